Context: an optimization exercise on an open-source flow, tuned for small area. The choices shown serve that exercise and are no tape-out recipe.
Only simulation tests tie the RTL to the original design; equivalence was not proved.
Runs are listed by start time; runs that overlapped did not see each other's results, and the first one shown may already differ from the original design.
Some runs may be left out. An edit can pass the tests and still lose a function that they never use.

### flow/config.mk
export PLATFORM = sky130hd
export DESIGN_NAME = color_pwm
export DESIGN_NICKNAME = color_pwm
export VERILOG_FILES = /design/flow/design.v
export SDC_FILE = /design/flow/constraint.sdc
export NUM_CORES = 4
export LEC_CHECK = 0
export CAP_MARGIN = 20
export CORE_MARGIN = 2
export CORE_UTILIZATION = 40
export PLACE_DENSITY = 0.6
export SLEW_MARGIN = 20
### flow/constraint.sdc
create_clock -name core_clock -period 4.0 [get_ports {CLK}]
set_input_delay 0.8000 -clock core_clock [delete_from_list [all_inputs] [get_ports {CLK}]]
set_output_delay 0.8000 -clock core_clock [all_outputs]
set_load 0.01 [all_outputs]
### flow/design.v
module pulse_generator
(
    input         clock,
    input         reset_n,
    input  [19:0] last_cycle,
    output        strobe
);
    reg [19:0] counter;
    always @(posedge clock or negedge reset_n)
    begin
        if (! reset_n)
            counter <= 0;
        else if (counter == last_cycle)
            counter <= 0;
        else
            counter <= counter + 1;
    end
    assign strobe = (counter == 0);
endmodule
module color_pwm
(
    input         CLK,          
    input         RST,          
    input         BUTTON,       
    output        RGB0_Red,     
    output        RGB0_Green,   
    output        RGB0_Blue     
);
    wire clock   = CLK;
    wire reset_n = ! RST;
    wire button  = BUTTON;
    wire red_strobe;
    wire green_strobe;
    wire blue_strobe;
    reg [19:0] last_cycle_red;
    reg [19:0] last_cycle_green;
    reg [19:0] last_cycle_blue;
    wire check_button;
    pulse_generator pulse_generator_red_strobe
    (
        .clock      ( clock            ),
        .reset_n    ( reset_n          ),
        .last_cycle ( last_cycle_red   ),
        .strobe     ( red_strobe       )
    );
    pulse_generator pulse_generator_green_strobe
    (
        .clock      ( clock            ),
        .reset_n    ( reset_n          ),
        .last_cycle ( last_cycle_green ),
        .strobe     ( green_strobe     )
    );
    pulse_generator pulse_generator_blue_strobe
    (
        .clock      ( clock            ),
        .reset_n    ( reset_n          ),
        .last_cycle ( last_cycle_blue  ),
        .strobe     ( blue_strobe      )
    );
    pulse_generator pulse_generator_check_button
    (
        .clock      ( clock         ),
        .reset_n    ( reset_n       ),
        .last_cycle ( 20'd11        ),
        .strobe     ( check_button  )
    );
    always @(posedge clock or negedge reset_n)
    begin
        if (! reset_n)
        begin
            last_cycle_red   <= 20;
            last_cycle_green <= 20;
            last_cycle_blue  <= 20;
        end
        else if (button & check_button)
        begin
            last_cycle_red   <= last_cycle_red   + 1;
            last_cycle_green <= last_cycle_green - 1;
            last_cycle_blue  <= last_cycle_blue  - 1;
        end
    end
    assign RGB0_Red   = ~ red_strobe;
    assign RGB0_Green = ~ green_strobe;
    assign RGB0_Blue  = ~ blue_strobe;
endmodule
### flow/run.sh
#!/bin/bash
# synth_recipe.tcl (not shown) runs the flow's synth.tcl, then flattens the netlist and writes it again
# the make line also repeats each setting of config.mk as NAME=value (left out here)
make -C /OpenROAD-flow-scripts/flow DESIGN_CONFIG=/design/flow/config.mk WORK_HOME=/design/flow/orfs CLKGATE_MAP_FILE= SYNTH_SCRIPT=/design/flow/synth_recipe.tcl finish
==> reports/results.txt, run 1 <==
status: complete, no violations
initial antenna violation count: 0
Post-CTS Setup Bufs: 0
#FFs+latches synth: 140
final core utilization: 45.7%
global-route wire length before repair: 24300 µm
final period utilization: 81.6%
# IOs: 6
hold buffer count at cts: 0
clock sinks: 140
clock transition at the registers of the reported paths: 0.06 ns
Initial Util: 40.5%
Critical Path Start Type: flop
crit end category: output pin
worst hold-check path type: reg -> reg
number of routed nets with antenna violations: 0
DPL Wire Length: 9490 µm
Slew @ Worst Pin: 0.799 ns
vias per cell: 5.12
YS warnings: 2
Root Buffer Master: clkbuf_16
sequential share of the synthesized area: 48.6%
Die Y: 138 µm
RSZ-0062 raised after global routing: false
Residual DRC: 0
Syn Inst Count: 711
gpl congestion: 0.829
Syn Nets: 725
final setup fails: 0
crit-path max FO: 6
clk latency of the worst-skew pair: 0.42 ns
GRT overflow: 0
commonest non-fill, non-tap cell in the layout: dfrtp_1
Area after DPL: 0.00752 mm²
number of global-route vias before repair: 4940
core area: 0.0178 mm²
syn_area_per_cell: 10.2 µm²
leading cell types in the layout, fill and taps excluded: dfrtp_1, xnor2_1, nor2_1
Max Fclk: 0.307 GHz
Tmin final: 3.26 ns
ANT cells: 0
Die W: 138 µm
Total Routing Usage GR: 15.4%
critical setup path kind: reg -> out
die area: 0.0192 mm²
nets: 727
WP data required: 3.20 ns
crit path DAT: 2.46 ns
synth unique cells: 34
CTS tree: yes
synthesis-to-layout area growth: 12.7%
H-tree level count: 4
Cell Area, Synth: 0.00722 mm²
Layout Skew: 0.0124 ns
final slew viol count: 0
Vias: 4894
clock buffer depth: 2
clock buffer count from CTS: 17
max_cap viols: 0
Total Wirelength: 13900 µm
post-cts repair resize count: 0
Sum Neg Setup Slack: 0 ns
DR WL/cell: 14.6 µm
slew margin rel.: 46.8%
Finished Cell Area: 0.00815 mm²
layout cells sized above 1: 6.61%
router iterations before antenna repair: 4
I/O Buffers: 5
Starting DRT DRC Count: 243
pin count of the biggest net entering global routing: 141
Final Hold Vio Count: 0
row cnt: 49
## area by class of cell
cell class	count	area [µm²]
Tap cell	229	287
Timing Repair Buffer	7	81.3
Multi-Input combinational cell	526	3570
Sequential cell	140	3510
Inverter	21	82.6
Clock buffer	26	509
Fill cell	1633	9700
Clock inverter	6	108
## synthesized netlist by cell type (all sizes together)
cell    number  area share [%]
and2         2            0.17
and3        15             1.3
and3b        1            0.12
and4        10             1.2
buf          3            0.21
clkbuf      21             1.1
dfrtp      134              46
dfstp        6             2.2
ha          11             1.9
inv         21             1.1
nand2       43             2.2
nand2b       3            0.26
nand3       43             3.0
nand3b       6            0.62
nand4       30             2.8
nand4b       2            0.24
nor2        90             4.7
nor2b        6            0.52
nor3        24             1.7
nor3b        4            0.48
nor4        30             3.2
nor4b        3            0.36
o21ai        2            0.14
or2          1           0.087
or3          4            0.35
or4          7            0.73
xnor2      104              13
xor2        85              10
## sequential cells by signal (all words and copies together) (netlist names)
name,cells
last_cycle_blue,20
pulse_generator_blue_strobe.counter,20
pulse_generator_check_button.counter,20
pulse_generator_red_strobe.counter,20
last_cycle_red,20
last_cycle_green,20
pulse_generator_green_strobe.counter,20
## worst paths after layout
kind | from | endpoint | slack, ns | depth (start not counted)
setup / recovery | pulse_generator_red_strobe.counter[0] | RGB0_Red | 0.74 | 6
hold / removal | last_cycle_blue[19] | last_cycle_blue[19] | 0.49 | 1
setup reg to reg | pulse_generator_check_button.counter[13] | last_cycle_blue[3] | 1.62 | 5
hold reg to reg | last_cycle_blue[19] | last_cycle_blue[19] | 0.49 | 1
max in group asynchronous | RST | last_cycle_red[14] | 2.44 | 3
min in group asynchronous | RST | pulse_generator_red_strobe.counter[4] | 0.90 | 3
## metal layers
metal	track usage (%)	vias up	routed length, µm
met5	0	-	0
met4	5.10	0	109
met3	3.74	9	318
met2	24.9	42	6720
met1	20.6	2441	6750
li1	-	2402	-
## per-stage QoR
| step | worst slack (ns) | std cells | hold WS (ns) |
|---|---|---|---|
| after floorplan | 1.46 | 711 | 0.447 |
| after global placement | 1.11 | 922 | 0.467 |
| after detailed placement | 1.08 | 923 | 0.481 |
| after CTS | 0.705 | 955 | 0.490 |
| after global routing | 0.611 | 955 | 0.517 |
| final | 0.738 | 955 | 0.488 |
## critical path: stages, from the launching register on
cell	delay [ns]
dfrtp_1	0.45
inv_1	0.09
ha_1	0.14
nor4b_1	0.30
nand4_1	0.12
or4_1	0.45
clkdlybuf4s50_1	0.51
## logic make-up (layout without fill, tap and decap cells)
group,after synthesis,after routing,synth area share [%]
AO/OA/AOI/OAI,2,2,0.139
XOR/XNOR,189,189,22.9
AND/OR/NAND/NOR,324,324,24.0
flip-flops,140,140,48.6
adder cells (fa/ha/maj),11,11,1.91
buffers and inverters,45,60,2.41
Power of run 1 is not shown: the default activity estimate is doubtful for this run.
==> inputs of run 2 (changes only) <==
==> flow/design.v (replaced) <==
module color_pwm
(
    input         CLK,          
    input         RST,          
    input         BUTTON,       
    output        RGB0_Red,     
    output        RGB0_Green,   
    output        RGB0_Blue     
);
    localparam [19:0] MR = 20'haaaaa;
    localparam [19:0] MS = 20'hffffd;
    localparam [19:0] MG = 20'h00015;
    reg  [19:0] yr;    
    reg  [19:0] yg;    
    reg  [19:0] ys;    
    reg  [1:0]  ka;
    reg  [1:0]  kb;
    wire check_button = ~(ka[0] | ka[1] | kb[0] | kb[1]);
    wire step         = BUTTON & check_button;
    wire [19:0] xr = yr ^ MR;
    wire [19:0] xg = yg ^ MG;
    wire [19:0] xs = ys ^ MS;
    wire [19:0] xr_next = { xr[18:0], xr[19] ^ xr[16] ^ ~(|xr[18:0]) };
    wire [19:0] xs_next = { xs[18:0], xs[19] ^ xs[16] ^ ~(|xs[18:0]) };
    wire [19:0] xg_prev = { xg[0] ^ xg[17] ^ ~(|xg[19:1]), xg[19:1] };
    wire eq_r = (yr ^ ys) == (MR ^ MS);
    wire eq_g = (yg ^ ys) == (MG ^ MS);
    always @(posedge CLK or posedge RST)
    begin
        if (RST)
        begin
            yr <= 20'd0;
            yg <= 20'd0;
            ys <= 20'd0;
            ka <= 2'd0;
            kb <= 2'd0;
        end
        else
        begin
            yr <= eq_r ? 20'd0 : (xr_next ^ MR);
            yg <= eq_g ? 20'd0 : (xg_prev ^ MG);
            if (step)
                ys <= xs_next ^ MS;
            ka <= { ka[0], ~(ka[0] | ka[1]) };
            kb <= { kb[0], ~kb[1] };
        end
    end
    assign RGB0_Red   = | yr;
    assign RGB0_Green = | yg;
    assign RGB0_Blue  = | yg;
endmodule
==> run 2 against run 1 <==
Highest routed layer unchanged. Utilization grew 0.14 points. Setup slack better by 0.51 ns. Count of clock-buffer cells in the layout shrank 15. Clock skew shrank 0.0037 ns. Global-route usage is 0.63 points higher. First-iteration DRC count is 61% lower. Wire length fell by 62%. Critical path type unchanged. Sequential cell count is 76 lower. Design area down 62%. Hold slack worse by 0.11 ns. Still clean. Critical endpoint is now RGB0_Blue. Cell count shrank 66%.
==> reports/results.txt, run 2 <==
Cell Area, Synth: 0.00279 mm² (-61%)
layout cells sized above 1: 16.0% (+9.4 points)
GRT overflow: 0 (unchanged)
Synth Flop Type: dfrtp_1
Crit-path slowest cell: clkdlybuf4s50_1
Post-CTS Setup Bufs: 0 (unchanged)
crit path DAT: 1.95 ns (-0.51 ns)
Total Wirelength: 5240 µm (-62%)
DPL Wire Length: 3690 µm (-61%)
Critical Path Start Type: flop
top flop regs: yg (20), yr (20), ys (20)
Syn Nets: 233 (-68%)
syn_area_per_cell: 12.1 µm² (+19%)
YS warnings: 1 (-1)
H-tree level count: 3 (-1)
max_cap viols: 0 (unchanged)
worst hold-check path type: reg -> reg
clock sinks: 64 (-54%)
Sum Neg Setup Slack: 0 ns (unchanged)
clock buffer count from CTS: 9 (-8)
ANT cells: 0 (unchanged)
Layout Skew: 0.00870 ns (-0.00374 ns)
Cell Chain, Critical Path: nor4_1 > nand3_1 > nor2_1 > nand2_1 > clkdlybuf4s50_1
DR WL/cell: 16.2 µm (+11%)
crit end category: output pin
clock buffer depth: 2 (unchanged)
synth unique cells: 25 (-26%)
CTS tree: yes
initial antenna violation count: 0 (unchanged)
Initial Util: 41.2% (+0.75 points)
Async SR Flop Fraction: 100% (unchanged)
sequential share of the synthesized area: 57.5% (+8.9 points)
router iterations before antenna repair: 4 (unchanged)
final slew viol count: 0 (unchanged)
number of routed nets with antenna violations: 0 (unchanged)
gpl congestion: 0.772 (-6.9%)
Die W: 87.5 µm (-37%)
post-synth top area share: 57.5% (+11 points)
most frequent cell after synthesis: dfrtp_1
Max Fclk: 0.364 GHz (+19%)
Root Buffer Master: clkbuf_8
die area: 0.00765 mm² (-60%)
clk latency of the worst-skew pair: 0.33 ns (-0.09 ns)
slew margin rel.: 39.2% (-7.6 points)
Starting DRT DRC Count: 95 (-61%)
Yosys top cell by area: dfrtp_1
I/O Buffers: 5 (unchanged)
Finished Cell Area: 0.00309 mm² (-62%)
commonest non-fill, non-tap cell in the layout: dfrtp_1
final period utilization: 68.7% (-13 points)
Area after DPL: 0.00290 mm² (-61%)
global-route wire length before repair: 9050 µm (-63%)
WP data required: 3.20 ns (about the same)
final setup fails: 0 (unchanged)
post-cts repair resize count: 0 (unchanged)
row cnt: 30 (-39%)
Vias: 1676 (-66%)
synthesis-to-layout area growth: 11.0%
number of global-route vias before repair: 1758 (-64%)
Syn Inst Count: 230 (-68%)
#FFs+latches synth: 64 (-54%)
post-placement worst setup slack: 1.43 ns (+0.354 ns)
crit-path max FO: 3 (-3)
EDFF count, synth: 0 (unchanged)
Slew @ Worst Pin: 0.912 ns (+0.113 ns)
final core utilization: 45.8% (+0.14 points)
Die Y: 87.5 µm (-37%)
clock transition at the registers of the reported paths: 0.07 ns (about the same)
Residual DRC: 0 (unchanged)
vias per cell: 5.19 (+1.3%)
Area contributors post-synth: dfrtp_1, xnor2_1, mux2_2
core area: 0.00676 mm² (-62%)
RSZ-0062 raised after global routing: false
Tmin final: 2.75 ns (-0.513 ns)
critical setup path kind: reg -> out
fin worst setup slack: 1.25 ns (+0.513 ns)
pin count of the biggest net entering global routing: 48 (-66%)
Commonest cells post-synth: dfrtp_1, nor2_1, xnor2_1, xor2_1, mux2_2
Top delay family on crit path: simple AND/OR/NAND/NOR gates
hold buffer count at cts: 0 (unchanged)
Max stage delay on crit path: 0.48 ns (-0.03 ns)
Final Hold Vio Count: 0 (unchanged)
status: complete, no violations
# IOs: 6 (unchanged)
Total Routing Usage GR: 16.1% (+0.63 points)
Buf+Inv Stages, Crit Path: 1 (-1)
leading cell types in the layout, fill and taps excluded: dfrtp_1, nor2_1, xnor2_1
nets: 242 (-67%)
[run 2: changes by cell type in the layout (fill, tap and decap cells not counted), moves of 14 or more]
cell       change
and3_1        -14
clkbuf_16     -17
dfrtp_1       -70
inv_1         -18
mux2_2        +17
nand2_1       -39
nand3_1       -39
nand4_1       -19
nor2_1        -62
nor3_1        -17
xnor2_1       -79
xor2_1        -64
[run 2: logic make-up (layout without fill, tap and decap cells)]
group | after synthesis | in the layout | share of synthesized area [%]
AND/OR/NAND/NOR | 84 | 84 | 17.2
XOR/XNOR | 46 | 46 | 14.5
multiplexers | 18 | 18 | 7.23
flip-flops | 64 | 64 | 57.5
AO/OA/AOI/OAI | 7 | 7 | 1.48
buffers and inverters | 11 | 24 | 2.11
[run 2: through the flow]
stage	hold slack (ns)	std cells
2_1_floorplan	0.354	230
3_3_place_gp	0.360	308
3_5_place_dp	0.368	308
4_1_cts	0.381	323
5_1_grt	0.404	323
6_report	0.378	323
[run 2: layout make-up]
cell class / count / area [µm²]
Timing Repair Buffer: 6 / 57.6
Clock inverter: 4 / 45.0
Multi-Input combinational cell: 155 / 1140
Clock buffer: 11 / 141
Tap cell: 80 / 100
Fill cell: 619 / 3660
Inverter: 3 / 11.3
Sequential cell: 64 / 1600
[run 2: worst paths after layout]
path	slack (ns)	startpoint	depth (start not counted)	to
max in group asynchronous	2.32	RST	3	yr[6]
max reg2reg	2.06	ys[11]	5	yr[0]
min	0.38	kb[0]	0	kb[1]
max	1.25	yg[13]	5	RGB0_Blue
min reg2reg	0.38	kb[0]	0	kb[1]
min in group asynchronous	0.75	RST	2	yg[14]
[run 2: worst register-to-register path, stage by stage (launching register included)]
cell	delay (ns)
dfrtp_1	0.46
xor2_1	0.20
nor4_1	0.29
nand3_1	0.17
nor3_4	0.56
nor2_1	0.12
[run 2: layer usage]
metal / up-vias / GRT usage (%) / share of wire, % / routed length (µm)
met5: - / 0 / 0 / 0
met4: 0 / 8.81 / 2.1 / 109
met3: 9 / 3.13 / 1.9 / 97
met2: 18 / 23.4 / 46 / 2390
met1: 848 / 22.5 / 50 / 2650
li1: 801 / - / - / -
Power of run 2 is not shown: the default activity estimate is doubtful for this run.
==> inputs of run 3 (changes only) <==
--- a/flow/design.v
+++ b/flow/design.v
@@ -7,9 +7,10 @@
     output        RGB0_Green,   
     output        RGB0_Blue     
 );
-    localparam [19:0] MR = 20'haaaaa;
-    localparam [19:0] MS = 20'hffffd;
-    localparam [19:0] MG = 20'h00015;
+    localparam [19:0] MR = 20'hfb20d;
+    localparam [19:0] MS = 20'h22264;
+    localparam [19:0] MG = 20'h33145;
+    reg         f;     
     reg  [19:0] yr;    
     reg  [19:0] yg;    
     reg  [19:0] ys;    
@@ -25,27 +26,40 @@
     wire [19:0] xg_prev = { xg[0] ^ xg[17] ^ ~(|xg[19:1]), xg[19:1] };
     wire eq_r = (yr ^ ys) == (MR ^ MS);
     wire eq_g = (yg ^ ys) == (MG ^ MS);
+    wire [19:0] yr_first = { MR[18:0], MR[19] ^ MR[16] ^ ~(|MR[18:0]) } ^ MR;
+    wire [19:0] yg_first = { MG[0] ^ MG[17] ^ ~(|MG[19:1]), MG[19:1] } ^ MG;
+    always @(posedge CLK)
+    begin
+        if (f)
+        begin
+            yr <= yr_first;
+            yg <= yg_first;
+        end
+        else
+        begin
+            yr <= eq_r ? 20'd0 : (xr_next ^ MR);
+            yg <= eq_g ? 20'd0 : (xg_prev ^ MG);
+        end
+    end
     always @(posedge CLK or posedge RST)
     begin
         if (RST)
         begin
-            yr <= 20'd0;
-            yg <= 20'd0;
+            f  <= 1'b1;
             ys <= 20'd0;
             ka <= 2'd0;
             kb <= 2'd0;
         end
         else
         begin
-            yr <= eq_r ? 20'd0 : (xr_next ^ MR);
-            yg <= eq_g ? 20'd0 : (xg_prev ^ MG);
+            f  <= 1'b0;
             if (step)
                 ys <= xs_next ^ MS;
             ka <= { ka[0], ~(ka[0] | ka[1]) };
             kb <= { kb[0], ~kb[1] };
         end
     end
-    assign RGB0_Red   = | yr;
-    assign RGB0_Green = | yg;
-    assign RGB0_Blue  = | yg;
+    assign RGB0_Red   = ~f & (| yr);
+    assign RGB0_Green = ~f & (| yg);
+    assign RGB0_Blue  = ~f & (| yg);
 endmodule
==> run 3 against run 2 <==
Wire length is 3.8% higher. Setup slack better by 0.063 ns. Non-clock buffer count stayed put. Critical path depth stayed put. Sequential share of layout area is 2.4 points lower. Global-route usage is 0.76 points higher. Design area is 6.6% lower. Count of clock-buffer cells in the layout stayed put. Critical endpoint is now RGB0_Red. Largest cell class unchanged. Highest routed layer unchanged.
==> reports/results.txt, run 3 <==
final setup fails: 0 (unchanged)
FF/Latch Area: 0.00143 mm² (-11%)
Vias: 1752 (+4.5%)
Syn Inst Count: 247 (+7.4%)
clock transition at the registers of the reported paths: 0.07 ns (about the same)
nets: 256 (+5.8%)
clock buffer count from CTS: 9 (unchanged)
Min-Delay Path Depth: 0 (unchanged)
clk latency of the worst-skew pair: 0.33 ns (about the same)
r2r setup slk: 1.58 ns (-0.48 ns)
Max Fclk: 0.372 GHz (+2.3%)
post-placement worst setup slack: 1.36 ns (-0.0676 ns)
leading cell types in the layout, fill and taps excluded: dfxtp_1, o21ai_0, xnor2_1
initial antenna violation count: 0 (unchanged)
Total Wirelength: 5440 µm (+3.8%)
Tmin final: 2.69 ns (-0.0630 ns)
row cnt: 29 (-3.3%)
RSZ-0062 raised after global routing: false
final period utilization: 67.2% (-1.6 points)
worst hold-check path type: reg -> reg
die area: 0.00718 mm² (-6.1%)
Commonest cells post-synth: dfxtp_1, o21ai_0, xnor2_1, dfrtp_1, xor2_1
RR Startpoint: ys[6]
Yosys top cell by area: dfxtp_1
DR WL/cell: 16.2 µm (about the same)
Layout Skew: 0.00838 ns (-0.000315 ns)
Async SR Flop Fraction: 38.5% (-62 points)
sequential share of the synthesized area: 54.8% (-2.7 points)
YS warnings: 1 (unchanged)
pin count of the biggest net entering global routing: 32 (-33%)
H-tree level count: 3 (unchanged)
slew margin rel.: 36.5% (-2.7 points)
FF-to-FF End: yg[0]
gpl congestion: 0.787 (+1.9%)
Final Hold Vio Count: 0 (unchanged)
Slew @ Worst Pin: 0.945 ns (+0.0335 ns)
clock buffer depth: 2 (unchanged)
Root Buffer Master: clkbuf_8
Post-CTS Setup Bufs: 0 (unchanged)
synth unique cells: 27 (+8.0%)
crit-path max FO: 3 (unchanged)
Synth Flop Type: dfxtp_1
Area contributors post-synth: dfxtp_1, dfrtp_1, xnor2_1
WP data required: 3.20 ns (about the same)
Total Routing Usage GR: 16.8% (+0.76 points)
max_cap viols: 0 (unchanged)
Multi-input gate area: 0.00113 mm² (-0.99%)
Hold Path Sink: ka[1]
crit end category: output pin
ANT cells: 0 (unchanged)
crit path DAT: 1.89 ns (-0.06 ns)
top flop regs: yg (20), yr (20), ys (20)
most frequent cell after synthesis: dfxtp_1
Cell Area, Synth: 0.00261 mm² (-6.4%)
number of routed nets with antenna violations: 0 (unchanged)
I/O Buffers: 5 (unchanged)
core area: 0.00631 mm² (-6.6%)
hold buffer count at cts: 0 (unchanged)
layout cells sized above 1: 9.30% (-6.7 points)
Hold Path Origin: ka[0]
global-route wire length before repair: 9250 µm (+2.3%)
router iterations before antenna repair: 4 (unchanged)
Die W: 84.7 µm (-3.1%)
CTS tree: yes
Residual DRC: 0 (unchanged)
DPL Wire Length: 3730 µm (+0.94%)
Syn Nets: 250 (+7.3%)
syn_area_per_cell: 10.6 µm² (-13%)
Die Y: 84.7 µm (-3.1%)
synthesis-to-layout area growth: 10.8%
number of global-route vias before repair: 1741 (-0.97%)
EDFF count, synth: 0 (unchanged)
Critical Path Start Type: flop
Worst R2R Path Depth: 6 (+1)
#FFs+latches synth: 65 (+1.6%)
vias per cell: 5.23 (+0.79%)
post-synth top area share: 30.7% (-27 points)
Layout fillers: 635 (+2.6%)
clock sinks: 65 (+1.6%)
final slew viol count: 0 (unchanged)
Starting DRT DRC Count: 131 (+38%)
Sum Neg Setup Slack: 0 ns (unchanged)
commonest non-fill, non-tap cell in the layout: dfxtp_1
fin worst setup slack: 1.31 ns (+0.0630 ns)
post-cts repair resize count: 0 (unchanged)
Initial Util: 41.3% (+0.059 points)
GRT overflow: 0 (unchanged)
# IOs: 6 (unchanged)
critical setup path kind: reg -> out
status: complete, no violations
[run 3: critical path, stage by stage (launching register included)]
cell and delay [ns]:
dfxtp_1 0.34, nor4_1 0.35, nand3_1 0.18, nor2_1 0.16
nor2_1 0.05, clkdlybuf4s50_1 0.47
[run 3: area by class of cell]
| class | instances | area share [%] |
|---|---|---|
| sequential | 65 | 49.4 |
| multi-input combinational | 168 | 39.0 |
| clock buffer | 11 | 5.24 |
| tap | 77 | 3.33 |
| timing repair buffer | 6 | 1.99 |
| clock inverter | 5 | 0.693 |
| inverter | 3 | 0.390 |
[run 3: stage by stage]
stage	utilization, %	hold WS, ns	cells	area (µm²)
after floorplan	-	0.354	247	2610
after global placement	43.0	0.358	319	2710
after detailed placement	43.0	0.364	319	2710
after CTS	45.7	0.380	335	2890
after global routing	45.8	0.390	335	2890
final	45.8	0.376	335	2890
[run 3: worst max-delay path by stage]
stage / cells after the start / slack (ns) / from / end
after floorplan: 3 / 2.11 / f / RGB0_Green
after global placement: 3 / 1.38 / BUTTON / ys[16]
after detailed placement: 3 / 1.36 / BUTTON / ys[15]
after CTS: 5 / 1.32 / yr[6] / RGB0_Red
after global routing: 5 / 1.24 / yr[6] / RGB0_Red
final: 5 / 1.31 / yr[6] / RGB0_Red
[run 3: logic make-up after synthesis]
kind of cell	share of synthesized area [%]
buffers and inverters	2.26
AOI/OAI and AO/OA	6.81
DFF	54.8
other	0.144
muxes	3.89
xor gates and xnor gates	15.1
and+or+nand+nor	17.0
[run 3: routing by layer]
metal  wire [µm]  track usage (%)
met5           0                0
met4          48             4.76
met3         184             5.31
met2        2430             23.6
met1        2780             24.9
Power of run 3 is not shown: the default activity estimate is doubtful for this run.
==> inputs of run 4 (changes only) <==
--- a/flow/design.v
+++ b/flow/design.v
@@ -7,16 +7,17 @@
     output        RGB0_Green,   
     output        RGB0_Blue     
 );
-    localparam [19:0] MR = 20'hfb20d;
-    localparam [19:0] MS = 20'h22264;
-    localparam [19:0] MG = 20'h33145;
-    reg         f;     
+    localparam [19:0] MR = 20'h00000;
+    localparam [19:0] MS = 20'h80004;
+    localparam [19:0] MG = 20'h80020;
     reg  [19:0] yr;    
     reg  [19:0] yg;    
     reg  [19:0] ys;    
     reg  [1:0]  ka;
     reg  [1:0]  kb;
-    wire check_button = ~(ka[0] | ka[1] | kb[0] | kb[1]);
+    wire ka0_next     = ~(ka[0] ^ ka[1]);
+    wire f            = ka[0] & ka[1];           
+    wire check_button = ka0_next & ~kb[0] & ~kb[1];
     wire step         = BUTTON & check_button;
     wire [19:0] xr = yr ^ MR;
     wire [19:0] xg = yg ^ MG;
@@ -45,17 +46,15 @@
     begin
         if (RST)
         begin
-            f  <= 1'b1;
             ys <= 20'd0;
-            ka <= 2'd0;
-            kb <= 2'd0;
+            ka <= 2'b11;
+            kb <= 2'b00;
         end
         else
         begin
-            f  <= 1'b0;
             if (step)
                 ys <= xs_next ^ MS;
-            ka <= { ka[0], ~(ka[0] | ka[1]) };
+            ka <= { ka[0] & ~ka[1], ka0_next };
             kb <= { kb[0], ~kb[1] };
         end
     end
==> flow/flow/run.sh (new file) <==
#!/bin/bash
# Own layout flow: the standard synthesis, then the combinational logic
# re-mapped by ABC with an area-oriented script (registers, and their names
# and cell types, left exactly as the standard synthesis made them), then
# the standard layout from floorplan on, with the port buffers and the
# clock tree built from small cells and no CTS dummy loads.
# Each tool's output goes to a log file of its own in the work folder.
set -euo pipefail
W=$PWD
F=$W/flow
R=$W/orfs/results/$FLOW_PLATFORM/color_pwm/base
LIB=$FLOW_HOME/platforms/$FLOW_PLATFORM/lib/sky130_fd_sc_hd__tt_025C_1v80.lib

# 1. standard synthesis
bash standard.sh synth > $W/log_1_standard_synth.log 2>&1

# 2. re-map the combinational logic
cp $R/1_2_yosys.v $W/standard_1_2_yosys.v
DU=""
for c in $(cat $F/dont_use.txt); do DU="$DU -dont_use $c"; done
cat > $W/remap.ys <<EOF
read_liberty -ignore_miss_func $LIB
read_verilog $W/standard_1_2_yosys.v
hierarchy -top $FLOW_TOP
blackbox sky130_fd_sc_hd__*df* sky130_fd_sc_hd__dl* sky130_fd_sc_hd__conb*
flatten -noscopeinfo
opt_clean
stat -liberty $LIB
abc -script $F/remap.abc -liberty $LIB $DU
opt_clean -purge
splitnets
opt_clean -purge
insbuf -buf sky130_fd_sc_hd__buf_4 A X
write_verilog -noattr -noexpr -nohex -nodec $W/remapped_1_2_yosys.v
EOF
yosys -s $W/remap.ys > $W/log_2_remap_yosys.log 2>&1
yosys -p "read_liberty -lib $LIB; read_verilog $W/remapped_1_2_yosys.v; hierarchy -check -top $FLOW_TOP; check -assert; stat -liberty $LIB" > $W/log_2_check_yosys.log 2>&1
cp $W/remapped_1_2_yosys.v $R/1_2_yosys.v
rm -f $R/1_synth.odb $R/1_synth.sdc

# 3. standard layout from the re-mapped netlist
export BUFFER_PORTS_ARGS="-buffer_cell sky130_fd_sc_hd__buf_1"
export CTS_ARGS="-sink_clustering_enable -repair_clock_nets -dont_use_dummy_load -buf_list sky130_fd_sc_hd__clkbuf_4"
bash standard.sh finish > $W/log_3_standard_finish.log 2>&1
==> flow/flow/dont_use.txt (new file) <==
sky130_fd_sc_hd__probe_p_8
sky130_fd_sc_hd__probec_p_8
sky130_fd_sc_hd__lpflow_bleeder_1
sky130_fd_sc_hd__lpflow_clkbufkapwr_1
sky130_fd_sc_hd__lpflow_clkbufkapwr_16
sky130_fd_sc_hd__lpflow_clkbufkapwr_2
sky130_fd_sc_hd__lpflow_clkbufkapwr_4
sky130_fd_sc_hd__lpflow_clkbufkapwr_8
sky130_fd_sc_hd__lpflow_clkinvkapwr_1
sky130_fd_sc_hd__lpflow_clkinvkapwr_16
sky130_fd_sc_hd__lpflow_clkinvkapwr_2
sky130_fd_sc_hd__lpflow_clkinvkapwr_4
sky130_fd_sc_hd__lpflow_clkinvkapwr_8
sky130_fd_sc_hd__lpflow_decapkapwr_12
sky130_fd_sc_hd__lpflow_decapkapwr_3
sky130_fd_sc_hd__lpflow_decapkapwr_4
sky130_fd_sc_hd__lpflow_decapkapwr_6
sky130_fd_sc_hd__lpflow_decapkapwr_8
sky130_fd_sc_hd__lpflow_inputiso0n_1
sky130_fd_sc_hd__lpflow_inputiso0p_1
sky130_fd_sc_hd__lpflow_inputiso1n_1
sky130_fd_sc_hd__lpflow_inputiso1p_1
sky130_fd_sc_hd__lpflow_inputisolatch_1
sky130_fd_sc_hd__lpflow_isobufsrc_1
sky130_fd_sc_hd__lpflow_isobufsrc_16
sky130_fd_sc_hd__lpflow_isobufsrc_2
sky130_fd_sc_hd__lpflow_isobufsrc_4
sky130_fd_sc_hd__lpflow_isobufsrc_8
sky130_fd_sc_hd__lpflow_isobufsrckapwr_16
sky130_fd_sc_hd__lpflow_lsbuf_lh_hl_isowell_tap_1
sky130_fd_sc_hd__lpflow_lsbuf_lh_hl_isowell_tap_2
sky130_fd_sc_hd__lpflow_lsbuf_lh_hl_isowell_tap_4
sky130_fd_sc_hd__lpflow_lsbuf_lh_isowell_4
sky130_fd_sc_hd__lpflow_lsbuf_lh_isowell_tap_1
sky130_fd_sc_hd__lpflow_lsbuf_lh_isowell_tap_2
sky130_fd_sc_hd__lpflow_lsbuf_lh_isowell_tap_4
==> flow/flow/remap.abc (new file) <==
strash
ifraig
dc2
dch -f
amap
==> flow/standard.sh (new file) <==
#!/bin/bash
# synth_recipe.tcl (not shown) runs the flow's synth.tcl, then flattens the netlist and writes it again
# the make line also repeats each setting of config.mk as NAME=value (left out here)
make -C /OpenROAD-flow-scripts/flow DESIGN_CONFIG=/design/flow/config.mk WORK_HOME=/design/flow/orfs CLKGATE_MAP_FILE= SYNTH_SCRIPT=/design/flow/synth_recipe.tcl "${@:-finish}"
removed: flow/run.sh
==> run 4 against run 3 <==
Still clean. Design area fell by 7.2%. Fmax fell by 16%. Count of clock-buffer cells in the layout fell by 2. Via count rose by 23%. Highest routed layer unchanged.
==> reports/results.txt, run 4 <==
status: complete, no violations
Layout Skew: 0.0164 ns (+0.00800 ns)
GRT overflow: 0 (unchanged)
I/O Buffers: 5 (unchanged)
final period utilization: 80.2% (+13 points)
Initial Util: 41.8% (+0.45 points)
H-tree level count: 3 (unchanged)
synthesis-to-layout area growth: 7.20%
crit path DAT: 3.46 ns (+1.57 ns)
WHS: 0.390 ns (+0.0146 ns)
crit-path max FO: 16 (+13)
RSZ-0062 raised after global routing: false
die area: 0.00690 mm² (-3.9%)
DPL Wire Length: 4870 µm (+31%)
Syn Nets: 283 (+13%)
# IOs: 6 (unchanged)
worst hold-check path type: reg -> reg
final slew viol count: 0 (unchanged)
DR WL/cell: 17.5 µm (+7.5%)
vias per cell: 5.82 (+11%)
final setup fails: 0 (unchanged)
Cells after DPL: 360 (+13%)
YS warnings: 1 (unchanged)
final core utilization: 44.8% (-1.0 points)
top flop regs: yg (20), yr (20), ys (20)
leading cell types in the layout, fill and taps excluded: clkinv_1, o22ai_1, nor2_1
Tmin final: 3.21 ns (+0.523 ns)
critical setup path kind: reg -> reg
clock buffer count from CTS: 9 (unchanged)
hold buffer count at cts: 0 (unchanged)
clk latency of the worst-skew pair: 0.40 ns (+0.07 ns)
Post-CTS Setup Bufs: 0 (unchanged)
layout cells sized above 1: 4.08% (-5.2 points)
row cnt: 28 (-3.4%)
Max Fclk: 0.312 GHz (-16%)
clock transition at the registers of the reported paths: 0.09 ns (+0.02 ns)
slew margin rel.: 42.2% (+5.7 points)
global-route wire length before repair: 10700 µm (+16%)
Critical Path Start Type: flop
number of routed nets with antenna violations: 0 (unchanged)
ANT cells: 0 (unchanged)
syn_area_per_cell: 8.93 µm² (-15%)
commonest non-fill, non-tap cell in the layout: clkinv_1
CTS tree: yes
clock buffer depth: 2 (unchanged)
max_cap viols: 0 (unchanged)
Root Buffer Master: clkbuf_4
core area: 0.00599 mm² (-5.1%)
crit end category: flop
Slew @ Worst Pin: 0.868 ns (-0.0779 ns)
Final Hold Vio Count: 0 (unchanged)
Finished Layout Cells: 369 (+10%)
nets: 299 (+17%)
Sum Neg Setup Slack: 0 ns (unchanged)
Residual DRC: 0 (unchanged)
Total Routing Usage GR: 19.9% (+3.1 points)
clock sinks: 64 (-1.5%)
WP data required: 4.25 ns (+1.05 ns)
number of global-route vias before repair: 2114 (+21%)
pin count of the biggest net entering global routing: 25 (-22%)
Total Wirelength: 6440 µm (+18%)
r2r setup slk: 0.79 ns (-0.79 ns)
Cell Area, Synth: 0.00250 mm² (-4.1%)
router iterations before antenna repair: 4 (unchanged)
gpl congestion: 0.904 (+15%)
initial antenna violation count: 0 (unchanged)
Die W: 83.1 µm (-2.0%)
Die Y: 83.1 µm (-2.0%)
Vias: 2149 (+23%)
post-cts repair resize count: 0 (unchanged)
Starting DRT DRC Count: 252 (+92%)
Syn Inst Count: 280 (+13%)
[run 4: metal layers]
metal  up-vias  track usage, %  wire, µm
li1       1025               -         -
met1      1034            27.0      2890
met2        79            30.3      2940
met3        11            6.06       521
met4         0            7.00        83
met5         -               0         0
[run 4: cell type report]
class / instances / area (µm²)
clock buffers: 9 / 67.6
fillers: 583 / 3310
inverters: 59 / 221
multi-input cells: 156 / 868
flip-flops and latches: 64 / 1400
well taps: 75 / 93.8
repair buffers: 6 / 26.3
[run 4: worst paths after layout]
path / startpoint / cells after the start / end
max: ys[13] / 7 / yg[9]
min: kb[0] / 0 / kb[1]
max reg2reg: ys[13] / 7 / yg[9]
min reg2reg: kb[0] / 0 / kb[1]
max in group asynchronous: RST / 2 / ys[10]
min in group asynchronous: RST / 2 / ys[19]
[run 4: worst max-delay path: stages, from the launching register on]
cell and delay (ns):
dfrtp_1 0.38, clkinv_1 0.21, a221o_1 0.37, a2111o_1 0.28, or4_1 0.40, nor4_1 0.59, or2_0 0.75, nor2_1 0.09
[run 4: stage by stage]
stage	setup WS (ns)	area [µm²]
floorplan	1.41	2500
global placement	0.758	2610
detailed placement	0.795	2610
CTS	0.792	2680
global route	0.592	2680
finish	0.790	2680
Power of run 4 is not shown: the default activity estimate is doubtful for this run.
==> inputs of run 5 (changes only) <==
--- a/flow/design.v
+++ b/flow/design.v
@@ -7,9 +7,9 @@
     output        RGB0_Green,   
     output        RGB0_Blue     
 );
-    localparam [19:0] MR = 20'h00000;
-    localparam [19:0] MS = 20'h80004;
-    localparam [19:0] MG = 20'h80020;
+    localparam [19:0] MR = 20'h49249;
+    localparam [19:0] MS = 20'h00000;
+    localparam [19:0] MG = 20'h80004;
     reg  [19:0] yr;    
     reg  [19:0] yg;    
     reg  [19:0] ys;    
@@ -29,31 +29,31 @@
     wire eq_g = (yg ^ ys) == (MG ^ MS);
     wire [19:0] yr_first = { MR[18:0], MR[19] ^ MR[16] ^ ~(|MR[18:0]) } ^ MR;
     wire [19:0] yg_first = { MG[0] ^ MG[17] ^ ~(|MG[19:1]), MG[19:1] } ^ MG;
+    wire [19:0] ys_first = { MS[18:0], MS[19] ^ MS[16] ^ ~(|MS[18:0]) } ^ MS;
     always @(posedge CLK)
     begin
         if (f)
         begin
             yr <= yr_first;
             yg <= yg_first;
+            ys <= ys_first & {20{step}};
         end
         else
         begin
             yr <= eq_r ? 20'd0 : (xr_next ^ MR);
             yg <= eq_g ? 20'd0 : (xg_prev ^ MG);
+            ys <= ((xs_next ^ MS) & {20{step}}) | (ys & ~{20{step}});
         end
     end
     always @(posedge CLK or posedge RST)
     begin
         if (RST)
         begin
-            ys <= 20'd0;
             ka <= 2'b11;
             kb <= 2'b00;
         end
         else
         begin
-            if (step)
-                ys <= xs_next ^ MS;
             ka <= { ka[0] & ~ka[1], ka0_next };
             kb <= { kb[0], ~kb[1] };
         end
==> run 5 against run 4 <==
Still clean. Sequential share of layout area fell by 5.3 points. Via count rose by 3.4%. Hold slack got worse by 0.18 ns. Area after synthesis rose by 2.7%. First-iteration DRC count fell by 25%. Critical path type is now reg -> out. Critical endpoint is now RGB0_Blue. Largest cell class unchanged. Highest routed layer unchanged.
==> reports/results.txt, run 5 <==
status: complete, no violations
Cell Chain, Critical Path: nor4_1 > nand4_1 > nor3_1 > a21oi_1 > buf_1
hold buffer count at cts: 0 (unchanged)
Crit-path slowest cell: dfxtp_1
final setup fails: 0 (unchanged)
number of global-route vias before repair: 2157 (+2.0%)
Total Routing Usage GR: 19.4% (-0.56 points)
critical setup path kind: reg -> out
Syn Inst Count: 299 (+6.8%)
Initial Util: 40.9% (-0.83 points)
final slew viol count: 0 (unchanged)
commonest non-fill, non-tap cell in the layout: dfxtp_1
max_cap viols: 0 (unchanged)
pin count of the biggest net entering global routing: 34 (+36%)
Tmin final: 2.73 ns (-0.480 ns)
clock buffer depth: 2 (unchanged)
global-route wire length before repair: 10700 µm (-0.71%)
Layout Skew: 0.0230 ns (+0.00657 ns)
Die Y: 84.1 µm (+1.3%)
post-cts repair resize count: 0 (unchanged)
Die W: 84.1 µm (+1.3%)
WHS: 0.211 ns (-0.179 ns)
crit end category: output pin
Worst R2R Path Depth: 8 (+1)
Starting DRT DRC Count: 190 (-25%)
Finished Cell Area: 0.00279 mm² (+4.2%)
final period utilization: 68.2% (-12 points)
worst hold-check path type: in -> async
Sum Neg Setup Slack: 0 ns (unchanged)
core area: 0.00628 mm² (+4.8%)
die area: 0.00708 mm² (+2.6%)
vias per cell: 5.64 (-3.2%)
ANT cells: 0 (unchanged)
Layout fillers: 632 (+8.4%)
Syn Nets: 302 (+6.7%)
Worst Setup EP: RGB0_Blue
clock sinks: 64 (unchanged)
number of routed nets with antenna violations: 0 (unchanged)
layout cells sized above 1: 5.68% (+1.6 points)
gpl congestion: 0.839 (-7.1%)
Cell Area, Synth: 0.00257 mm² (+2.7%)
fin worst setup slack: 1.27 ns (+0.480 ns)
# IOs: 6 (unchanged)
synthesis-to-layout area growth: 8.77%
leading cell types in the layout, fill and taps excluded: dfxtp_1, clkinv_1, nor2_1
Vias: 2222 (+3.4%)
RSZ-0062 raised after global routing: false
DPL Wire Length: 4830 µm (-0.74%)
clk latency of the worst-skew pair: 0.41 ns (about the same)
crit path DAT: 1.93 ns (-1.53 ns)
syn_area_per_cell: 8.59 µm² (-3.8%)
CP startpoint: yg[17]
DR WL/cell: 16.5 µm (-5.6%)
Slew @ Worst Pin: 0.549 ns (-0.319 ns)
Max stage delay on crit path: 0.37 ns (-0.38 ns)
RR Startpoint: ka[1]
Critical Path Start Type: flop
router iterations before antenna repair: 4 (unchanged)
Residual DRC: 0 (unchanged)
Post-CTS Setup Bufs: 0 (unchanged)
CTS tree: yes
row cnt: 29 (+3.6%)
GRT overflow: 0 (unchanged)
slew margin rel.: 63.2% (+21 points)
post-placement worst setup slack: 1.58 ns (+0.785 ns)
nets: 322 (+7.7%)
crit-path max FO: 5 (-11)
Total Wirelength: 6500 µm (+0.84%)
I/O Buffers: 5 (unchanged)
Final Hold Vio Count: 0 (unchanged)
Root Buffer Master: clkbuf_4
clock buffer count from CTS: 9 (unchanged)
WP data required: 3.20 ns (-1.05 ns)
clock transition at the registers of the reported paths: 0.09 ns (about the same)
YS warnings: 1 (unchanged)
H-tree level count: 3 (unchanged)
r2r setup slk: 1.51 ns (+0.72 ns)
Max Fclk: 0.366 GHz (+18%)
initial antenna violation count: 0 (unchanged)
Area after DPL: 0.00273 mm² (+4.3%)
run 5: per-layer routing:
layer	global-route usage (%)	part of all wire, %	wire length [µm]
met5	0	0	0
met1	26.7	48	3150
met3	2.95	4.7	303
met4	9.68	1.6	103
met2	29.7	45	2940
run 5: layout make-up:
type	instances	area, µm²	area share (%)
sequential	64	1310	47.0
tap	77	96.3	3.45
timing repair buffer	10	56.3	2.02
clock buffer	9	67.6	2.42
multi-input combinational	186	1080	38.6
inverter	48	180	6.45
run 5: worst min-delay path by stage:
stage / cells past startpoint / endpoint / slack, ns / from
2_1_floorplan: 0 / kb[1] / 0.35 / kb[0]
3_3_place_gp: 0 / kb[1] / 0.36 / kb[0]
3_5_place_dp: 0 / kb[1] / 0.36 / kb[0]
4_1_cts: 2 / kb[1] / 0.20 / RST
5_1_grt: 2 / kb[1] / 0.21 / RST
6_report: 2 / kb[0] / 0.21 / RST
run 5: worst max-delay path: cells and delay by family (launching register included):
family,cells,cell delay [ns]
and+or+nand+nor,3,0.81
DFF,1,0.37
AOI/OAI and AO/OA,1,0.19
buffers and inverters,1,0.17
run 5: metrics by stage:
| step | std cells | util (%) |
|---|---|---|
| after CTS | 394 | 44.5 |
| after floorplan | 299 | - |
| final | 394 | 44.5 |
| after global placement | 385 | 43.4 |
| after global routing | 394 | 44.5 |
| after detailed placement | 385 | 43.4 |
Power of run 5 is not shown: the default activity estimate is doubtful for this run.
==> inputs of run 6 (changes only) <==
--- a/flow/design.v
+++ b/flow/design.v
@@ -7,9 +7,9 @@
     output        RGB0_Green,   
     output        RGB0_Blue     
 );
-    localparam [19:0] MR = 20'h49249;
-    localparam [19:0] MS = 20'h00000;
-    localparam [19:0] MG = 20'h80004;
+    localparam [19:0] MR = 20'h80000;
+    localparam [19:0] MS = 20'h40002;
+    localparam [19:0] MG = 20'h40010;
     reg  [19:0] yr;    
     reg  [19:0] yg;    
     reg  [19:0] ys;    
--- a/flow/flow/run.sh
+++ b/flow/flow/run.sh
@@ -1,6 +1,7 @@
 #!/bin/bash
 # Own layout flow: the standard synthesis, then the combinational logic
-# re-mapped by ABC with an area-oriented script (registers, and their names
+# re-mapped by ABC with area-oriented scripts, keeping the smallest result
+# (registers, and their names
 # and cell types, left exactly as the standard synthesis made them), then
 # the standard layout from floorplan on, with the port buffers and the
 # clock tree built from small cells and no CTS dummy loads.
@@ -18,23 +19,36 @@
 cp $R/1_2_yosys.v $W/standard_1_2_yosys.v
 DU=""
 for c in $(cat $F/dont_use.txt); do DU="$DU -dont_use $c"; done
-cat > $W/remap.ys <<EOF
+# each ABC script in flow/remap_*.abc is tried; the smallest result is kept
+best=""; best_area=""
+for s in $F/remap_*.abc; do
+  n=$(basename $s .abc)
+  cat > $W/$n.ys <<EOF
 read_liberty -ignore_miss_func $LIB
 read_verilog $W/standard_1_2_yosys.v
 hierarchy -top $FLOW_TOP
 blackbox sky130_fd_sc_hd__*df* sky130_fd_sc_hd__dl* sky130_fd_sc_hd__conb*
 flatten -noscopeinfo
 opt_clean
-stat -liberty $LIB
-abc -script $F/remap.abc -liberty $LIB $DU
+abc -script $s -liberty $LIB $DU
 opt_clean -purge
 splitnets
 opt_clean -purge
 insbuf -buf sky130_fd_sc_hd__buf_4 A X
-write_verilog -noattr -noexpr -nohex -nodec $W/remapped_1_2_yosys.v
+write_verilog -noattr -noexpr -nohex -nodec $W/$n.v
 EOF
-yosys -s $W/remap.ys > $W/log_2_remap_yosys.log 2>&1
-yosys -p "read_liberty -lib $LIB; read_verilog $W/remapped_1_2_yosys.v; hierarchy -check -top $FLOW_TOP; check -assert; stat -liberty $LIB" > $W/log_2_check_yosys.log 2>&1
+  if yosys -s $W/$n.ys > $W/log_2_${n}_yosys.log 2>&1 && \
+     yosys -p "read_liberty -lib $LIB; read_verilog $W/$n.v; hierarchy -check -top $FLOW_TOP; check -assert; stat -liberty $LIB" > $W/log_2_${n}_check_yosys.log 2>&1; then
+    a=$(grep "Chip area" $W/log_2_${n}_check_yosys.log | tail -1 | awk '{print $NF}')
+    echo "$n $a" >> $W/remap_areas.txt
+    if [[ -n "$a" ]] && { [[ -z "$best_area" ]] || python3 -c "import sys; sys.exit(0 if $a < $best_area else 1)"; }; then
+      best=$n; best_area=$a
+    fi
+  fi
+done
+echo "chosen $best $best_area" >> $W/remap_areas.txt
+[[ -n "$best" ]]
+cp $W/$best.v $W/remapped_1_2_yosys.v
 cp $W/remapped_1_2_yosys.v $R/1_2_yosys.v
 rm -f $R/1_synth.odb $R/1_synth.sdc
 
==> flow/flow/remap_1.abc (new file) <==
strash
ifraig
dc2
dch -f
amap
topo
==> flow/flow/remap_2.abc (new file) <==
strash
ifraig
dc2
dch -f
amap -F 4 -A 8
topo
==> flow/flow/remap_3.abc (new file) <==
strash
ifraig
dc2
rewrite -z
refactor -z
dch -f
amap -F 4 -A 8
topo
==> flow/flow/remap_4.abc (new file) <==
strash
ifraig
dc2
rewrite -z
resub -z
refactor -z
dch -f
amap -F 4 -A 8
topo
==> flow/flow/remap_5.abc (new file) <==
strash
ifraig
dc2
rewrite -z
refactor -z
dch -f
amap
topo
==> flow/flow/remap_6.abc (new file) <==
strash
ifraig
dc2
dch -f
amap -F 8 -A 16
topo
removed: flow/flow/remap.abc
==> run 6 against run 5 <==
Design area fell by 6.0%. Global-route usage rose by 1.5 points. Wire length fell by 4.6%. Cell count fell by 6.6%. Utilization fell by 0.13 points. Area after synthesis decreased by 5.0%. Count of clock-buffer cells in the layout did not move. Critical endpoint is now RGB0_Red. Sequential cell count unchanged.
==> reports/results.txt, run 6 <==
status: complete, no violations
vias per cell: 5.62 (-0.36%)
Starting DRT DRC Count: 187 (-1.6%)
clock buffer depth: 2 (unchanged)
crit end category: output pin
grt met2 use: 30.6% (+0.92 points)
Initial Util: 41.2% (+0.29 points)
Max Fclk: 0.310 GHz (-15%)
crit path DAT: 2.43 ns (+0.50 ns)
Cells after DPL: 359 (-6.8%)
WP data required: 3.20 ns (about the same)
DR WL/cell: 16.8 µm (+2.1%)
I/O Buffers: 5 (unchanged)
final period utilization: 80.6% (+12 points)
max_cap viols: 0 (unchanged)
Total Routing Usage GR: 20.9% (+1.5 points)
Area after DPL: 0.00256 mm² (-6.1%)
Slew @ Worst Pin: 0.692 ns (+0.143 ns)
DPL Wire Length: 4680 µm (-3.0%)
Residual DRC: 0 (unchanged)
critical setup path kind: reg -> out
number of global-route vias before repair: 1994 (-7.6%)
Sum Neg Setup Slack: 0 ns (unchanged)
Die W: 82.1 µm (-2.4%)
Root Buffer Master: clkbuf_4
nets: 298 (-7.5%)
row cnt: 28 (-3.4%)
slew margin rel.: 53.7% (-9.5 points)
Syn Inst Count: 278 (-7.0%)
Die Y: 82.1 µm (-2.4%)
RSZ-0062 raised after global routing: false
worst hold-check path type: in -> async
post-cts repair resize count: 0 (unchanged)
clock sinks: 64 (unchanged)
CP startpoint: yr[8]
FF-to-FF End: yg[12]
Worst Setup EP: RGB0_Red
die area: 0.00674 mm² (-4.8%)
layout cells sized above 1: 4.44% (-1.2 points)
Vias: 2068 (-6.9%)
pin count of the biggest net entering global routing: 22 (-35%)
hold buffer count at cts: 0 (unchanged)
crit-path max FO: 3 (-2)
H-tree level count: 3 (unchanged)
commonest non-fill, non-tap cell in the layout: clkinv_1
Syn Nets: 281 (-7.0%)
GRT overflow: 0 (unchanged)
clock transition at the registers of the reported paths: 0.12 ns (+0.03 ns)
Finished Layout Cells: 368 (-6.6%)
Critical Path Start Type: flop
final setup fails: 0 (unchanged)
clock buffer count from CTS: 9 (unchanged)
synthesis-to-layout area growth: 7.69%
busiest grt layer: met2
Cell Area, Synth: 0.00244 mm² (-5.0%)
initial antenna violation count: 0 (unchanged)
syn_area_per_cell: 8.78 µm² (+2.2%)
Tmin final: 3.23 ns (+0.495 ns)
Global Route met3 Usage: 4.02% (+1.1 points)
CTS tree: yes
Worst R2R Path Depth: 9 (+1)
ANT cells: 0 (unchanged)
Layout Skew: 0.0369 ns (+0.0140 ns)
final slew viol count: 0 (unchanged)
Post-CTS Setup Bufs: 0 (unchanged)
number of routed nets with antenna violations: 0 (unchanged)
Total Wirelength: 6200 µm (-4.6%)
clk latency of the worst-skew pair: 0.44 ns (+0.03 ns)
r2r setup slk: 0.98 ns (-0.53 ns)
Final Hold Vio Count: 0 (unchanged)
YS warnings: 1 (unchanged)
core area: 0.00592 mm² (-5.7%)
# IOs: 6 (unchanged)
global-route wire length before repair: 10300 µm (-3.1%)
router iterations before antenna repair: 5 (+1)
routing usage on met1: 29.2% (+2.5 points)
Finished Cell Area: 0.00263 mm² (-6.0%)
leading cell types in the layout, fill and taps excluded: clkinv_1, dfxtp_1, o22ai_1, nor2_1, o21ai_0
gpl congestion: 0.872 (+3.9%)
-- run 6: changes by cell type in the layout (fill, tap and decap cells not counted), sizes merged, moves of 7 or more --
cell / previous run / this run
o21ai: 27 / 14
nor2: 31 / 41
nand2: 15 / 4
o22a: 16 / 0
nor3: 23 / 5
o22ai: 21 / 41
or4: 6 / 13
clkinv: 48 / 58
-- run 6: area by class of cell --
| cell class | instances | area (µm²) |
|---|---|---|
| fill | 590 | 3290 |
| sequential | 64 | 1340 |
| multi-input combinational | 155 | 871 |
| inverter | 58 | 218 |
| tap | 75 | 93.8 |
| clock buffer | 9 | 67.6 |
| timing repair buffer | 7 | 33.8 |
-- run 6: critical path, cell delays in order, from the launching register on --
cell and delay (ns):
dfxtp_1 0.32, clkinv_1 0.06, nand4_1 0.10, or4_1 0.39
or4_1 0.38, or4_1 0.43, nor2_1 0.14, nor2_1 0.06
buf_1 0.12
-- run 6: stage by stage --
| stage | hold slack, ns | setup slack, ns | util, % |
|---|---|---|---|
| after floorplan | 0.345 | 1.07 | - |
| final | 0.174 | 0.775 | 44.4 |
| after global routing | 0.167 | 0.608 | 44.4 |
| after CTS | 0.178 | 0.771 | 44.4 |
| after detailed placement | 0.368 | 1.11 | 43.2 |
| after global placement | 0.353 | 1.14 | 43.2 |
-- run 6: how the worst min path moves through the flow --
| stage | end | from |
|---|---|---|
| 6_report | kb[1] | RST |
| 5_1_grt | kb[1] | RST |
| 4_1_cts | kb[1] | RST |
| 3_5_place_dp | kb[1] | kb[0] |
| 3_3_place_gp | kb[1] | kb[0] |
| 2_1_floorplan | kb[1] | kb[0] |
-- run 6: layer usage --
layer  share of wire, %  routed length [µm]
met2                 44                2750
met1                 48                3000
met3                4.1                 257
met5                  0                   0
met4                2.9                 179
Power of run 6 is not shown: the default activity estimate is doubtful for this run.
==> inputs of run 7 (changes only) <==
--- a/flow/design.v
+++ b/flow/design.v
@@ -17,7 +17,7 @@
     reg  [1:0]  kb;
     wire ka0_next     = ~(ka[0] ^ ka[1]);
     wire f            = ka[0] & ka[1];           
-    wire check_button = ka0_next & ~kb[0] & ~kb[1];
+    wire check_button = f | (~ka[0] & ~ka[1] & ~kb[0] & ~kb[1]);
     wire step         = BUTTON & check_button;
     wire [19:0] xr = yr ^ MR;
     wire [19:0] xg = yg ^ MG;
@@ -37,12 +37,14 @@
             yr <= yr_first;
             yg <= yg_first;
             ys <= ys_first & {20{step}};
+            kb <= 2'b01;
         end
         else
         begin
             yr <= eq_r ? 20'd0 : (xr_next ^ MR);
             yg <= eq_g ? 20'd0 : (xg_prev ^ MG);
             ys <= ((xs_next ^ MS) & {20{step}}) | (ys & ~{20{step}});
+            kb <= { kb[0], ~kb[1] };
         end
     end
     always @(posedge CLK or posedge RST)
@@ -50,12 +52,10 @@
         if (RST)
         begin
             ka <= 2'b11;
-            kb <= 2'b00;
         end
         else
         begin
             ka <= { ka[0] & ~ka[1], ka0_next };
-            kb <= { kb[0], ~kb[1] };
         end
     end
     assign RGB0_Red   = ~f & (| yr);
==> flow/flow/remap_01.abc (new file) <==
strash
ifraig
dc2
dch -f
amap
topo
==> flow/flow/remap_02.abc (new file) <==
strash
ifraig
dc2
dch -f
amap -F 4 -A 8
topo
==> flow/flow/remap_03.abc (new file) <==
strash
ifraig
dc2
rewrite -z
refactor -z
dch -f
amap -F 4 -A 8
topo
==> flow/flow/remap_04.abc (new file) <==
strash
ifraig
dc2
rewrite -z
resub -z
refactor -z
dch -f
amap -F 4 -A 8
topo
==> flow/flow/remap_05.abc (new file) <==
strash
ifraig
dc2
rewrite -z
refactor -z
dch -f
amap
topo
==> flow/flow/remap_06.abc (new file) <==
strash
ifraig
dc2
dch -f
amap -F 8 -A 16
topo
==> flow/flow/remap_07.abc (new file) <==
strash
&get -n
&synch2
&put
dch -f
amap -F 4 -A 8
topo
==> flow/flow/remap_08.abc (new file) <==
strash
&get -n
&syn4
&put
dch -f
amap -F 4 -A 8
topo
==> flow/flow/remap_09.abc (new file) <==
strash
balance
dc2
dch -f
amap -F 4 -A 8
topo
==> flow/flow/remap_10.abc (new file) <==
strash
&get -n
&dch -f
&put
amap -F 4 -A 8
topo
==> flow/flow/remap_11.abc (new file) <==
strash
&get -n
&dc2
&put
dch -f
amap -F 4 -A 8
topo
==> flow/flow/remap_12.abc (new file) <==
strash
&get -n
&syn2
&put
dch -f
amap -F 4 -A 8
topo
removed: flow/flow/remap_1.abc
removed: flow/flow/remap_2.abc
removed: flow/flow/remap_3.abc
removed: flow/flow/remap_4.abc
removed: flow/flow/remap_5.abc
removed: flow/flow/remap_6.abc
==> run 7 against run 6 <==
Wire length rose by 1.3%. Highest routed layer unchanged. Sequential share of layout area rose by 0.16 points. Critical path type unchanged. First-iteration DRC count rose by 27%. Global-route usage fell by 0.37 points. Clock skew fell by 0.010 ns. Via count rose by 4.1%. Count of clock-buffer cells in the layout did not move. Hold slack improved by 0.17 ns. Still clean on timing, DRC and antenna. Die area fell by 1.1%.
==> reports/results.txt, run 7 <==
vias per cell: 6.01 (+7.0%)
r2r setup slk: 1.08 ns (+0.10 ns)
Initial Util: 41.0% (-0.22 points)
DR WL/cell: 17.5 µm (+4.2%)
CP most frequent cell: or4_1
Cell Chain, Critical Path: clkinv_1 > nand4_1 > or4_1 > or4_1 > or4_1 > nor2_1 > nor2_1 > buf_1
initial antenna violation count: 0 (unchanged)
grt met2 use: 30.0% (-0.57 points)
Post-CTS Setup Bufs: 0 (unchanged)
Syn Inst Count: 268 (-3.6%)
Cell Area, Synth: 0.00241 mm² (-1.1%)
pin count of the biggest net entering global routing: 21 (-4.5%)
worst hold-check path type: in -> async
layout cells sized above 1: 4.59% (+0.16 points)
ANT cells: 0 (unchanged)
Die Y: 81.7 µm (-0.54%)
clock sinks: 64 (unchanged)
Residual DRC: 0 (unchanged)
clk latency of the worst-skew pair: 0.42 ns (-0.02 ns)
synthesis-to-layout area growth: 7.78% (about the same)
CTS tree: yes
Tmin final: 3.30 ns (+0.0721 ns)
Root Buffer Master: clkbuf_4
Layout Skew: 0.0267 ns (-0.0102 ns)
WP data required: 3.20 ns (about the same)
YS warnings: 1 (unchanged)
Worst R2R Path Depth: 8 (-1)
commonest non-fill, non-tap cell in the layout: dfxtp_1
Vias: 2153 (+4.1%)
Die W: 81.7 µm (-0.54%)
Multi-input gate area: 887 µm² (+1.9%)
busiest grt layer: met2
post-cts repair resize count: 0 (unchanged)
Finished Cell Area: 0.00260 mm² (-1.0%)
clock transition at the registers of the reported paths: 0.10 ns (-0.02 ns)
global-route wire length before repair: 9950 µm (-3.7%)
RSZ-0062 raised after global routing: false
routing usage on met1: 27.5% (-1.8 points)
FF-to-FF End: yg[19]
FF/Latch Area: 0.00133 mm² (-0.74%)
Layout fillers: 588 (-0.34%)
Global Route met3 Usage: 4.73% (+0.70 points)
Total Routing Usage GR: 20.5% (-0.37 points)
Final Hold Vio Count: 0 (unchanged)
crit-path max FO: 4 (+1)
syn_area_per_cell: 9.00 µm² (+2.6%)
core area: 0.00589 mm² (-0.59%)
number of routed nets with antenna violations: 0 (unchanged)
# IOs: 6 (unchanged)
H-tree level count: 3 (unchanged)
die area: 0.00667 mm² (-1.1%)
Total Wirelength: 6280 µm (+1.3%)
DPL Wire Length: 4560 µm (-2.6%)
crit end category: output pin
crit path DAT: 2.50 ns (+0.07 ns)
final slew viol count: 0 (unchanged)
router iterations before antenna repair: 5 (unchanged)
fin worst setup slack: 0.703 ns (-0.0721 ns)
critical setup path kind: reg -> out
hold buffer count at cts: 0 (unchanged)
leading cell types in the layout, fill and taps excluded: dfxtp_1, clkinv_1, nor2_1
status: complete, no violations
slew margin rel.: 43.3% (-10 points)
Area after DPL: 0.00253 mm² (-1.1%)
row cnt: 28 (unchanged)
Crit-path slowest cell: or4_1
Starting DRT DRC Count: 237 (+27%)
final setup fails: 0 (unchanged)
max_cap viols: 0 (unchanged)
clock buffer depth: 2 (unchanged)
final period utilization: 82.4% (+1.8 points)
Slew @ Worst Pin: 0.850 ns (+0.157 ns)
post-placement worst setup slack: 1.15 ns (+0.0436 ns)
GRT overflow: 0 (unchanged)
I/O Buffers: 5 (unchanged)
Max Fclk: 0.303 GHz (-2.2%)
gpl congestion: 0.920 (+5.6%)
Syn Nets: 271 (-3.6%)
number of global-route vias before repair: 1952 (-2.1%)
Critical Path Start Type: flop
clock buffer count from CTS: 9 (unchanged)
nets: 288 (-3.4%)
final core utilization: 44.2% (-0.20 points)
Sum Neg Setup Slack: 0 ns (unchanged)
Max stage delay on crit path: 0.46 ns (+0.03 ns)
## run 7: cell count changes in the layout (fill, tap and decap cells not counted), sizes merged, moves of 4 or more
cell,delta
clkinv,-9
or4,-7
a222oi,+4
nand2,+5
nor2b,+6
o22ai,-10
nor4,+5
nor2,-5
## run 7: area by class of cell
cell class                      count  share of cell area [%]
Clock buffer                        9                    2.60
Inverter                           49                    7.07
Multi-Input combinational cell    154                    34.1
Sequential cell                    64                    51.3
Tap cell                           75                    3.61
Timing Repair Buffer                7                    1.30
## run 7: critical path, delay by kind of cell, from the launching register on
kind | cells | cell delay (ns)
buf+inv | 2 | 0.22
flops | 1 | 0.32
simple gates | 6 | 1.55
## run 7: worst max path at each step
| stage | from | to | slack [ns] | cells after the start |
|---|---|---|---|---|
| final | yr[3] | RGB0_Red | 0.70 | 8 |
| after floorplan | yr[13] | RGB0_Red | 1.40 | 7 |
| after global placement | yr[3] | RGB0_Red | 1.19 | 8 |
| after detailed placement | flop | yg[19] | 1.15 | 8 |
| after global routing | yr[3] | RGB0_Red | 0.57 | 8 |
| after CTS | yr[3] | RGB0_Red | 0.70 | 8 |
## run 7: through the flow
stage	hold WS [ns]	std cells
2_1_floorplan	0.358	268
3_3_place_gp	0.366	349
3_5_place_dp	0.380	349
4_1_cts	0.338	358
5_1_grt	0.354	358
6_report	0.340	358
## run 7: metal layers
metal	up-vias	wire, µm
li1	1008	-
met1	1002	2870
met2	115	2790
met3	28	418
met4	0	204
met5	-	0
Power of run 7 is not shown: the default activity estimate is doubtful for this run.
==> inputs of run 8 (changes only) <==
==> flow/flow/run.sh (replaced) <==
#!/bin/bash
# Own layout flow: the standard synthesis, then the combinational logic
# re-mapped by ABC with area-oriented scripts, keeping the smallest result
# over a few rounds
# (registers, and their names
# and cell types, left exactly as the standard synthesis made them), then
# the standard layout from floorplan on, with the port buffers and the
# clock tree built from small cells and no CTS dummy loads.
# Each tool's output goes to a log file of its own in the work folder.
set -euo pipefail
W=$PWD
F=$W/flow
R=$W/orfs/results/$FLOW_PLATFORM/color_pwm/base
LIB=$FLOW_HOME/platforms/$FLOW_PLATFORM/lib/sky130_fd_sc_hd__tt_025C_1v80.lib

# 1. standard synthesis
bash standard.sh synth > $W/log_1_standard_synth.log 2>&1

# 2. re-map the combinational logic
cp $R/1_2_yosys.v $W/standard_1_2_yosys.v
DU=""
for c in $(cat $F/dont_use.txt); do DU="$DU -dont_use $c"; done
# Each ABC script in flow/remap_*.abc is tried on the netlist and the
# smallest result kept; this is repeated on the kept netlist for up to
# three rounds, while the area keeps going down.
remap_round() {  # $1 input netlist, $2 round tag; sets best_v, best_a
  local in=$1 tag=$2 s n a
  best_v=""; best_a=""
  for s in $F/remap_*.abc; do
    n=${tag}_$(basename $s .abc)
    cat > $W/$n.ys <<EOF
read_liberty -ignore_miss_func $LIB
read_verilog $in
hierarchy -top $FLOW_TOP
blackbox sky130_fd_sc_hd__*df* sky130_fd_sc_hd__dl* sky130_fd_sc_hd__conb*
flatten -noscopeinfo
opt_clean
abc -script $s -liberty $LIB $DU
opt_clean -purge
splitnets
opt_clean -purge
insbuf -buf sky130_fd_sc_hd__buf_4 A X
write_verilog -noattr -noexpr -nohex -nodec $W/$n.v
EOF
    if yosys -s $W/$n.ys > $W/log_2_${n}_yosys.log 2>&1 && \
       yosys -p "read_liberty -lib $LIB; read_verilog $W/$n.v; hierarchy -check -top $FLOW_TOP; check -assert; stat -liberty $LIB" > $W/log_2_${n}_check_yosys.log 2>&1; then
      a=$(grep "Chip area" $W/log_2_${n}_check_yosys.log | tail -1 | awk '{print $NF}')
      echo "$n $a" >> $W/remap_areas.txt
      if [[ -n "$a" ]] && { [[ -z "$best_a" ]] || python3 -c "import sys; sys.exit(0 if $a < $best_a else 1)"; }; then
        best_v=$W/$n.v; best_a=$a
      fi
    fi
  done
}
cur=$W/standard_1_2_yosys.v; cur_a=""
for round in r1 r2 r3; do
  remap_round $cur $round
  [[ -n "$best_v" ]] || break
  if [[ -n "$cur_a" ]] && ! python3 -c "import sys; sys.exit(0 if $best_a < $cur_a else 1)"; then break; fi
  cur=$best_v; cur_a=$best_a
  echo "kept $cur $cur_a" >> $W/remap_areas.txt
done
[[ -n "$cur_a" ]]
cp $cur $W/remapped_1_2_yosys.v
cp $W/remapped_1_2_yosys.v $R/1_2_yosys.v
rm -f $R/1_synth.odb $R/1_synth.sdc

# 3. standard layout from the re-mapped netlist
export BUFFER_PORTS_ARGS="-buffer_cell sky130_fd_sc_hd__buf_1"
export CTS_ARGS="-sink_clustering_enable -repair_clock_nets -dont_use_dummy_load -buf_list sky130_fd_sc_hd__clkbuf_4"
bash standard.sh finish > $W/log_3_standard_finish.log 2>&1
==> run 8 against run 7 <==
Die area is 0.31% lower. Hold slack improved by 0.022 ns. Non-clock buffer count is the same. Area after synthesis is 0.31% lower. Setup slack gained 0.14 ns. Utilization rose by 0.14 points. Sequential cell count did not move. Fmax up 4.6%. Count of clock-buffer cells in the layout stayed put. Clock skew is 0.0036 ns lower. Register-to-register slack got worse by 0.23 ns.
==> reports/results.txt, run 8 <==
Syn Inst Count: 262 (-2.2%)
layout cells sized above 1: 4.69% (+0.10 points)
uppermost layer routed: met4
Syn Nets: 265 (-2.2%)
clock sinks: 64 (unchanged)
crit end category: flop
Layout Skew: 0.0231 ns (-0.00361 ns)
Area after DPL: 0.00252 mm² (-0.30%)
YS warnings: 1 (unchanged)
Max Fclk: 0.317 GHz (+4.6%)
Finished Cell Area: 0.00259 mm² (-0.29%)
vias per cell: 5.80 (-3.5%)
Max stage delay on crit path: 0.73 ns (+0.27 ns)
synthesis-to-layout area growth: 7.80% (about the same)
Starting DRT DRC Count: 213 (-10%)
commonest non-fill, non-tap cell in the layout: dfxtp_1
DR WL met2: 2590 µm (-7.0%)
Initial Util: 41.1% (+0.12 points)
clock buffer count from CTS: 9 (unchanged)
RSZ-0062 raised after global routing: false
Critical Path Start Type: flop
Slew @ Worst Pin: 0.845 ns (-0.00467 ns)
pin count of the biggest net entering global routing: 22 (+4.8%)
slew margin rel.: 43.7% (+0.31 points)
clock buffer depth: 2 (unchanged)
Cell Chain, Critical Path: clkinv_1 > a222oi_1 > o2111ai_1 > or4_1 > nor4b_1 > or2_0 > nor2_1
final setup fails: 0 (unchanged)
# IOs: 6 (unchanged)
row cnt: 28 (unchanged)
DR WL/cell: 16.7 µm (-4.6%)
Sum Neg Setup Slack: 0 ns (unchanged)
syn_area_per_cell: 9.18 µm² (+2.0%)
Tmin final: 3.15 ns (-0.145 ns)
router iterations before antenna repair: 5 (unchanged)
H-tree level count: 3 (unchanged)
global-route wire length before repair: 9780 µm (-1.7%)
Crit-path slowest cell: or2_0
max_cap viols: 0 (unchanged)
gpl congestion: 0.959 (+4.2%)
post-cts repair resize count: 0 (unchanged)
GRT overflow: 0 (unchanged)
WP data required: 4.26 ns (+1.06 ns)
I/O Buffers: 5 (unchanged)
Total Routing Usage GR: 19.8% (-0.79 points)
critical setup path kind: reg -> reg
worst hold-check path type: in -> async
met1 wire length: 2820 µm (-1.5%)
Root Buffer Master: clkbuf_4
Die Y: 81.5 µm (-0.15%)
crit-path max FO: 16 (+12)
number of global-route vias before repair: 1922 (-1.5%)
crit path DAT: 3.42 ns (+0.92 ns)
Final Hold Vio Count: 0 (unchanged)
Total Wirelength: 5890 µm (-6.2%)
leading cell types in the layout, fill and taps excluded: dfxtp_1, clkinv_1, nor2_1
initial antenna violation count: 0 (unchanged)
clock transition at the registers of the reported paths: 0.09 ns (about the same)
CTS tree: yes
hold buffer count at cts: 0 (unchanged)
Post-CTS Setup Bufs: 0 (unchanged)
Cells after DPL: 343 (-1.7%)
WL met3: 303 µm (-28%)
ANT cells: 0 (unchanged)
clk latency of the worst-skew pair: 0.42 ns (about the same)
DPL Wire Length: 4340 µm (-4.9%)
Residual DRC: 0 (unchanged)
Cell Area, Synth: 0.00240 mm² (-0.31%)
Layout fillers: 581 (-1.2%)
final slew viol count: 0 (unchanged)
core area: 0.00585 mm² (-0.60%)
status: complete, no violations
final period utilization: 78.8% (-3.6 points)
number of routed nets with antenna violations: 0 (unchanged)
Finished Layout Cells: 352 (-1.7%)
nets: 282 (-2.1%)
Die W: 81.5 µm (-0.15%)
die area: 0.00665 mm² (-0.31%)
Vias: 2042 (-5.2%)
## run 8: metal layers
metal	up-vias	GRT usage [%]
met3	16	3.63
met1	963	27.1
met2	69	29.3
li1	994	-
met5	-	0
met4	0	10.8
## run 8: final timing paths
| path | endpoint | slack (ns) | cells past startpoint |
|---|---|---|---|
| setup / recovery | yg[19] | 0.85 | 7 |
| hold reg to reg | kb[0] | 0.39 | 1 |
| min in group core_clock | kb[0] | 0.39 | 1 |
| hold / removal | ka[1] | 0.36 | 2 |
| setup reg to reg | yg[19] | 0.85 | 7 |
| max in group asynchronous | ka[0] | 3.62 | 2 |
## run 8: final cells by class
type | count | area, µm² | share of cell area (%)
Clock buffer | 9 | 67.6 | 2.61
Inverter | 46 | 173 | 6.66
Multi-Input combinational cell | 151 | 891 | 34.4
Sequential cell | 64 | 1330 | 51.4
Tap cell | 75 | 93.8 | 3.62
Timing Repair Buffer | 7 | 33.8 | 1.30
## run 8: worst max-delay path: cells and delay by family, from the launching register on
kind            cells  cell delay (ns)
simple gates        4             1.82
compound gates      2             0.52
flops               1             0.47
buf+inv             1             0.19
## run 8: metrics by stage
step	util [%]	worst slack, ns	hold WS [ns]
6_report	44.3	0.848	0.362
5_1_grt	44.3	0.564	0.366
4_1_cts	44.3	0.887	0.353
3_5_place_dp	43.2	0.892	0.377
3_3_place_gp	43.2	0.981	0.374
2_1_floorplan	-	1.46	0.358
Power of run 8 is not shown: the default activity estimate is doubtful for this run.
==> inputs of run 9 (changes only) <==
--- a/flow/flow/run.sh
+++ b/flow/flow/run.sh
@@ -22,7 +22,7 @@
 for c in $(cat $F/dont_use.txt); do DU="$DU -dont_use $c"; done
 # Each ABC script in flow/remap_*.abc is tried on the netlist and the
 # smallest result kept; this is repeated on the kept netlist for up to
-# three rounds, while the area keeps going down.
+# four rounds, while the area keeps going down.
 remap_round() {  # $1 input netlist, $2 round tag; sets best_v, best_a
   local in=$1 tag=$2 s n a
   best_v=""; best_a=""
@@ -39,7 +39,6 @@
 opt_clean -purge
 splitnets
 opt_clean -purge
-insbuf -buf sky130_fd_sc_hd__buf_4 A X
 write_verilog -noattr -noexpr -nohex -nodec $W/$n.v
 EOF
     if yosys -s $W/$n.ys > $W/log_2_${n}_yosys.log 2>&1 && \
@@ -53,7 +52,7 @@
   done
 }
 cur=$W/standard_1_2_yosys.v; cur_a=""
-for round in r1 r2 r3; do
+for round in r1 r2 r3 r4; do
   remap_round $cur $round
   [[ -n "$best_v" ]] || break
   if [[ -n "$cur_a" ]] && ! python3 -c "import sys; sys.exit(0 if $best_a < $cur_a else 1)"; then break; fi
@@ -61,7 +60,8 @@
   echo "kept $cur $cur_a" >> $W/remap_areas.txt
 done
 [[ -n "$cur_a" ]]
-cp $cur $W/remapped_1_2_yosys.v
+# buffer the wire that feeds two output ports, as the standard synthesis does
+yosys -p "read_liberty -lib $LIB; read_verilog $cur; hierarchy -check -top $FLOW_TOP; insbuf -buf sky130_fd_sc_hd__buf_4 A X; check -assert; stat -liberty $LIB; write_verilog -noattr -noexpr -nohex -nodec $W/remapped_1_2_yosys.v" > $W/log_2_final_yosys.log 2>&1
 cp $W/remapped_1_2_yosys.v $R/1_2_yosys.v
 rm -f $R/1_synth.odb $R/1_synth.sdc
 
==> flow/flow/remap_13.abc (new file) <==
strash
ifraig
dc2
rewrite -z
refactor -z
dch -f
amap -F 8 -A 16
topo
==> flow/flow/remap_14.abc (new file) <==
strash
&get -n
&dch -f
&put
amap -F 8 -A 16
topo
==> flow/flow/remap_15.abc (new file) <==
strash
dc2
dch -f
amap -F 4 -A 8
topo
==> flow/flow/remap_16.abc (new file) <==
strash
ifraig
dc2
resub -K 6 -z
dch -f
amap -F 4 -A 8
topo
==> run 9 against run 8 <==
Via count rose by 2.6%. Fmax is 3.6% higher. Design area decreased by 0.82%. Utilization fell by 0.36 points. Critical path depth stayed put. Global-route usage is 1.7 points higher. Critical path type unchanged.
==> reports/results.txt, run 9 <==
status: complete, no violations
Slew @ Worst Pin: 1.01 ns (+0.165 ns)
hold buffer count at cts: 0 (unchanged)
clock buffer count from CTS: 9 (unchanged)
leading cell types in the layout, fill and taps excluded: dfxtp_1, clkinv_1, nor2_1
FF-to-FF End: yr[11]
clock sinks: 64 (unchanged)
initial antenna violation count: 0 (unchanged)
Sum Neg Setup Slack: 0 ns (unchanged)
r2r setup slk: 0.96 ns (+0.11 ns)
crit end category: flop
syn_area_per_cell: 8.88 µm² (-3.2%)
GRT overflow: 0 (unchanged)
Syn Nets: 273 (+3.0%)
Starting DRT DRC Count: 243 (+14%)
Root Buffer Master: clkbuf_4
DPL Wire Length: 4590 µm (+5.8%)
ANT cells: 0 (unchanged)
I/O Buffers: 5 (unchanged)
die area: 0.00663 mm² (-0.25%)
layout cells sized above 1: 3.89% (-0.81 points)
Syn Inst Count: 270 (+3.1%)
RSZ-0062 raised after global routing: false
clock transition at the registers of the reported paths: 0.11 ns (+0.02 ns)
number of routed nets with antenna violations: 0 (unchanged)
Total Routing Usage GR: 21.4% (+1.7 points)
H-tree level count: 3 (unchanged)
crit-path max FO: 19 (+3)
final period utilization: 76.0% (-2.8 points)
Vias: 2095 (+2.6%)
final setup fails: 0 (unchanged)
gpl congestion: 0.909 (-5.3%)
slew margin rel.: 32.7% (-11 points)
WP data required: 4.24 ns (-0.02 ns)
clock buffer depth: 2 (unchanged)
number of global-route vias before repair: 2007 (+4.4%)
Post-CTS Setup Bufs: 0 (unchanged)
router iterations before antenna repair: 6 (+1)
Worst R2R Path Depth: 7 (unchanged)
Cell Area, Synth: 0.00240 mm² (-0.26%)
global-route wire length before repair: 10400 µm (+6.1%)
vias per cell: 5.85 (+0.88%)
Layout fillers: 568 (-2.2%)
Final Hold Vio Count: 0 (unchanged)
Initial Util: 41.0% (-0.11 points)
Die W: 81.4 µm (-0.12%)
critical setup path kind: reg -> reg
row cnt: 28 (unchanged)
Critical Path Start Type: flop
YS warnings: 1 (unchanged)
worst hold-check path type: in -> async
synthesis-to-layout area growth: 7.20%
Residual DRC: 0 (unchanged)
Tmin final: 3.04 ns (-0.111 ns)
max_cap viols: 0 (unchanged)
# IOs: 6 (unchanged)
DR WL/cell: 17.7 µm (+5.7%)
core area: 0.00585 mm² (unchanged)
post-cts repair resize count: 0 (unchanged)
Die Y: 81.4 µm (-0.12%)
Max Fclk: 0.329 GHz (+3.6%)
Layout Skew: 0.0358 ns (+0.0127 ns)
nets: 288 (+2.1%)
crit path DAT: 3.28 ns (-0.14 ns)
Total Wirelength: 6330 µm (+7.5%)
CTS tree: yes
clk latency of the worst-skew pair: 0.42 ns (about the same)
pin count of the biggest net entering global routing: 22 (unchanged)
final slew viol count: 0 (unchanged)
commonest non-fill, non-tap cell in the layout: dfxtp_1
## run 9: worst max path at each step
stage / startpoint / endpoint / slack [ns] / cells after the start
floorplan: flop / yr[2] / 1.56 / 7
global placement: flop / yr[2] / 1.01 / 7
detailed placement: flop / yr[11] / 1.06 / 7
CTS: flop / yr[11] / 1.00 / 7
global route: flop / yr[9] / 0.66 / 7
finish: flop / yr[11] / 0.96 / 7
## run 9: cell type report
cell class / count / area (µm²) / share of cell area, %
timing repair buffer: 5 / 18.8 / 0.730
sequential: 64 / 1330 / 51.9
clock buffer: 9 / 67.6 / 2.63
tap: 75 / 93.8 / 3.65
multi-input combinational: 152 / 858 / 33.4
inverter: 53 / 199 / 7.74
## run 9: stage by stage
step	setup WS [ns]	cell area, µm²	std cells	utilization, %	hold slack (ns)
6_report	0.958	2570	358	43.9	0.335
5_1_grt	0.660	2570	358	43.9	0.332
4_1_cts	1.00	2570	358	43.9	0.332
3_5_place_dp	1.06	2500	349	42.8	0.383
3_3_place_gp	1.01	2500	349	42.8	0.375
2_1_floorplan	1.56	2400	270	-	0.358
## run 9: metal layers
| metal | global-route usage, % | part of all wire, % | vias up |
|---|---|---|---|
| met4 | 11.5 | 2.4 | 0 |
| met3 | 4.95 | 6.0 | 21 |
| met1 | 28.5 | 46 | 973 |
| met2 | 32.2 | 45 | 96 |
| li1 | - | - | 1005 |
| met5 | 0 | 0 | - |
## run 9: critical path, stage by stage, from the launching register on
cell and delay [ns]:
dfxtp_1 0.38, clkinv_1 0.17, a222oi_1 0.37, o221ai_1 0.20, or4_1 0.44, nor4b_1 0.38, or2_0 0.82, nor2_1 0.11
Power of run 9 is not shown: the default activity estimate is doubtful for this run.

what the ideal ports hide:
How much do the figures lean on ideal ports? The routed layouts below were timed once more, with nothing changed but the port constraints. Step 1 assumes that a clkbuf_16 drives the clock port and a buf_2 every other input. Step 2 also shifts input and output timing later by t, the mid clock arrival at the registers, as if the neighbouring blocks saw the same clock. Slacks: ideal ports / drivers / drivers and shift; pairs: ideal ports / drivers.
| run | t (ns) | setup slack, ns | worst slew at a driven data input, ns | pins driven straight from the clock port |
|---|---|---|---|---|
| run 1 | 0.457 | 0.738 / 0.695 / 1.089 | 0.03 | 1 |
| run 2 | 0.356 | 1.251 / 1.222 / 1.439 | 0.03 | 1 |
| run 3 | 0.354 | 1.314 / 1.286 / 1.576 | 0.03 | 1 |
| run 4 | 0.421 | 0.790 / 0.790 / 0.790 | 0.03 | 1 |
| run 5 | 0.425 | 1.270 / 1.240 / 1.506 | 0.03 | 1 |
| run 6 | 0.444 | 0.775 / 0.749 / 0.985 | 0.03 | 1 |
| run 7 | 0.432 | 0.703 / 0.677 / 1.081 | 0.03 | 1 |
| run 8 | 0.432 | 0.848 / 0.848 / 0.848 | 0.03 | 1 |
| run 9 | 0.427 | 0.958 / 0.958 / 0.958 | 0.03 | 1 |
After both steps every run listed still meets setup and hold.
